Background: an optimization exercise with open tools, aiming at small area, a short achievable clock period and few clock cycles per item. Do not read the settings as production practice. Only simulation tests tie the RTL to the original design; equivalence was not proved. Order is by start time. A run may have started before the one above it ended, and the first run may already hold edits. Some runs may be left out. An edit can pass the tests and still lose a function that they never use.

===== run.sh =====
#!/bin/bash
# synth_recipe.tcl (not shown) runs the flow's synth.tcl, then flattens the netlist and writes it again
# the make line also repeats each setting of config.mk as NAME=value (left out here)
make -C /OpenROAD-flow-scripts/flow DESIGN_CONFIG=/design/flow/config.mk WORK_HOME=/design/flow/orfs CLKGATE_MAP_FILE= SYNTH_SCRIPT=/design/flow/synth_recipe.tcl finish

===== config.mk =====
export PLATFORM = sky130hd
export DESIGN_NAME = MulDiv
export DESIGN_NICKNAME = MulDiv
export VERILOG_FILES = /design/flow/design.v
export SDC_FILE = /design/flow/constraint.sdc
export NUM_CORES = 4
export LEC_CHECK = 0
export CAP_MARGIN = 20
export CORE_MARGIN = 2
export CORE_UTILIZATION = 40
export SLEW_MARGIN = 20

===== constraint.sdc =====
create_clock -name core_clock -period 30.0 [get_ports {clk}]
set_input_delay 6.0000 -clock core_clock [delete_from_list [all_inputs] [get_ports {clk}]]
set_output_delay 6.0000 -clock core_clock [all_outputs]
set_load 0.01 [all_outputs]

===== design.v =====
module Multiplicador (A, B, resultHigh, resultLow, MultIn, MultOut, clk, Reset);
input [31:0] A, B;
input clk, Reset;
output reg [31:0] resultHigh, resultLow;
reg [64:0] Add, Sub, Produto;
reg [31:0] comp2;
output reg MultOut;
integer contador;
input MultIn;
always @(posedge clk) begin
if (Reset == 1) begin
resultHigh = 32'b0;
resultLow = 32'b0;
MultOut = 1'b0;
contador = -1;
end
if (MultIn == 1'b1) begin
Add = {A, 33'b0};
comp2 = (~A + 1'b1);
Sub = {comp2, 33'b0};
Produto = {32'b0, B, 1'b0};
contador = 32;
MultOut = 1'b0;
end
case (Produto[1:0])
2'b01: begin
 Produto = Produto + Add;
end
2'b10: begin
    Produto = Produto + Sub;
end
default: ;
endcase
Produto = Produto >> 1;
if (Produto[63] == 1'b1) begin
Produto[64] = 1'b1;
end
if (contador > 0) begin
contador = (contador - 1);
end
if (contador == 0) begin
resultHigh = Produto[64:33];
resultLow = Produto[32:1];
MultOut = 1'b1;
contador = -1;
end
if(contador == -1)begin
    Add = 65'd0;
    comp2 = 32'd0;
    Sub = 65'd0;
    Produto = 65'd0; 
end
end
endmodule
module Divisao (
input[31:0] Divisor, input[31:0] Dividendo,
output reg[31:0] Hi, output reg[31:0] Lo,
input divIn, output reg divOut, output reg divZero,
input clock, input reset );
reg signed[31:0] A, Q, M, Support;
reg working, select, signal, signalEnd;
reg[5:0] contador;
always@(negedge clock)
begin
if(reset == 0)
begin
    case(working)
    1'b0:
    begin
        Q = Dividendo;
        A = 32'b11111111111111111111111111111111;
        if(Q[31] == 0)
        begin
            A = 0;
        end
        M = Divisor;
        divOut <= 1'b0;
        if(divIn == 1)
        begin
            if(M == 0)
            begin
                divZero <= 1;
            end
            else
            begin
                divZero <= 0;
                working <= 1'b1;
                {A, Q} = {A, Q} << 1;
                Support = A^M;
                signalEnd = Support[31];
                signal = A[31];
                if(Support>=0)
                begin
                    A = A - M;
                    select = 0;
                end
                else
                begin
                    A = A + M;
                    select = 1;
                end
                if((((A < 0) && (signal == 1)) || ((A>=0) && (signal == 0))) || ((A == 0) && (Q == 0)))
                begin
                    Q = Q + 1;
                end
                else
                begin
                    if(select == 0)
                    begin
                        A = A + M;
                    end
                    else
                    begin
                        A = A - M;
                    end
                end
                contador = 31;
            end
        end
    end
    1'b1:
    begin
        {A, Q} = {A, Q} << 1;
        Support = A^M;
        signal = A[31];
        if(Support>=0)
        begin
            A = A - M;
            select = 0;
        end
        else
        begin
            A = A + M;
            select = 1;
        end
        if((((A < 0) && (signal == 1)) || ((A>=0) && (signal == 0))) || ((A == 0) && (Q == 0)))
        begin
            Q = Q + 1;
        end
        else
        begin
            if(select == 0)
            begin
                A = A + M;
            end
            else
            begin
                A = A - M;
            end
        end
        contador = contador - 1;
        if(contador == 0)
        begin
            working <= 1'b0;
            if(signalEnd ==1)
            begin
                Q = -Q;
            end
            if(A < 0)
            begin
                if(M < 0)
                begin
                    A = A - M;
                end
                else
                begin
                    A = A + M;
                end
                if(Q < 0)
                begin
                    Q = Q - 1;
                end
                else
                begin
                    Q = Q + 1;
                end
            end
            Lo <= Q;
            Hi <= A;
            divOut <= 1'b1;
        end
        else
        begin
            divOut <= 1'b0;
        end
    end
    endcase
end
else
begin
    A <= 0;
    Q <= 0;
    M <= 0;
    Support <= 0;
    working <= 0;
    select <= 0;
    signal <= 0;
    signalEnd <= 0;
    contador <= 0;
    Hi <= 0;
    Lo <= 0;
    divOut <= 0;
    divZero <= 0;
end    
end
endmodule
module MulDiv (
    input         clk,
    input         reset,
    input  [31:0] a,
    input  [31:0] b,
    input         start_mul,
    input         start_div,
    output [31:0] hi,
    output [31:0] lo,
    output        done,
    output        div_zero
);
wire [31:0] mul_hi, mul_lo, div_hi, div_lo;
wire mul_out, div_out, div_z;
reg  sel_div;
reg  div_done;
Multiplicador mult (a, b, mul_hi, mul_lo, start_mul, mul_out, clk, reset);
Divisao div (b, a, div_hi, div_lo, start_div, div_out, div_z, clk, reset);
always @(posedge clk) begin
    if (reset) begin
        sel_div  <= 1'b0;
        div_done <= 1'b0;
    end else begin
        if (start_mul)
            sel_div <= 1'b0;
        else if (start_div)
            sel_div <= 1'b1;
        if (start_div)
            div_done <= 1'b0;
        else if (div_out)
            div_done <= 1'b1;
    end
end
assign hi       = sel_div ? div_hi : mul_hi;
assign lo       = sel_div ? div_lo : mul_lo;
assign done     = sel_div ? (div_out | div_done | div_z) : mul_out;
assign div_zero = sel_div & div_z;
endmodule

==> results of run 1 <==
worst paths after layout:
kind | slack, ps | from | to | cells after the start
setup / recovery | 620 | a[0] | div.A[12] | 26
hold / removal | 450 | mult.MultOut | mult.MultOut | 2
setup reg to reg | 14300 | div.divOut | div_done | 2
hold reg to reg | 450 | mult.MultOut | mult.MultOut | 2
through the flow:
| step | hold WS (ps) | utilization [%] | area [sq um] |
|---|---|---|---|
| floorplan | 417 | - | 37200 |
| global placement | 433 | 43.1 | 39600 |
| detailed placement | 435 | 43.1 | 39600 |
| CTS | 447 | 45.8 | 42100 |
| global route | 454 | 45.8 | 42100 |
| finish | 448 | 45.8 | 42100 |
cells by family after synthesis:
family          Yosys count
mux                     294
simple gates           1789
compound gates         1171
buf+inv                 432
fa+ha+maj               217
flops                   461
xor+xnor                460
critical path, stage by stage:
cell	delay, ps
clkdlybuf4s50_1	420
inv_1	90
ha_1	220
or4b_4	480
or4_4	440
or3_4	340
or3b_4	390
or4_4	490
or4_4	450
or3_4	370
or3b_4	470
nor3_1	230
nand3b_1	110
or4_1	410
or4_1	410
or4_1	420
or4_1	420
or4_1	420
or4_1	420
or4b_1	550
o21a_1	220
o21ai_4	150
buf_12	200
mux2_2	350
a221oi_1	260
o22ai_1	120
sequential cells by signal, summed over array words and instances (netlist names), 6 cells and up:
name,flops
mult.Sub,65
div.Lo,32
mult.contador,32
div.A,31
div.Q,32
mult.Add,65
div.contador,6
mult.Produto,64
div.Hi,32
mult.resultLow,32
div.M,32
mult.resultHigh,31
synth_stat cells, types with 29 or more instances:
master	number
clkbuf_1	217
nor2_1	630
mux2i_1	185
a21o_1	96
nand2b_1	57
nor2b_1	68
a21oi_1	365
o22ai_1	35
o21bai_1	38
nor4_1	40
nand2_1	468
or3_1	41
inv_1	157
o21a_1	29
nand4_1	31
and3_1	29
a31oi_1	54
ha_1	196
o21ai_0	279
mux2_2	108
nand3_1	84
nor3_1	121
buf_1	37
xor2_1	162
and2_1	101
edfxtp_1	63
dfxtp_1	398
xnor2_1	289
a221oi_1	36
area by class of cell:
type                            count  share of cell area, %
Clock inverter                    200                   2.33
Inverter                          162                   1.44
Sequential cell                   461                   23.4
Tap cell                         1243                   3.69
Clock buffer                       64                   3.58
Multi-Input combinational cell   3931                   61.1
Timing Repair Buffer              202                   4.45
layer usage:
metal | up-vias | share of wire (%) | wire length, microns | track usage [%]
met4 | 2 | 4.3 | 5600 | 11.3
met3 | 238 | 6.4 | 8420 | 3.72
met5 | - | 0.0099 | 13 | 0
met2 | 1141 | 43 | 56100 | 41.3
li1 | 17400 | - | - | -
met1 | 16700 | 46 | 60800 | 37.7
==> impl_results.md, run 1 <==
* Mux share of post-synthesis cell area at 8.31%
* Hold WC Path Type: reg -> reg
* Max_cap viols at 0
* Clock latency (worst-skew pair) at 670 ps
* Yosys top cell by area: dfxtp_1
* Multi-input gate area at 0.0257 sq mm
* Setup TNS at 0 ps
* Seq cells post-synth at around 460
* CTS Buffer Depth at 3
* Relative max-transition margin at 16.9%
* Core Footprint at slightly above 0.09 sq mm
* Setup Buffers After CTS at 0
* Syn Nets at 5091
* GRT Resource Usage Total at 26.9%
* Final worst slack at between 600 and 700 ps
* Ports at 134
* Die Span Y at 309 microns
* RSZ-0062 raised after global routing: no
* Area share of fa/ha/maj cells after synthesis at 7.24%
* Most common cell after layout, fill and taps aside: nor2_1
* Final wirelength at between 100000 and 150000 microns
* Complex-gate fraction of the synthesized area at 19.7%
* Final Net Count at 5245
* Post-Syn Area at 0.0372 sq mm
* Clk pin slew, worst setup/hold paths at 70 ps
* Vias per inst at 5.66
* Post-synth EDFFs at 63
* Endpoints failing setup at 0
* DRC Markers at 0
* Final cell count without fillers at roughly 6300
* First-pass GRT wire length at 199000 microns
* Filler cell count in the final layout at 9340
* Sequential area share after synthesis at 26.5%
* Share of the synthesized area in the top cell type at 21.4%
* Simple-gate share of the synthesized area at 22.6%
* Critical Path RT at between 15000 and 20000 ps
* # port buffers at 133
* Final GP Congestion at 0.969
* Synth area leaders: dfxtp_1, xnor2_1, ha_1, nor2_1, edfxtp_1
* Status: timing/DRC/antenna clean
* Antenna viol nets, final at 0
* Initial drt markers at 3387
* Die area at 0.0954 sq mm
* Drt pass-1 iters at 6
* Crit. End Element: flip-flop
* Sequential Area at 0.00987 sq mm
* Total grt overflow at 0
* Largest family of logic cells by synthesized area: simple AND/OR/NAND/NOR gates
* Initial Util at between 40% and 50%
* CP arrival at 14860 ps
* # diodes at 0
* XOR/XNOR share of the synthesized area at 11.2%
* Crit start category: input pin
* Worst Tran Pin Value at approximately 1200 ps
* Die W at 309 microns
* FP Rows at about 110
* Most frequent cells in the layout: nor2_1, nand2_1, dfxtp_1
* CTS tree: built
* Area delta synth->final at 13.4%
* Via count at 35500
* Resized cells post-CTS at 0
* Clock skew at 31.0 ps
* Worst-path fanout max at 34
* Syn Area/Cell at slightly below 8 sq um
* Fin. max-slew vios at 0
* Pre-CTS setup slack at -8.22 ps
* Htree depth at 2
* Post-Synthesis Cells at ~4800
* Largest net degree at the start of global routing at 86
* DPL Wire Length at between 100000 and 150000 microns
* Main flop type after synthesis: dfxtp_1
* Clock Sinks at between 400 and 500
* Placed cells at 5998
* Initial antenna violation count at 2
* Hold Vio Cnt, Final at 0
* DR WL/cell at about 21 microns
* Synth warnings at 3
* CTS buffer count at 51
* FFs w/ async S/R, synth at 0%
* Post-synth cell types at 96
* Hold Buf Count CTS at 0
* Vias in the first global route at 33400
* Clock Root Buffer: clkbuf_16
* Layout cells sized above 1 at under 10%
* Path type of the worst setup path: in -> reg
Testbench counts, summed over its fixed seeds: cycles 61,440, items 1,920.
Power of run 1 is not shown: the default activity estimate is doubtful for this run.
==> inputs of run 2 (changes only) <==
==> design.v (replaced) <==
module Multiplicador (
    input  [33:0] P,       
    input  [32:0] X,       
    input  [8:0]  Y,       
    output [41:0] S        
);
function [33:0] pp;        
    input [32:0] x;
    input [2:0]  y;
    reg one, two, neg;
    begin
        one = y[1] ^ y[0];
        two = (y[2] & ~y[1] & ~y[0]) | (~y[2] & y[1] & y[0]);
        neg = y[2];
        pp  = (({34{one}} & {x[32], x}) | ({34{two}} & {x, 1'b0})) ^ {34{neg & (one | two)}};
    end
endfunction
wire [33:0] p0 = pp(X, Y[2:0]);
wire [33:0] p1 = pp(X, Y[4:2]);
wire [33:0] p2 = pp(X, Y[6:4]);
wire [33:0] p3 = pp(X, Y[8:6]);
wire n0 = Y[2] & ~(Y[1] & Y[0]);
wire n1 = Y[4] & ~(Y[3] & Y[2]);
wire n2 = Y[6] & ~(Y[5] & Y[4]);
wire n3 = Y[8] & ~(Y[7] & Y[6]);
wire [41:0] o0 = {{8{P[33]}}, P};
wire [41:0] o1 = {{8{p0[33]}}, p0};
wire [41:0] o2 = {{6{p1[33]}}, p1, 2'b0};
wire [41:0] o3 = {{4{p2[33]}}, p2, 4'b0};
wire [41:0] o4 = {{2{p3[33]}}, p3, 6'b0};
wire [41:0] o5 = {35'b0, n3, 1'b0, n2, 1'b0, n1, 1'b0, n0};
wire [41:0] s1a = o0 ^ o1 ^ o2;
wire [41:0] c1a = {((o0 & o1) | (o0 & o2) | (o1 & o2)), 1'b0};
wire [41:0] s1b = o3 ^ o4 ^ o5;
wire [41:0] c1b = {((o3 & o4) | (o3 & o5) | (o4 & o5)), 1'b0};
wire [41:0] s2  = s1a ^ c1a ^ s1b;
wire [41:0] c2  = {((s1a & c1a) | (s1a & s1b) | (c1a & s1b)), 1'b0};
wire [41:0] s3  = s2 ^ c2 ^ c1b;
wire [41:0] c3  = {((s2 & c2) | (s2 & c1b) | (c2 & c1b)), 1'b0};
assign S = s3 + c3;
endmodule
module Divisao (
    input  [31:0] R,       
    input  [33:0] D,       
    output [31:0] R2,      
    output        q1,      
    output        q2,      
    output [31:0] t1       
);
wire [34:0] d1 = {3'b0, R} - {1'b0, D};
assign q1 = ~d1[34];
assign t1 = d1[31:0];
wire [31:0] R1 = q1 ? d1[31:0] : R;
wire [34:0] d2 = {3'b0, R1} - {2'b0, D[33:1]};
assign q2 = ~d2[34];
assign R2 = q2 ? d2[31:0] : R1;
endmodule
module MulDiv (
    input         clk,
    input         reset,
    input  [31:0] a,
    input  [31:0] b,
    input         start_mul,
    input         start_div,
    output [31:0] hi,
    output [31:0] lo,
    output        done,
    output        div_zero
);
localparam IDLE = 3'd0, MUL = 3'd1, DPRE = 3'd2, DIV = 3'd3, DPOST = 3'd4;
reg [2:0]  st;
reg [4:0]  cnt;
reg [33:0] H;        
reg [31:0] L;        
reg [33:0] X;        
reg        e;        
reg        first;    
reg        sa, sb;   
reg        done_r, dz_r;
assign hi       = H[31:0];
assign lo       = L;
assign done     = done_r;
assign div_zero = dz_r;
wire [32:0] xm = {X[31] & (|X[30:0]), X[31:0]};    
wire [41:0] msum;
Multiplicador mstep (
    .P (first ? 34'd0 : H),
    .X (xm),
    .Y ({L[7:0], e & ~first}),
    .S (msum)
);
wire [31:0] r2, t1;
wire        q1, q2;
Divisao dstep (.R(H[31:0]), .D(X), .R2(r2), .q1(q1), .q2(q2), .t1(t1));
function [5:0] bitlen;
    input [31:0] v;
    integer i;
    begin
        bitlen = 6'd0;
        for (i = 0; i < 32; i = i + 1)
            if (v[i]) bitlen = i + 1;
    end
endfunction
wire        a_neg = X[31];
wire        b_neg = L[31];
wire [31:0] xa    = X[31:0] ^ {32{a_neg}};           
wire [31:0] xb    = L ^ {32{b_neg}};                  
wire [31:0] dabs  = b_neg ? (32'd0 - L) : L;          
wire [5:0]  la    = bitlen(xa);
wire [5:0]  lb    = bitlen(xb);
wire [6:0]  sdiff = {1'b0, la} - {1'b0, lb};          
wire        qzero = sdiff[6];                         
wire [4:0]  kk    = sdiff[5:1];                       
wire [33:0] dal   = qzero ? {2'b0, dabs} : ({1'b0, dabs, 1'b0} << {kk, 1'b0});
wire        bzero = ~|L;
wire        inv   = sa ^ sb;
wire        quirk = sa & ~sb & ~|L & ~&t1;            
wire [31:0] qfix  = quirk ? 32'd1 : ((L ^ {32{inv}}) + {31'd0, sb});
always @(posedge clk) begin
    if (reset) begin
        st     <= IDLE;
        done_r <= 1'b0;
        dz_r   <= 1'b0;
    end else begin
        case (st)
        IDLE: begin
            X <= {2'b0, a};
            if (start_mul | start_div) begin
                L      <= b;
                done_r <= 1'b0;
                dz_r   <= 1'b0;
            end
            first <= 1'b1;
            cnt   <= 5'd3;
            if (start_mul)      st <= MUL;
            else if (start_div) st <= DPRE;
        end
        MUL: begin
            H     <= msum[41:8];
            L     <= {msum[7:0], L[31:8]};
            e     <= L[7];
            first <= 1'b0;
            cnt   <= cnt - 5'd1;
            if (cnt == 5'd0) begin
                st     <= IDLE;
                done_r <= 1'b1;
            end
        end
        DPRE: begin
            sa  <= a_neg;
            sb  <= b_neg;
            H   <= {2'b0, xa};
            L   <= 32'd0;
            X   <= dal;
            cnt <= kk;
            if (bzero) begin
                st     <= IDLE;
                done_r <= 1'b1;
                dz_r   <= 1'b1;
            end else if (qzero) begin
                if (a_neg) st <= DPOST;
                else begin
                    st     <= IDLE;
                    done_r <= 1'b1;
                end
            end else
                st <= DIV;
        end
        DIV: begin
            H   <= {2'b0, r2};
            L   <= {L[29:0], q1, q2};
            cnt <= cnt - 5'd1;
            if (cnt == 5'd0) begin
                X <= {1'b0, X[33:1]};
                if (sa | sb) st <= DPOST;
                else begin
                    st     <= IDLE;
                    done_r <= 1'b1;
                end
            end else
                X <= {2'b0, X[33:2]};
        end
        DPOST: begin
            if (sa) H <= {2'b0, ~t1};
            L      <= qfix;
            st     <= IDLE;
            done_r <= 1'b1;
        end
        default: st <= IDLE;
        endcase
    end
end
endmodule
==> impl_results.md, run 2 <==
* Max_cap viols at 0 (unchanged)
* Clock latency (worst-skew pair) at 510 ps (-160 ps)
* Initial drt markers at 3664 (+8.2%)
* Resized cells post-CTS at 0 (unchanged)
* Drt pass-1 iters at 7 (+1)
* Htree depth at 4 (+2)
* Share of the synthesized area in the top cell type at 12.7% (-8.7 points)
* Family with the most delay on the worst path: buffers and inverters
* Complex-gate fraction of the synthesized area at 33.1% (+13 points)
* Largest family of logic cells by synthesized area: compound AO/OA/AOI/OAI gates
* Slowest CP cell: clkdlybuf4s50_1
* Via count at 27700 (-22%)
* Seq cells post-synth at 114 (-75%)
* Die Span Y at 257 microns (-17%)
* Crit start category: flip-flop
* # port buffers at 133 (unchanged)
* Initial Util at 40.6% (+0.14 points)
* CP cell instances: buf_4 > clkdlybuf4s50_1
* Filler cell count in the final layout at 6537 (-30%)
* Tightest hold margin at 581 ps (+133 ps)
* FMAX at 121 MHz
* Setup TNS at 0 ps (unchanged)
* RSZ-0062 raised after global routing: no
* Status: timing/DRC/antenna clean
* Tcrit/Tclk final at approximately 27%
* Reg2reg end: H[26]
* FFs w/ async S/R, synth at 0% (unchanged)
* DPL Wire Length at 75300 microns (-25%)
* Antenna viol nets, final at 0 (unchanged)
* Die W at 257 microns (-17%)
* Final Net Count at 3817 (-27%)
* Total grt overflow at 0 (unchanged)
* FP Rows at 92 (-17%)
* Most frequent cells in the layout: a21oi_1, nand2_1, nor2_1
* CP arrival at 2230 ps (-12630 ps)
* Worst-path fanout max at 80 (+140%)
* Fin. max-slew vios at 0 (unchanged)
* DRC Markers at 0 (unchanged)
* Worst-case reg-to-reg path depth at 24 (+22)
* Final GP Congestion at 0.986 (+1.8%)
* Finished Cell Area at 0.0279 sq mm (-34%)
* Yosys top cell by area: edfxtp_1
* CP Buf/Inv Count at 2 (-1)
* Post-Synthesis Cells at 3579 (-26%)
* Sequential area share after synthesis at 13.1% (-13 points)
* # diodes at 0 (unchanged)
* Simple-gate share of the synthesized area at 18.0% (-4.6 points)
* Post-synth cell types at 91 (-5.2%)
* Hold WC Path Type: reg -> reg
* Placed Area at 0.0274 sq mm (-31%)
* Hold Vio Cnt, Final at 0 (unchanged)
* Reg-to-reg startpoint: X[15]
* Hold Buf Count CTS at 0 (unchanged)
* Largest net degree at the start of global routing at 86 (unchanged)
* Vias in the first global route at 25100 (-25%)
* Synth area leaders: edfxtp_1, fa_1, a21oi_1, ha_1, nand2_1
* Most common cell after layout, fill and taps aside: a21oi_1
* Initial antenna violation count at 1 (-1)
* Ports at 134 (unchanged)
* Crit. End Element: output port
* Clock Root Buffer: clkbuf_16
* Clock skew at 24.6 ps (-6.32 ps)
* Post-Syn Area at 0.0257 sq mm (-31%)
* DR WL/cell at 24.0 microns (+15%)
* Path type of the worst setup path: reg -> out
* Endpoints failing setup at 0 (unchanged)
* Core Footprint at 0.0633 sq mm (-31%)
* GRT Resource Usage Total at 30.5% (+3.6 points)
* Setup Buffers After CTS at 0 (unchanged)
* Mux share of post-synthesis cell area at 3.36% (-5.0 points)
* Most common cell in the synthesized netlist: a21oi_1
* Clk pin slew, worst setup/hold paths at 70 ps (about the same)
* CTS tree: built
* CP peak stage delay at 700 ps (+150 ps)
* Synth top cells by count: a21oi_1, nand2_1, nor2_1
* Vias per inst at 6.39 (+13%)
* Hold path cells at 2 (unchanged)
* Syn Area/Cell at 7.18 sq um (-6.9%)
* Post-synth EDFFs at 109 (+73%)
* XOR/XNOR share of the synthesized area at 6.55% (-4.6 points)
* Crit path time final at just over 8000 ps
* Final wirelength at 104000 microns (-21%)
* Critical hold path startpoint: done_r
* Syn Nets at 3925 (-23%)
* Clock Sinks at 114 (-75%)
* Layout cells sized above 1 at 6.26% (-0.42 points)
* Main flop type after synthesis: edfxtp_1
* CTS buffer count at 17 (-67%)
* Relative max-transition margin at 21.2% (+4.3 points)
* Register-to-register setup slack at 21780 ps (+7480 ps)
* CTS Buffer Depth at 2 (-1)
* Worst Tran Pin Value at 1180 ps (-51.0 ps)
* Area share of fa/ha/maj cells after synthesis at 16.8% (+9.5 points)
* Area delta synth->final at 8.71%
* Synth warnings at 2 (-1)
* First-pass GRT wire length at 158000 microns (-21%)
* Die area at 0.0663 sq mm (-31%)
* Hold Path Sink: done_r
* Critical Path RT at 24000 ps (+8520 ps)
==> run 2: worst max-delay path by stage <==
stage / depth (start not counted) / slack [ps] / end / start
floorplan: 2 / 20920 / L[0] / reset
global placement: 23 / 22010 / H[33] / L[6]
detailed placement: 4 / 22050 / st[2] / reset
CTS: 2 / 21760 / lo[1] / L[1]
global route: 24 / 21390 / H[16] / X[15]
finish: 2 / 21770 / lo[1] / L[1]
==> run 2: tightest hold or removal path: cells and delay by family, from the launching register on <==
| kind | cells | cell delay (ps) |
|---|---|---|
| AOI/OAI and AO/OA | 1 | 140 |
| and+or+nand+nor | 1 | 40 |
| DFF | 1 | 360 |
==> run 2: kinds of logic (layout without fill, tap and decap cells) <==
| group | Yosys count | after routing |
|---|---|---|
| and+or+nand+nor | 1009 | 1009 |
| DFF | 114 | 114 |
| adders and majority gates | 278 | 278 |
| buffers and inverters | 586 | 491 |
| xor gates and xnor gates | 192 | 192 |
| AOI/OAI and AO/OA | 1320 | 1320 |
| muxes | 80 | 80 |
==> run 2: final cells by class <==
type	count	area, sq um	share of cell area, %
Clock buffer	17	425	1.52
Clock inverter	15	135	0.484
Inverter	245	920	3.29
Multi-Input combinational cell	2879	20100	71.9
Sequential cell	114	3380	12.1
Tap cell	846	1060	3.79
Timing Repair Buffer	214	1940	6.95
==> run 2: metal layers <==
layer  up-vias  track usage (%)  wire (microns)
li1      12800                -               -
met1     13300             43.2           45400
met2      1490             46.2           45100
met3       161             4.90            9590
met4         0             12.0            3910
met5         -                0               0
==> run 2: through the flow <==
| step | worst slack (ps) | std cells | utilization, % |
|---|---|---|---|
| 2_1_floorplan | 20920 | 3579 | - |
| 3_3_place_gp | 22010 | 4298 | 43.2 |
| 3_5_place_dp | 22050 | 4298 | 43.2 |
| 4_1_cts | 21760 | 4330 | 44.1 |
| 5_1_grt | 21390 | 4330 | 44.1 |
| 6_report | 21770 | 4330 | 44.1 |
Testbench counts for the RTL of run 2, summed over its fixed seeds: cycles 10,268, items 1,920.
Power of run 2 is left out: the tool's default activity adds up to more than one toggle a clock period on the data nets, which glitch-free logic cannot reach.
==> inputs of run 3 (changes only) <==
--- a/design.v
+++ b/design.v
@@ -41,17 +41,18 @@
 endmodule
 module Divisao (
     input  [31:0] R,       
-    input  [33:0] D,       
+    input  [34:0] N,       
+    input         cin,
     output [31:0] R2,      
     output        q1,      
     output        q2,      
     output [31:0] t1       
 );
-wire [34:0] d1 = {3'b0, R} - {1'b0, D};
+wire [34:0] d1 = {3'b0, R} + N + {34'd0, cin};
 assign q1 = ~d1[34];
 assign t1 = d1[31:0];
 wire [31:0] R1 = q1 ? d1[31:0] : R;
-wire [34:0] d2 = {3'b0, R1} - {2'b0, D[33:1]};
+wire [34:0] d2 = {3'b0, R1} + {N[34], N[34:1]} + {34'd0, cin};
 assign q2 = ~d2[34];
 assign R2 = q2 ? d2[31:0] : R1;
 endmodule
@@ -72,9 +73,10 @@
 reg [4:0]  cnt;
 reg [33:0] H;        
 reg [31:0] L;        
-reg [33:0] X;        
+reg [34:0] X;        
 reg        e;        
 reg        first;    
+reg [1:0]  skip;     
 reg        sa, sb;   
 reg        done_r, dz_r;
 assign hi       = H[31:0];
@@ -82,16 +84,32 @@
 assign done     = done_r;
 assign div_zero = dz_r;
 wire [32:0] xm = {X[31] & (|X[30:0]), X[31:0]};    
-wire [41:0] msum;
+wire [41:0] ms;
 Multiplicador mstep (
     .P (first ? 34'd0 : H),
     .X (xm),
     .Y ({L[7:0], e & ~first}),
-    .S (msum)
-);
+    .S (ms)
+);
+wire fit8  = (&L[31:7])  | ~|L[31:7];
+wire fit16 = (&L[31:15]) | ~|L[31:15];
+wire fit24 = (&L[31:23]) | ~|L[31:23];
+wire [1:0] skip0 = fit8 ? 2'd3 : fit16 ? 2'd2 : fit24 ? 2'd1 : 2'd0;
+wire       mlast = first ? fit8 : (cnt == 5'd0);
+wire [1:0] sk    = ~mlast ? 2'd0 : first ? skip0 : skip;
+reg [33:0] mh;
+reg [31:0] ml;
+always @(*) begin
+    case (sk)
+    2'd0: begin mh = ms[41:8];                   ml = {ms[7:0],  L[31:8]};  end
+    2'd1: begin mh = {{8{ms[41]}},  ms[41:16]};  ml = {ms[15:0], L[31:16]}; end
+    2'd2: begin mh = {{16{ms[41]}}, ms[41:24]};  ml = {ms[23:0], L[31:24]}; end
+    default: begin mh = {{24{ms[41]}}, ms[41:32]}; ml = ms[31:0];          end
+    endcase
+end
 wire [31:0] r2, t1;
 wire        q1, q2;
-Divisao dstep (.R(H[31:0]), .D(X), .R2(r2), .q1(q1), .q2(q2), .t1(t1));
+Divisao dstep (.R(H[31:0]), .N(X), .cin(~sb), .R2(r2), .q1(q1), .q2(q2), .t1(t1));
 function [5:0] bitlen;
     input [31:0] v;
     integer i;
@@ -105,13 +123,14 @@
 wire        b_neg = L[31];
 wire [31:0] xa    = X[31:0] ^ {32{a_neg}};           
 wire [31:0] xb    = L ^ {32{b_neg}};                  
-wire [31:0] dabs  = b_neg ? (32'd0 - L) : L;          
 wire [5:0]  la    = bitlen(xa);
-wire [5:0]  lb    = bitlen(xb);
+wire [5:0]  lb    = bitlen(xb);                       
 wire [6:0]  sdiff = {1'b0, la} - {1'b0, lb};          
 wire        qzero = sdiff[6];                         
 wire [4:0]  kk    = sdiff[5:1];                       
-wire [33:0] dal   = qzero ? {2'b0, dabs} : ({1'b0, dabs, 1'b0} << {kk, 1'b0});
+wire [34:0] bx    = {{3{b_neg}}, L};
+wire [34:0] bsh   = qzero ? bx : ({bx[33:0], 1'b0} << {kk, 1'b0});
+wire [34:0] nd    = bsh ^ {35{~b_neg}};               
 wire        bzero = ~|L;
 wire        inv   = sa ^ sb;
 wire        quirk = sa & ~sb & ~|L & ~&t1;            
@@ -124,24 +143,27 @@
     end else begin
         case (st)
         IDLE: begin
-            X <= {2'b0, a};
+            X <= {3'b0, a};
             if (start_mul | start_div) begin
                 L      <= b;
                 done_r <= 1'b0;
                 dz_r   <= 1'b0;
             end
             first <= 1'b1;
-            cnt   <= 5'd3;
             if (start_mul)      st <= MUL;
             else if (start_div) st <= DPRE;
         end
         MUL: begin
-            H     <= msum[41:8];
-            L     <= {msum[7:0], L[31:8]};
+            H     <= mh;
+            L     <= ml;
             e     <= L[7];
             first <= 1'b0;
-            cnt   <= cnt - 5'd1;
-            if (cnt == 5'd0) begin
+            if (first) begin
+                skip <= skip0;
+                cnt  <= {3'b0, 2'd2 - skip0};
+            end else
+                cnt  <= cnt - 5'd1;
+            if (mlast) begin
                 st     <= IDLE;
                 done_r <= 1'b1;
             end
@@ -151,7 +173,7 @@
             sb  <= b_neg;
             H   <= {2'b0, xa};
             L   <= 32'd0;
-            X   <= dal;
+            X   <= nd;
             cnt <= kk;
             if (bzero) begin
                 st     <= IDLE;
@@ -171,14 +193,14 @@
             L   <= {L[29:0], q1, q2};
             cnt <= cnt - 5'd1;
             if (cnt == 5'd0) begin
-                X <= {1'b0, X[33:1]};
+                X <= {X[34], X[34:1]};
                 if (sa | sb) st <= DPOST;
                 else begin
                     st     <= IDLE;
                     done_r <= 1'b1;
                 end
             end else
-                X <= {2'b0, X[33:2]};
+                X <= {{2{X[34]}}, X[34:2]};
         end
         DPOST: begin
             if (sa) H <= {2'b0, ~t1};
==> impl_results.md, run 3 <==
* FP Rows at 95 (+3.3%)
* Crit path time final at 8880 ps (+649 ps)
* Hold Buf Count CTS at 0 (unchanged)
* Via count at 30800 (+11%)
* Core Util, Final at 43.9% (-0.23 points)
* Multi-input gate area at 0.0214 sq mm (+6.7%)
* Path type of the worst setup path: reg -> reg
* Final GP Congestion at 1.03 (+4.6%)
* CTS buffer count at 17 (unchanged)
* Post-synth EDFFs at 112 (+2.8%)
* Yosys top cell by area: edfxtp_1
* Final wirelength at 125000 microns (+20%)
* Worst-path fanout max at 42 (-48%)
* Tightest hold margin at 545 ps (-36.0 ps)
* Post-Syn Area at 0.0272 sq mm (+5.9%)
* Vias in the first global route at 27900 (+11%)
* Worst Tran Pin Value at 1140 ps (-40.3 ps)
* Die Span Y at 265 microns (+2.9%)
* GRT Resource Usage Total at 34.7% (+4.2 points)
* Hold Vio Cnt, Final at 0 (unchanged)
* DR WL/cell at 27.3 microns (+14%)
* Core Footprint at 0.0673 sq mm (+6.3%)
* Clock latency (worst-skew pair) at 500 ps (about the same)
* RSZ-0062 raised after global routing: no
* Most flops, register: X
* FFs w/ async S/R, synth at 0% (unchanged)
* Sequential Area at 0.00346 sq mm (+2.6%)
* Area delta synth->final at 8.53%
* Tcrit/Tclk final at 29.6% (+2.2 points)
* Ports at 134 (unchanged)
* Post-Synthesis Cells at 3815 (+6.6%)
* Htree depth at 4 (unchanged)
* CP arrival at 9220 ps (+6990 ps)
* Setup Buffers After CTS at 0 (unchanged)
* Critical Path RT at 30340 ps (+6340 ps)
* Syn Area/Cell at 7.13 sq um (-0.67%)
* Most frequent cells in the layout: nand2_1, a21oi_1, nor2_1
* First-pass GRT wire length at 184000 microns (+17%)
* Total grt overflow at 0 (unchanged)
* # port buffers at 133 (unchanged)
* Finished Cell Area at 0.0295 sq mm (+5.7%)
* Initial drt markers at 4641 (+27%)
* Fin. max-slew vios at 0 (unchanged)
* CP peak stage delay at 800 ps (+100 ps)
* CTS Buffer Depth at 2 (unchanged)
* Initial Util at 40.4% (-0.15 points)
* DPL Wire Length at 91100 microns (+21%)
* Endpoints failing setup at 0 (unchanged)
* Crit. End Element: flip-flop
* Hold WC Path Type: reg -> reg
* Clk pin slew, worst setup/hold paths at 70 ps (about the same)
* Clock skew at 22.4 ps (-2.27 ps)
* Initial antenna violation count at 3 (+2)
* Slowest CP cell: edfxtp_1
* Sequential area share after synthesis at 12.7% (-0.40 points)
* Most common cell after layout, fill and taps aside: nand2_1
* Synth top cells by count: nand2_1, a21oi_1, nor2_1
* Relative max-transition margin at 23.3% (+2.1 points)
* Clock Root Buffer: clkbuf_16
* Max_cap viols at 0 (unchanged)
* Drt pass-1 iters at 11 (+4)
* Layout cells sized above 1 at 6.67% (+0.42 points)
* Synth area leaders: edfxtp_1, fa_1, ha_1, a21oi_1, nand2_1
* CTS tree: built
* Crit start category: flip-flop
* Share of the synthesized area in the top cell type at 12.4% (-0.38 points)
* Seq cells post-synth at 117 (+2.6%)
* Resized cells post-CTS at 0 (unchanged)
* Syn Nets at 4155 (+5.9%)
* Clock Sinks at 117 (+2.6%)
* Antenna viol nets, final at 0 (unchanged)
* Filler cell count in the final layout at 6995 (+7.0%)
* DRC Markers at 0 (unchanged)
* Main flop type after synthesis: edfxtp_1
* Final Net Count at 4028 (+5.5%)
* Most common cell in the synthesized netlist: nand2_1
* Setup TNS at 0 ps (unchanged)
* Largest net degree at the start of global routing at 62 (-28%)
* Die W at 265 microns (+2.9%)
* Status: timing/DRC/antenna clean
* Post-synth cell types at 100 (+9.9%)
* Placed Area at 0.0289 sq mm (+5.5%)
* Most frequent CP cell: fa_1
* Die area at 0.0701 sq mm (+5.8%)
* Max FFs per register at 35
* Vias per inst at 6.74 (+5.4%)
* FMAX at 113 MHz (-7.3%)
* Synth warnings at 2 (unchanged)
==> run 3: changes by cell type in the layout (fill, tap and decap cells not counted), moves of 26 or more <==
| cell | before | now |
|---|---|---|
| o31ai_1 | 72 | 15 |
| mux2i_1 | 48 | 88 |
| o22ai_1 | 34 | 60 |
| a31oi_1 | 69 | 119 |
| o21ai_0 | 192 | 220 |
| o21ai_1 | 64 | 10 |
| nand3_1 | 56 | 96 |
| nand2_1 | 323 | 441 |
| a21oi_1 | 434 | 375 |
==> run 3: area by class of cell <==
| cell class | count | area share [%] |
|---|---|---|
| diodes | 1 | 0.00848 |
| clock buffers | 17 | 1.44 |
| inverters | 224 | 2.85 |
| flip-flops and latches | 117 | 11.7 |
| well taps | 873 | 3.70 |
| multi-input cells | 3094 | 72.6 |
| repair buffers | 234 | 7.08 |
| clock inverters | 15 | 0.606 |
==> run 3: metrics by stage <==
stage               setup slack (ps)  std cells
global placement               21460       4541
CTS                            21290       4573
floorplan                      21680       3815
detailed placement             21330       4541
global route                   20600       4574
finish                         21120       4575
==> run 3: logic make-up (layout without fill, tap and decap cells) <==
group,count (synthesis),after routing,share of synthesized area [%]
compound gates,1343,1343,32.4
xor+xnor,171,171,5.51
fa+ha+maj,272,272,15.6
buf+inv,604,490,9.04
flops,117,117,12.7
mux,121,121,4.60
other cells,0,1,0
simple gates,1187,1187,20.0
==> run 3: routing by layer <==
| metal | track usage (%) | vias up | routed length [microns] |
|---|---|---|---|
| li1 | - | 13700 | - |
| met1 | 45.4 | 14500 | 48700 |
| met2 | 51.2 | 2236 | 51300 |
| met3 | 11.1 | 431 | 17400 |
| met4 | 17.3 | 4 | 7520 |
| met5 | 0.762 | - | 82 |
==> run 3: final timing paths <==
path,start,to,slack (ps),cells past startpoint
worst max register to register,X[0],H[10],21120,25
worst max-delay path,X[0],H[10],21120,25
worst min-delay path,done_r,done_r,540,2
worst min register to register,done_r,done_r,540,2
==> run 3: critical path, delay by kind of cell, from the launching register on <==
| kind | cells | cell delay (ps) |
|---|---|---|
| DFF | 1 | 800 |
| buffers and inverters | 2 | 790 |
| and+or+nand+nor | 3 | 1280 |
| AOI/OAI and AO/OA | 15 | 3750 |
| adders and majority gates | 4 | 1850 |
| muxes | 1 | 210 |
Testbench counts for the RTL of run 3, summed over its fixed seeds: cycles 8,909, items 1,920.
Power of run 3 is left out for the same reason.
==> inputs of run 4 (changes only) <==
--- a/design.v
+++ b/design.v
@@ -23,12 +23,12 @@
 wire n1 = Y[4] & ~(Y[3] & Y[2]);
 wire n2 = Y[6] & ~(Y[5] & Y[4]);
 wire n3 = Y[8] & ~(Y[7] & Y[6]);
-wire [41:0] o0 = {{8{P[33]}}, P};
-wire [41:0] o1 = {{8{p0[33]}}, p0};
-wire [41:0] o2 = {{6{p1[33]}}, p1, 2'b0};
-wire [41:0] o3 = {{4{p2[33]}}, p2, 4'b0};
-wire [41:0] o4 = {{2{p3[33]}}, p3, 6'b0};
-wire [41:0] o5 = {35'b0, n3, 1'b0, n2, 1'b0, n1, 1'b0, n0};
+wire [41:0] o0 = {8'b0, ~P[33],  P[32:0]};
+wire [41:0] o1 = {8'b0, ~p0[33], p0[32:0]};
+wire [41:0] o2 = {6'b0, ~p1[33], p1[32:0], 2'b0};
+wire [41:0] o3 = {4'b0, ~p2[33], p2[32:0], 4'b0};
+wire [41:0] o4 = {2'b0, ~p3[33], p3[32:0], 6'b0};
+wire [41:0] o5 = {8'b11010101, 27'b0, n3, 1'b0, n2, 1'b0, n1, 1'b0, n0};
 wire [41:0] s1a = o0 ^ o1 ^ o2;
 wire [41:0] c1a = {((o0 & o1) | (o0 & o2) | (o1 & o2)), 1'b0};
 wire [41:0] s1b = o3 ^ o4 ^ o5;
==> flow/run.sh (new file) <==
#!/bin/bash
# Standard layout, with repair_timing aiming for extra setup slack so that
# the critical paths get sized for a shorter period than the 30 ns clock.
set -euo pipefail
bash standard.sh SETUP_SLACK_MARGIN=23 finish > standard.log 2>&1
==> standard.sh (new file) <==
#!/bin/bash
# synth_recipe.tcl (not shown) runs the flow's synth.tcl, then flattens the netlist and writes it again
# the make line also repeats each setting of config.mk as NAME=value (left out here)
make -C /OpenROAD-flow-scripts/flow DESIGN_CONFIG=/design/flow/config.mk WORK_HOME=/design/flow/orfs CLKGATE_MAP_FILE= SYNTH_SCRIPT=/design/flow/synth_recipe.tcl "${@:-finish}"
--- a/config.mk
+++ b/config.mk
@@ -7,5 +7,5 @@
 export LEC_CHECK = 0
 export CAP_MARGIN = 20
 export CORE_MARGIN = 2
-export CORE_UTILIZATION = 40
+export CORE_UTILIZATION = 50
 export SLEW_MARGIN = 20
removed: run.sh
==> impl_results.md, run 4 <==
* Endpoints failing setup at 0 (unchanged)
* Final wirelength at 143000 microns (+14%)
* Relative max-transition margin at 14.5% (-8.8 points)
* Antenna viol nets, final at 0 (unchanged)
* Worst-path fanout max at 2 (-95%)
* RSZ-0062 raised after global routing: yes
* FMAX at 138 MHz (+23%)
* CP arrival at 1250 ps (-7970 ps)
* CTS tree: built
* DR WL met3 at 21900 microns (+26%)
* Clk pin slew, worst setup/hold paths at 70 ps (about the same)
* Status: timing/DRC/antenna clean
* Synth top cells by count: nand2_1, a21oi_1, o21ai_0
* Initial Util at 50.4% (+10 points)
* FFs w/ async S/R, synth at 0% (unchanged)
* Final worst slack at 22750 ps (+1630 ps)
* Total grt overflow at 0 (unchanged)
* Ports at 134 (unchanged)
* GRT Resource Usage Total at 49.1% (+14 points)
* Setup TNS at 0 ps (unchanged)
* Crit. End Element: output port
* Hold WC Path Type: reg -> reg
* Share of the synthesized area in the top cell type at 12.7% (+0.35 points)
* Syn Area/Cell at 7.10 sq um (-0.35%)
* Max FFs per register at 35 (unchanged)
* Max_cap viols at 0 (unchanged)
* Synth area leaders: edfxtp_1, fa_1, ha_1, a21oi_1, o21ai_0
* Die Span Y at 234 microns (-12%)
* Top routing layer in use: met5
* Clock latency (worst-skew pair) at 500 ps (about the same)
* Sequential area share after synthesis at 13.1% (+0.36 points)
* Vias in the first global route at 30000 (+7.5%)
* Post-Syn Area at 0.0264 sq mm (-2.8%)
* Main flop type after synthesis: edfxtp_1
* Slowest CP cell: edfxtp_1
* Post-Synthesis Cells at 3722 (-2.4%)
* DR WL met2 at 58000 microns (+13%)
* Critical Path RT at 24000 ps (-6340 ps)
* Final GP Congestion at 1.11 (+7.4%)
* Die W at 234 microns (-12%)
* Area delta synth->final at 19.9%
* Largest net degree at the start of global routing at 70 (+13%)
* DPL Wire Length at 92800 microns (+1.8%)
* Post-synth EDFFs at 112 (unchanged)
* Hold Vio Cnt, Final at 0 (unchanged)
* Most flops, register: X
* Clock Sinks at 117 (unchanged)
* Met1 wire length at 49700 microns (+2.2%)
* Die area at 0.0547 sq mm (-22%)
* Synth warnings at 2 (unchanged)
* Final Net Count at 4156 (+3.2%)
* Fin. max-slew vios at 0 (unchanged)
* Tcrit/Tclk final at 24.2% (-5.4 points)
* FP Rows at 84 (-12%)
* Syn Nets at 4053 (-2.5%)
* Vias per inst at 7.32 (+8.6%)
* Clock skew at 26.1 ps (+3.79 ps)
* Clock Root Buffer: clkbuf_16
* CP Buf/Inv Count at 1 (-1)
* Initial drt markers at 5809 (+25%)
* CTS Buffer Depth at 2 (unchanged)
* Initial antenna violation count at 2 (-1)
* DRC Markers at 0 (unchanged)
* Most common cell in the synthesized netlist: nand2_1
* First-pass GRT wire length at 197000 microns (+7.0%)
* Crit path time final at 7250 ps (-1630 ps)
* Worst Tran Pin Value at 1270 ps (+131 ps)
* Post-synth cell types at 91 (-9.0%)
* # port buffers at 133 (unchanged)
* Yosys top cell by area: edfxtp_1
* DR WL/cell at 31.5 microns (+15%)
* Hold Buf Count CTS at 0 (unchanged)
* CTS buffer count at 17 (unchanged)
* Most common cell after layout, fill and taps aside: nand2_1
* Seq cells post-synth at 117 (unchanged)
* Core Footprint at 0.0524 sq mm (-22%)
* Htree depth at 4 (unchanged)
* Path type of the worst setup path: reg -> out
* CP cell instances: buf_2
* Family with the most delay on the worst path: flip-flops
* Via count at 33100 (+7.5%)
* CP peak stage delay at 550 ps (-250 ps)
* Pre-CTS setup slack at 21030 ps (-300 ps)
* Crit start category: flip-flop
* Most frequent cells in the layout: nand2_1, a21oi_1, o21ai_0
* Layout cells sized above 1 at 17.0% (+10 points)
* Drt pass-1 iters at 10 (-1)
[run 4: cell count changes after synthesis, sizes merged, moves of 14 or more]
cell    delta
nand2     -39
a21o      -18
o22ai     -28
xnor2     +25
a31oi     -37
nand2b    -18
a22oi     +29
nor2      -18
a221oi    -14
inv       -14
o21ai     +97
buf       -17
[run 4: metrics by stage]
step                hold slack (ps)  cell area (sq um)  utilization, %  std cells
floorplan                       491              26500               -       3722
global placement                536              28000            53.3       4271
detailed placement              550              28000            53.3       4271
CTS                             544              30200            57.5       4442
global route                    586              31700            60.4       4526
finish                          553              31700            60.4       4528
[run 4: area by class of cell]
type	instances	area [sq um]
Inverter	212	822
Sequential cell	117	3470
Fill cell	4805	20800
Clock inverter	15	159
Timing Repair Buffer	447	4190
Multi-Input combinational cell	3030	21800
Antenna cell	2	5.00
Tap cell	688	861
Clock buffer	17	425
[run 4: path summary, 6_finish.rpt]
path                            cells past startpoint  endpoint  startpoint  slack (ps)
worst max-delay path                                1    hi[14]       H[14]       22750
worst max register to register                     29     H[17]        H[0]       22840
worst min register to register                      2      dz_r        dz_r         550
worst min-delay path                                2      dz_r        dz_r         550
[run 4: layer usage]
layer  up-vias  global-route usage, %
met3       817                   16.1
met2      3060                   72.2
met5         -                      0
met4         2                   35.8
met1     15500                   60.0
li1      13700                      -
[run 4: kinds of logic (layout without fill, tap and decap cells)]
logic type | Yosys count | in the layout | share of synthesized area [%]
other cells | 0 | 2 | 0
buf+inv | 582 | 691 | 8.79
simple gates | 1110 | 1113 | 19.3
mux | 117 | 120 | 4.73
flops | 117 | 117 | 13.1
compound gates | 1333 | 1334 | 32.0
fa+ha+maj | 264 | 264 | 15.4
xor+xnor | 199 | 199 | 6.65
[run 4: what timing repair did]
item                                    CTS  global route
setup buffers                           127            69
gates resized for setup                 420           140
pin swaps                                15            44
endpoints found under the setup margin  242           123
gates cloned                             12            15
Testbench counts for the RTL of run 4, summed over its fixed seeds: cycles 8,909, items 1,920.
Power of run 4 is left out for the same reason.
==> inputs of run 5 (changes only) <==
==> flow/run.sh (replaced) <==
#!/bin/bash
# Standard layout, with repair_timing aiming for extra setup slack so that
# the critical paths get sized for a shorter period than the 30 ns clock.
set -euo pipefail
bash standard.sh SETUP_SLACK_MARGIN=22.5 finish > standard.log 2>&1
--- a/config.mk
+++ b/config.mk
@@ -7,5 +7,5 @@
 export LEC_CHECK = 0
 export CAP_MARGIN = 20
 export CORE_MARGIN = 2
-export CORE_UTILIZATION = 50
+export CORE_UTILIZATION = 45
 export SLEW_MARGIN = 20
==> impl_results.md, run 5 <==
* Crit path time final at 7490 ps (+242 ps)
* Clock Root Buffer: clkbuf_16
* GR Util met3 at 10.7% (-5.3 points)
* Endpoints failing setup at 0 (unchanged)
* Htree depth at 4 (unchanged)
* Tcrit/Tclk final at 25.0% (+0.81 points)
* # diodes at 0 (-2)
* Vias in the first global route at 28700 (-4.1%)
* Vias per inst at 6.95 (-5.1%)
* Family with the most delay on the worst path: buffers and inverters
* Seq cells post-synth at 117 (unchanged)
* Worst Tran Pin Value at 1190 ps (-87.3 ps)
* Hold WC Path Type: reg -> reg
* Placed cells at 4358 (+2.0%)
* FMAX at 133 MHz (-3.2%)
* Hold Vio Cnt, Final at 0 (unchanged)
* Initial antenna violation count at 5 (+3)
* Synth top cells by count: nand2_1, a21oi_1, o21ai_0
* CP cell instances: clkdlybuf4s50_1
* Slowest CP cell: clkdlybuf4s50_1
* Critical hold path startpoint: dz_r
* CP Buf/Inv Count at 1 (unchanged)
* Final Net Count at 4031 (-3.0%)
* CTS Buffer Depth at 2 (unchanged)
* Max FFs per register at 35 (unchanged)
* Main flop type after synthesis: edfxtp_1
* Post-Syn Area at 0.0264 sq mm (unchanged)
* FP Rows at 88 (+4.8%)
* Die area at 0.0607 sq mm (+11%)
* Placed Area at 0.0281 sq mm (+0.66%)
* DPL Wire Length at 96500 microns (+4.1%)
* Post-Synthesis Cells at 3722 (unchanged)
* Fin. max-slew vios at 0 (unchanged)
* Critical Path RT at 24000 ps (about the same)
* Path type of the worst setup path: reg -> out
* Sequential area share after synthesis at 13.1% (unchanged)
* Via count at 31100 (-6.1%)
* Met2 Usage GRT at 65.4% (-6.7 points)
* Most flops, register: X
* Most common cell after layout, fill and taps aside: nand2_1
* Syn Area/Cell at 7.10 sq um (unchanged)
* Clock skew at 16.2 ps (-9.95 ps)
* # port buffers at 133 (unchanged)
* Synth area leaders: edfxtp_1, fa_1, ha_1, a21oi_1, o21ai_0
* Global route hottest layer: met2
* DRC Markers at 0 (unchanged)
* Drt pass-1 iters at 8 (-2)
* Relative max-transition margin at 20.4% (+5.9 points)
* Most common cell in the synthesized netlist: nand2_1
* Reg-to-reg startpoint: L[1]
* Final cell count without fillers at 4478 (-1.1%)
* Post-synth EDFFs at 112 (unchanged)
* Clock latency (worst-skew pair) at 480 ps (-20 ps)
* Post-synth cell types at 91 (unchanged)
* Status: timing/DRC/antenna clean
* First-pass GRT wire length at 194000 microns (-1.5%)
* Synth warnings at 2 (unchanged)
* Finished Cell Area at 0.0300 sq mm (-5.2%)
* CTS buffer count at 17 (unchanged)
* Antenna viol nets, final at 0 (unchanged)
* Largest net degree at the start of global routing at 60 (-14%)
* CP peak stage delay at 580 ps (+30 ps)
* Die W at 246 microns (+5.3%)
* CP arrival at 1490 ps (+240 ps)
* Final wirelength at 135000 microns (-5.3%)
* Die Span Y at 246 microns (+5.3%)
* Crit start category: flip-flop
* Clk pin slew, worst setup/hold paths at 70 ps (about the same)
* Worst-path fanout max at 2 (unchanged)
* Initial drt markers at 4544 (-22%)
* GRT Resource Usage Total at 43.3% (-5.8 points)
* FFs w/ async S/R, synth at 0% (unchanged)
* Ports at 134 (unchanged)
* Area delta synth->final at 13.6%
* Final GP Congestion at 1.02 (-7.7%)
* Layout cells sized above 1 at 10.6% (-6.4 points)
* Yosys top cell by area: edfxtp_1
* Share of the synthesized area in the top cell type at 12.7% (unchanged)
* Syn Nets at 4053 (unchanged)
* Core Footprint at 0.0579 sq mm (+10%)
* Total grt overflow at 0 (unchanged)
* Most frequent cells in the layout: nand2_1, a21oi_1, o21ai_0
* Hold Buf Count CTS at 0 (unchanged)
* RSZ-0062 raised after global routing: yes
* Max_cap viols at 0 (unchanged)
* Crit. End Element: output port
* DR WL/cell at 30.1 microns (-4.3%)
* Clock Sinks at 117 (unchanged)
* Met1 usage at 55.5% (-4.5 points)
* Critical path origin: H[1]
* Initial Util at 45.7% (-4.8 points)
* Setup TNS at 0 ps (unchanged)
* CTS tree: built
==> run 5: final timing paths <==
check                           endpoint  slack, ps  depth (start not counted)
worst max-delay path               hi[1]      22510                          1
worst max register to register      H[2]      22630                         27
worst min register to register      dz_r        480                          2
worst min-delay path                dz_r        480                          2
==> run 5: area by class of cell <==
type	count	area, sq um
multi-input cells	3026	21200
inverters	212	803
clock inverters	11	97.6
repair buffers	326	3030
well taps	765	957
flip-flops and latches	117	3460
clock buffers	21	526
fillers	5764	27900
==> run 5: logic make-up after synthesis <==
logic type / Yosys count / share of synthesized area (%)
compound gates: 1333 / 32.0
xor+xnor: 199 / 6.65
fa+ha+maj: 264 / 15.4
buf+inv: 582 / 8.79
flops: 117 / 13.1
mux: 117 / 4.73
simple gates: 1110 / 19.3
==> run 5: per-layer routing <==
metal	share of wire [%]	up-vias	wire length, microns
li1	-	13500	-
met1	38	14800	51500
met2	42	2266	57000
met3	12	512	16500
met4	7.3	10	9870
met5	0.060	-	81
==> run 5: metrics by stage <==
step	worst slack, ps	utilization, %	hold WS (ps)
after floorplan	22630	-	495
after global placement	21050	48.6	465
after detailed placement	20940	48.6	472
after CTS	22390	51.1	481
after global routing	22380	51.9	557
final	22510	51.9	480
==> run 5: timing repair <==
| action | 4_1_cts | 5_1_grt |
|---|---|---|
| resized for setup | 87 | 56 |
| buffers inserted | 63 | 19 |
| setup endpoints to repair | 203 | 93 |
| cloned | 5 | 1 |
| pin swaps | 3 | 10 |
Power of run 5 is left out for the same reason.
==> inputs of run 6 (changes only) <==
--- a/design.v
+++ b/design.v
@@ -1,8 +1,8 @@
 module Multiplicador (
-    input  [33:0] P,       
+    input  [31:0] P,       
     input  [32:0] X,       
     input  [8:0]  Y,       
-    output [41:0] S        
+    output [39:0] S        
 );
 function [33:0] pp;        
     input [32:0] x;
@@ -23,20 +23,20 @@
 wire n1 = Y[4] & ~(Y[3] & Y[2]);
 wire n2 = Y[6] & ~(Y[5] & Y[4]);
 wire n3 = Y[8] & ~(Y[7] & Y[6]);
-wire [41:0] o0 = {8'b0, ~P[33],  P[32:0]};
-wire [41:0] o1 = {8'b0, ~p0[33], p0[32:0]};
-wire [41:0] o2 = {6'b0, ~p1[33], p1[32:0], 2'b0};
-wire [41:0] o3 = {4'b0, ~p2[33], p2[32:0], 4'b0};
-wire [41:0] o4 = {2'b0, ~p3[33], p3[32:0], 6'b0};
-wire [41:0] o5 = {8'b11010101, 27'b0, n3, 1'b0, n2, 1'b0, n1, 1'b0, n0};
-wire [41:0] s1a = o0 ^ o1 ^ o2;
-wire [41:0] c1a = {((o0 & o1) | (o0 & o2) | (o1 & o2)), 1'b0};
-wire [41:0] s1b = o3 ^ o4 ^ o5;
-wire [41:0] c1b = {((o3 & o4) | (o3 & o5) | (o4 & o5)), 1'b0};
-wire [41:0] s2  = s1a ^ c1a ^ s1b;
-wire [41:0] c2  = {((s1a & c1a) | (s1a & s1b) | (c1a & s1b)), 1'b0};
-wire [41:0] s3  = s2 ^ c2 ^ c1b;
-wire [41:0] c3  = {((s2 & c2) | (s2 & c1b) | (c2 & c1b)), 1'b0};
+wire [39:0] o0 = {8'b0, ~P[31],  P[30:0]};
+wire [39:0] o1 = {6'b0, ~p0[33], p0[32:0]};
+wire [39:0] o2 = {4'b0, ~p1[33], p1[32:0], 2'b0};
+wire [39:0] o3 = {2'b0, ~p2[33], p2[32:0], 4'b0};
+wire [39:0] o4 = {~p3[33], p3[32:0], 6'b0};
+wire [39:0] o5 = {9'b010101011, 24'b0, n3, 1'b0, n2, 1'b0, n1, 1'b0, n0};
+wire [39:0] s1a = o0 ^ o1 ^ o2;
+wire [39:0] c1a = {((o0 & o1) | (o0 & o2) | (o1 & o2)), 1'b0};
+wire [39:0] s1b = o3 ^ o4 ^ o5;
+wire [39:0] c1b = {((o3 & o4) | (o3 & o5) | (o4 & o5)), 1'b0};
+wire [39:0] s2  = s1a ^ c1a ^ s1b;
+wire [39:0] c2  = {((s1a & c1a) | (s1a & s1b) | (c1a & s1b)), 1'b0};
+wire [39:0] s3  = s2 ^ c2 ^ c1b;
+wire [39:0] c3  = {((s2 & c2) | (s2 & c1b) | (c2 & c1b)), 1'b0};
 assign S = s3 + c3;
 endmodule
 module Divisao (
@@ -71,7 +71,7 @@
 localparam IDLE = 3'd0, MUL = 3'd1, DPRE = 3'd2, DIV = 3'd3, DPOST = 3'd4;
 reg [2:0]  st;
 reg [4:0]  cnt;
-reg [33:0] H;        
+reg [31:0] H;        
 reg [31:0] L;        
 reg [34:0] X;        
 reg        e;        
@@ -79,14 +79,14 @@
 reg [1:0]  skip;     
 reg        sa, sb;   
 reg        done_r, dz_r;
-assign hi       = H[31:0];
+assign hi       = H;
 assign lo       = L;
 assign done     = done_r;
 assign div_zero = dz_r;
 wire [32:0] xm = {X[31] & (|X[30:0]), X[31:0]};    
-wire [41:0] ms;
+wire [39:0] ms;
 Multiplicador mstep (
-    .P (first ? 34'd0 : H),
+    .P (first ? 32'd0 : H),
     .X (xm),
     .Y ({L[7:0], e & ~first}),
     .S (ms)
@@ -97,19 +97,19 @@
 wire [1:0] skip0 = fit8 ? 2'd3 : fit16 ? 2'd2 : fit24 ? 2'd1 : 2'd0;
 wire       mlast = first ? fit8 : (cnt == 5'd0);
 wire [1:0] sk    = ~mlast ? 2'd0 : first ? skip0 : skip;
-reg [33:0] mh;
+reg [31:0] mh;
 reg [31:0] ml;
 always @(*) begin
     case (sk)
-    2'd0: begin mh = ms[41:8];                   ml = {ms[7:0],  L[31:8]};  end
-    2'd1: begin mh = {{8{ms[41]}},  ms[41:16]};  ml = {ms[15:0], L[31:16]}; end
-    2'd2: begin mh = {{16{ms[41]}}, ms[41:24]};  ml = {ms[23:0], L[31:24]}; end
-    default: begin mh = {{24{ms[41]}}, ms[41:32]}; ml = ms[31:0];          end
+    2'd0: begin mh = ms[39:8];                   ml = {ms[7:0],  L[31:8]};  end
+    2'd1: begin mh = {{8{ms[39]}},  ms[39:16]};  ml = {ms[15:0], L[31:16]}; end
+    2'd2: begin mh = {{16{ms[39]}}, ms[39:24]};  ml = {ms[23:0], L[31:24]}; end
+    default: begin mh = {{24{ms[39]}}, ms[39:32]}; ml = ms[31:0];          end
     endcase
 end
 wire [31:0] r2, t1;
 wire        q1, q2;
-Divisao dstep (.R(H[31:0]), .N(X), .cin(~sb), .R2(r2), .q1(q1), .q2(q2), .t1(t1));
+Divisao dstep (.R(H), .N(X), .cin(~sb), .R2(r2), .q1(q1), .q2(q2), .t1(t1));
 function [5:0] bitlen;
     input [31:0] v;
     integer i;
@@ -171,7 +171,7 @@
         DPRE: begin
             sa  <= a_neg;
             sb  <= b_neg;
-            H   <= {2'b0, xa};
+            H   <= xa;
             L   <= 32'd0;
             X   <= nd;
             cnt <= kk;
@@ -189,7 +189,7 @@
                 st <= DIV;
         end
         DIV: begin
-            H   <= {2'b0, r2};
+            H   <= r2;
             L   <= {L[29:0], q1, q2};
             cnt <= cnt - 5'd1;
             if (cnt == 5'd0) begin
@@ -203,7 +203,7 @@
                 X <= {{2{X[34]}}, X[34:2]};
         end
         DPOST: begin
-            if (sa) H <= {2'b0, ~t1};
+            if (sa) H <= ~t1;
             L      <= qfix;
             st     <= IDLE;
             done_r <= 1'b1;
==> impl_results.md, run 6 <==
* Initial antenna violation count at 9 (+4)
* Final worst slack at 22530 ps (+19.8 ps)
* Ports at 134 (unchanged)
* Filler cell count in the final layout at 5670 (-1.6%)
* Pre-CTS setup slack at 21440 ps (+507 ps)
* Final GP Congestion at 1.05 (+3.3%)
* Post-synth EDFFs at 110 (-1.8%)
* Worst-path fanout max at 2 (unchanged)
* Worst Tran Pin Value at 1200 ps (+16.6 ps)
* Area share of fa/ha/maj cells after synthesis at 15.6% (+0.24 points)
* Vias in the first global route at 28100 (-2.0%)
* Vias per inst at 7.04 (+1.3%)
* Main flop type after synthesis: edfxtp_1
* Most frequent cells in the layout: nand2_1, a21oi_1, nor2_1, o21ai_0, inv_1
* Post-synth cell types at 105 (+15%)
* Initial drt markers at 4742 (+4.4%)
* Initial Util at 45.5% (-0.15 points)
* Multi-input gate area at 0.0204 sq mm (-3.4%)
* Core Footprint at 0.0564 sq mm (-2.6%)
* Placed cells at 4214 (-3.3%)
* Sequential Area at 0.00340 sq mm (-1.7%)
* Final cell count without fillers at 4339 (-3.1%)
* Path type of the worst setup path: reg -> out
* Endpoints failing setup at 0 (unchanged)
* XOR/XNOR share of the synthesized area at 6.49% (-0.16 points)
* Complex-gate fraction of the synthesized area at 32.1% (about the same)
* Post-Synthesis Cells at 3548 (-4.7%)
* # port buffers at 133 (unchanged)
* Clock Sinks at 115 (-1.7%)
* DR WL/cell at 31.2 microns (+3.5%)
* Area delta synth->final at 14.0%
* Hold WC Path Type: reg -> reg
* FMAX at 134 MHz (+0.26%)
* Setup TNS at 0 ps (unchanged)
* Clk pin slew, worst setup/hold paths at 70 ps (about the same)
* Relative max-transition margin at 19.2% (-1.2 points)
* Final wirelength at 135000 microns (+0.26%)
* Share of the synthesized area in the top cell type at 12.9% (+0.15 points)
* Tcrit/Tclk final at 24.9% (-0.066 points)
* Simple-gate share of the synthesized area at 18.2% (-1.0 points)
* RSZ-0062 raised after global routing: no
* Syn Nets at 3876 (-4.4%)
* Synth warnings at 2 (unchanged)
* Antenna viol nets, final at 0 (unchanged)
* Max FFs per register at 35 (unchanged)
* Final Net Count at 3896 (-3.3%)
* Syn Area/Cell at 7.23 sq um (+1.8%)
* Drt pass-1 iters at 9 (+1)
* CP cell instances: clkdlybuf4s50_1
* CP Buf/Inv Count at 1 (unchanged)
* DPL Wire Length at 94700 microns (-1.9%)
* DRC Markers at 0 (unchanged)
* Mux share of post-synthesis cell area at 5.99% (+1.3 points)
* Max_cap viols at 0 (unchanged)
* Critical Path RT at 24000 ps (about the same)
* CTS tree: built
* Clock Root Buffer: clkbuf_16
* Yosys top cell by area: edfxtp_1
* Synth area leaders: edfxtp_1, fa_1, ha_1, a21oi_1, nand2_1
* Total grt overflow at 0 (unchanged)
* Seq cells post-synth at 115 (-1.7%)
* Status: timing/DRC/antenna clean
* Most common cell in the synthesized netlist: nand2_1
* Clock skew at 23.9 ps (+7.66 ps)
* Slowest CP cell: clkdlybuf4s50_1
* Die area at 0.0589 sq mm (-2.9%)
* CP arrival at 1470 ps (-20 ps)
* CTS Buffer Depth at 2 (unchanged)
* Family with the most delay on the worst path: buffers and inverters
* Clock latency (worst-skew pair) at 500 ps (+20 ps)
* Crit start category: flip-flop
* Largest family of logic cells by synthesized area: compound AO/OA/AOI/OAI gates
* GRT Resource Usage Total at 44.3% (+1.1 points)
* Die Span Y at 243 microns (-1.5%)
* Layout cells sized above 1 at 10.5% (-0.11 points)
* FFs w/ async S/R, synth at 0% (unchanged)
* Crit. End Element: output port
* CTS buffer count at 17 (unchanged)
* Hold Vio Cnt, Final at 0 (unchanged)
* FP Rows at 87 (-1.1%)
* Most flops, register: X
* Die W at 243 microns (-1.5%)
* Hold Buf Count CTS at 0 (unchanged)
* Most common cell after layout, fill and taps aside: nand2_1
* Crit path time final at 7470 ps (-19.8 ps)
* Fin. max-slew vios at 0 (unchanged)
* Largest net degree at the start of global routing at 62 (+3.3%)
* Synth top cells by count: nand2_1, a21oi_1, clkbuf_1, o21ai_0, nor2_1
* CP peak stage delay at 560 ps (-20 ps)
* First-pass GRT wire length at 194000 microns (-0.26%)
* Htree depth at 4 (unchanged)
* Via count at 30500 (-1.8%)
* Post-Syn Area at 0.0257 sq mm (-3.0%)
* Sequential area share after synthesis at 13.3% (+0.17 points)
==> run 6: path summary, 6_finish.rpt <==
check	slack (ps)	endpoint	start	cells past startpoint
hold / removal	510	done_r	done_r	2
setup reg to reg	22630	L[31]	L[0]	25
hold reg to reg	510	done_r	done_r	2
setup / recovery	22530	hi[1]	H[1]	1
==> run 6: cell families (layout without fill, tap and decap cells) <==
logic type | count (synthesis) | in the layout
AOI/OAI and AO/OA | 1272 | 1272
xor gates and xnor gates | 188 | 188
adders and majority gates | 261 | 261
buffers and inverters | 543 | 575
DFF | 115 | 115
muxes | 146 | 146
other | 0 | 2
and+or+nand+nor | 1023 | 1024
==> run 6: what timing repair did <==
| action | CTS | global route |
|---|---|---|
| gates resized for setup | 80 | 41 |
| pin swaps | 3 | 10 |
| endpoints found under the setup margin | 149 | 66 |
| cloned | 5 | 1 |
| setup buffers | 66 | 19 |
==> run 6: area by class of cell <==
class | count | area share (%)
clock buffer | 17 | 1.45
tap | 756 | 3.23
multi-input combinational | 2891 | 69.9
sequential | 115 | 11.6
clock inverter | 15 | 0.697
inverter | 219 | 2.81
timing repair buffer | 324 | 10.3
antenna | 2 | 0.0171
==> run 6: per-stage QoR <==
stage / utilization [%] / hold slack, ps / instance area, sq um
floorplan: - / 506 / 25700
global placement: 48.7 / 480 / 27500
detailed placement: 48.7 / 491 / 27500
CTS: 51.2 / 511 / 28900
global route: 51.9 / 550 / 29300
finish: 51.9 / 506 / 29300
==> run 6: per-layer routing <==
metal	part of all wire (%)	global-route usage, %	wire (microns)
met2	40	63.4	54400
met5	0.059	0	80
met1	39	59.8	52800
met3	14	13.6	19600
met4	6.3	22.6	8480
Testbench counts for the RTL of run 6, summed over its fixed seeds: cycles 8,909, items 1,920.
Power of run 6 is left out for the same reason.
==> inputs of run 7 (changes only) <==
==> flow/run.sh (replaced) <==
#!/bin/bash
# Standard layout, with repair_timing aiming for extra setup slack so that
# the critical paths get sized for a shorter period than the 30 ns clock.
set -euo pipefail
bash standard.sh SETUP_SLACK_MARGIN=22.75 finish > standard.log 2>&1
--- a/config.mk
+++ b/config.mk
@@ -7,5 +7,5 @@
 export LEC_CHECK = 0
 export CAP_MARGIN = 20
 export CORE_MARGIN = 2
-export CORE_UTILIZATION = 45
+export CORE_UTILIZATION = 50
 export SLEW_MARGIN = 20
==> impl_results.md, run 7 <==
* Htree depth at 4 (unchanged)
* Hold Vio Cnt, Final at 0 (unchanged)
* Vias in the first global route at 27800 (-1.3%)
* Syn Nets at 3876 (unchanged)
* Post-synth EDFFs at 110 (unchanged)
* Clk pin slew, worst setup/hold paths at 60 ps (about the same)
* Hold Buf Count CTS at 0 (unchanged)
* Final GP Congestion at 0.994 (-5.8%)
* Fin. max-slew vios at 0 (unchanged)
* FFs w/ async S/R, synth at 0% (unchanged)
* Drt pass-1 iters at 10 (+1)
* Family with the most delay on the worst path: flip-flops
* Post-synth cell types at 105 (unchanged)
* Die Span Y at 231 microns (-5.0%)
* Crit. End Element: output port
* GRT Resource Usage Total at 45.5% (+1.2 points)
* DRC Markers at 0 (unchanged)
* Final Net Count at 3943 (+1.2%)
* Seq cells post-synth at 115 (unchanged)
* Crit path time final at 7260 ps (-207 ps)
* Share of the synthesized area in the top cell type at 12.9% (unchanged)
* Critical Path RT at 24000 ps (about the same)
* Synth warnings at 2 (unchanged)
* CP peak stage delay at 490 ps (-70 ps)
* Area delta synth->final at 16.6%
* CTS Buffer Depth at 2 (unchanged)
* Initial drt markers at 4545 (-4.2%)
* Clock Root Buffer: clkbuf_16
* Die area at 0.0531 sq mm (-9.8%)
* # port buffers at 133 (unchanged)
* Status: timing/DRC/antenna clean
* Synth area leaders: edfxtp_1, fa_1, ha_1, a21oi_1, nand2_1
* Main flop type after synthesis: edfxtp_1
* CP cell instances: clkdlybuf4s15_1
* Max_cap viols at 0 (unchanged)
* Syn Area/Cell at 7.23 sq um (unchanged)
* FMAX at 138 MHz (+2.9%)
* Initial Util at 50.3% (+4.8 points)
* Max FFs per register at 35 (unchanged)
* DR WL/cell at 29.4 microns (-5.9%)
* Worst-path fanout max at 2 (unchanged)
* Critical Path Stages at 1 (unchanged)
* Clock skew at 9.65 ps (-14.2 ps)
* Ports at 134 (unchanged)
* Hold WC Path Type: reg -> reg
* Worst Tran Pin Value at 1220 ps (+16.1 ps)
* Synth top cells by count: nand2_1, a21oi_1, clkbuf_1, o21ai_0, nor2_1
* Final wirelength at 127000 microns (-6.4%)
* FP Rows at 83 (-4.6%)
* Core Footprint at 0.0510 sq mm (-9.6%)
* Clock latency (worst-skew pair) at 490 ps (about the same)
* Sequential area share after synthesis at 13.3% (unchanged)
* Path type of the worst setup path: reg -> out
* Initial antenna violation count at 5 (-4)
* Most common cell in the synthesized netlist: nand2_1
* CP arrival at 1260 ps (-210 ps)
* First-pass GRT wire length at 181000 microns (-6.3%)
* Post-Syn Area at 0.0257 sq mm (unchanged)
* Relative max-transition margin at 18.1% (-1.1 points)
* Crit start category: flip-flop
* Via count at 30600 (+0.12%)
* Tcrit/Tclk final at 24.2% (-0.69 points)
* Most common cell after layout, fill and taps aside: nand2_1
* Largest net degree at the start of global routing at 71 (+15%)
* DPL Wire Length at 86800 microns (-8.3%)
* Vias per inst at 7.09 (+0.70%)
* CTS tree: built
* CTS buffer count at 17 (unchanged)
* Yosys top cell by area: edfxtp_1
* Worst-case reg-to-reg path depth at 24 (-4.0%)
* Slowest CP cell: edfxtp_1
* Most flops, register: X
* Antenna viol nets, final at 0 (unchanged)
* Setup TNS at 0 ps (unchanged)
* RSZ-0062 raised after global routing: yes
* Layout cells sized above 1 at 13.6% (+3.1 points)
* Endpoints failing setup at 0 (unchanged)
* Clock Sinks at 115 (unchanged)
* Most frequent cells in the layout: nand2_1, a21oi_1, o21ai_0
* Post-Synthesis Cells at 3548 (unchanged)
* Total grt overflow at 0 (unchanged)
* Die W at 231 microns (-5.0%)
* CP Buf/Inv Count at 1 (unchanged)
* Hold path cells at 2 (unchanged)
[run 7: final cells by class]
type                    instances  area [sq um]
inverters                     219           826
clock inverters                14           179
multi-input cells            2894         20800
well taps                     680           851
fillers                      4762         21100
flip-flops and latches        115          3400
clock buffers                  18           429
repair buffers                368          3440
diodes                          6          15.0
[run 7: stage by stage]
stage | area [sq um] | setup slack (ps) | cells | utilization (%) | hold slack (ps)
floorplan | 25700 | 22750 | 3548 | - | 506
detailed placement | 27400 | 21450 | 4132 | 53.7 | 526
global placement | 27300 | 21590 | 4130 | 53.6 | 533
global route | 29900 | 22700 | 4308 | 58.6 | 575
finish | 29900 | 22740 | 4314 | 58.7 | 558
CTS | 29100 | 22700 | 4260 | 57.0 | 549
[run 7: kinds of logic (layout without fill, tap and decap cells)]
logic type / Yosys count / in the layout / share of synthesized area [%]
adders and majority gates: 261 / 261 / 15.6
other: 0 / 6 / 0
and+or+nand+nor: 1023 / 1024 / 18.2
DFF: 115 / 115 / 13.3
muxes: 146 / 147 / 5.99
xor gates and xnor gates: 188 / 188 / 6.49
AOI/OAI and AO/OA: 1272 / 1274 / 32.1
buffers and inverters: 543 / 619 / 8.31
[run 7: path summary, 6_finish.rpt]
path,start,end,slack (ps)
setup / recovery,L[28],lo[28],22740
hold / removal,done_r,done_r,560
setup reg to reg,L[5],L[19],22770
hold reg to reg,done_r,done_r,560
[run 7: per-layer routing]
| layer | track usage, % | wire length, microns | part of all wire, % | vias up |
|---|---|---|---|---|
| met2 | 69.5 | 53700 | 42 | 2409 |
| li1 | - | - | - | 13100 |
| met4 | 30.5 | 10500 | 8.3 | 6 |
| met3 | 12.3 | 16100 | 13 | 553 |
| met1 | 56.1 | 46200 | 37 | 14500 |
| met5 | 0.643 | 119 | 0.094 | - |
[run 7: worst min-delay path: stages, from the launching register on]
cell and delay (ps):
dfxtp_1 360, a21oi_1 80, nor2_1 80
[run 7: what timing repair did]
item,CTS,global route
hold endpoints to repair,0,0
setup buffers,91,41
gates resized for setup,259,95
cloned,5,7
setup endpoints to repair,214,67
pin swaps,6,19
Power of run 7 is left out for the same reason.
==> inputs of run 8 (changes only) <==
--- a/design.v
+++ b/design.v
@@ -127,7 +127,7 @@
 wire [5:0]  lb    = bitlen(xb);                       
 wire [6:0]  sdiff = {1'b0, la} - {1'b0, lb};          
 wire        qzero = sdiff[6];                         
-wire [4:0]  kk    = sdiff[5:1];                       
+wire [3:0]  kk    = sdiff[5] ? 4'd15 : sdiff[4:1];
 wire [34:0] bx    = {{3{b_neg}}, L};
 wire [34:0] bsh   = qzero ? bx : ({bx[33:0], 1'b0} << {kk, 1'b0});
 wire [34:0] nd    = bsh ^ {35{~b_neg}};               
@@ -174,7 +174,7 @@
             H   <= xa;
             L   <= 32'd0;
             X   <= nd;
-            cnt <= kk;
+            cnt <= {1'b0, kk};
             if (bzero) begin
                 st     <= IDLE;
                 done_r <= 1'b1;
==> flow/run.sh (replaced) <==
#!/bin/bash
# Standard layout, with repair_timing aiming for extra setup slack so that
# the critical paths get sized for a shorter period than the 30 ns clock.
set -euo pipefail
bash standard.sh SETUP_SLACK_MARGIN=22.5 finish > standard.log 2>&1
--- a/config.mk
+++ b/config.mk
@@ -7,5 +7,5 @@
 export LEC_CHECK = 0
 export CAP_MARGIN = 20
 export CORE_MARGIN = 2
-export CORE_UTILIZATION = 50
+export CORE_UTILIZATION = 45
 export SLEW_MARGIN = 20
==> impl_results.md, run 8 <==
* Hold WC Path Type: reg -> reg
* Hold Path Sink: dz_r
* CTS tree: built
* Initial Util at 45.7% (-4.6 points)
* Crit start category: flip-flop
* Clock Root Buffer: clkbuf_16
* Synth warnings at 2 (unchanged)
* Synth area leaders: edfxtp_1, fa_1, ha_1, a21oi_1, nand2_1
* Final Net Count at 4056 (+2.9%)
* CTS Buffer Depth at 2 (unchanged)
* Vias per inst at 7.05 (-0.50%)
* DPL Wire Length at 96200 microns (+11%)
* Drt pass-1 iters at 9 (-1)
* Clock skew at 14.9 ps (+5.22 ps)
* Critical Path RT at 24000 ps (about the same)
* Layout cells sized above 1 at 10.7% (-2.9 points)
* Status: timing/DRC/antenna clean
* Vias in the first global route at 29500 (+6.3%)
* Die W at 247 microns (+7.0%)
* Most common cell in the synthesized netlist: nand2_1
* Tightest hold margin at 558 ps (-0.464 ps)
* Tcrit/Tclk final at 25.0% (+0.76 points)
* Max FFs per register at 35 (unchanged)
* CP cell instances: clkdlybuf4s50_1
* Share of the synthesized area in the top cell type at 12.5% (-0.41 points)
* Endpoints failing setup at 0 (unchanged)
* Total grt overflow at 0 (unchanged)
* Antenna viol nets, final at 0 (unchanged)
* Most frequent cells in the layout: nand2_1, a21oi_1, o21ai_0
* FFs w/ async S/R, synth at 0% (unchanged)
* Core Footprint at 0.0579 sq mm (+14%)
* Max_cap viols at 0 (unchanged)
* First-pass GRT wire length at 197000 microns (+8.5%)
* CP arrival at 1490 ps (+230 ps)
* Clock latency (worst-skew pair) at 480 ps (about the same)
* Largest net degree at the start of global routing at 69 (-2.8%)
* Setup TNS at 0 ps (unchanged)
* Crit path time final at 7490 ps (+229 ps)
* Worst Tran Pin Value at 1220 ps (+5.54 ps)
* Via count at 31800 (+4.0%)
* Placed Area at 0.0284 sq mm (+3.9%)
* Final wirelength at 135000 microns (+6.9%)
* Post-synth cell types at 91 (-13%)
* Htree depth at 4 (unchanged)
* Most common cell after layout, fill and taps aside: nand2_1
* CTS buffer count at 17 (unchanged)
* Area delta synth->final at 13.8%
* Critical hold path startpoint: dz_r
* Seq cells post-synth at 115 (unchanged)
* Initial drt markers at 4616 (+1.6%)
* FP Rows at 88 (+6.0%)
* Ports at 134 (unchanged)
* Crit. End Element: output port
* FMAX at 133 MHz (-3.1%)
* RSZ-0062 raised after global routing: yes
* # port buffers at 133 (unchanged)
* Fin. max-slew vios at 0 (unchanged)
* Yosys top cell by area: edfxtp_1
* Family with the most delay on the worst path: buffers and inverters
* Most flops, register: X
* CP peak stage delay at 570 ps (+80 ps)
* CP Buf/Inv Count at 1 (unchanged)
* Hold Buf Count CTS at 0 (unchanged)
* Finished Cell Area at 0.0302 sq mm (+0.81%)
* Clk pin slew, worst setup/hold paths at 60 ps (about the same)
* GRT Resource Usage Total at 43.6% (-1.9 points)
* Reg-to-reg startpoint: L[0]
* Sequential area share after synthesis at 12.8% (-0.42 points)
* Hold Vio Cnt, Final at 0 (unchanged)
* Worst-case reg-to-reg path depth at 24 (unchanged)
* Die area at 0.0608 sq mm (+14%)
* Post-Syn Area at 0.0265 sq mm (+3.3%)
* Slowest CP cell: clkdlybuf4s50_1
* Syn Area/Cell at 7.10 sq um (-1.8%)
* Reg2reg end: L[25]
* Hold path cells at 2 (unchanged)
* Post-Synthesis Cells at 3732 (+5.2%)
* Path type of the worst setup path: reg -> out
* Main flop type after synthesis: edfxtp_1
* Die Span Y at 247 microns (+7.0%)
* Syn Nets at 4060 (+4.7%)
* DRC Markers at 0 (unchanged)
* DR WL/cell at 30.0 microns (+2.3%)
* Register-to-register setup slack at 22630 ps (-140 ps)
* Clock Sinks at 115 (unchanged)
* Worst-path fanout max at 2 (unchanged)
* Relative max-transition margin at 17.8% (-0.33 points)
* Post-synth EDFFs at 110 (unchanged)
* Final GP Congestion at 1.05 (+5.8%)
* Synth top cells by count: nand2_1, a21oi_1, clkbuf_1
* Initial antenna violation count at 2 (-3)
## run 8: cell types whose count changed after synthesis, moves of 16 or more
cell	previous run	this run
clkbuf_1	250	305
mux2i_1	112	66
a211oi_1	35	77
nand2b_1	24	65
a21oi_1	353	389
o21ai_0	250	273
nor2_1	249	270
nand2_1	423	443
buf_2	27	9
a31o_2	18	34
o31ai_2	0	16
## run 8: layout make-up
type	instances	area, sq um
well taps	765	957
clock buffers	20	437
repair buffers	319	3050
multi-input cells	3058	21300
diodes	4	10.0
clock inverters	12	133
flip-flops and latches	115	3400
fillers	5812	27800
inverters	217	822
## run 8: worst min-delay path, cell delays in order (launching register included)
cell and delay (ps):
dfxtp_1 340, nor2_1 110, nor3_1 50
## run 8: logic make-up after synthesis
family	after synthesis	share of synthesized area (%)
compound gates	1427	35.6
xor+xnor	175	5.79
fa+ha+maj	260	15.1
buf+inv	560	8.08
flops	115	12.8
mux	95	3.73
simple gates	1100	18.8
## run 8: routing by layer
metal / GRT usage [%] / routed length (microns)
met1: 54.2 / 49800
met2: 67.2 / 57900
met3: 10.2 / 16300
met4: 29.0 / 11500
met5: 0 / 0
## run 8: worst max-delay path by stage
stage	slack, ps	depth (start not counted)	from	end
floorplan	22450	3	reset	L[0]
global placement	21520	26	X[0]	H[16]
detailed placement	21220	26	X[0]	H[28]
CTS	22420	4	reset	L[13]
global route	22490	23	L[3]	L[28]
finish	22510	1	H[15]	hi[15]
## run 8: what timing repair did
item	4_1_cts	5_1_grt
buffers inserted	55	13
setup endpoints to repair	159	164
pin swaps	2	3
gates cloned	6	0
resized for setup	109	47
## run 8: metrics by stage
step / instances / utilization [%] / setup WS [ps]
floorplan: 3732 / - / 22450
global placement: 4400 / 49.1 / 21520
detailed placement: 4400 / 49.1 / 21220
CTS: 4493 / 51.5 / 22420
global route: 4506 / 52.1 / 22490
finish: 4510 / 52.1 / 22510
Testbench counts for the RTL of run 8, summed over its fixed seeds: cycles 8,909, items 1,920.
Power of run 8 is left out for the same reason.
==> inputs of run 9 (changes only) <==
--- a/config.mk
+++ b/config.mk
@@ -7,5 +7,5 @@
 export LEC_CHECK = 0
 export CAP_MARGIN = 20
 export CORE_MARGIN = 2
-export CORE_UTILIZATION = 45
+export CORE_UTILIZATION = 40
 export SLEW_MARGIN = 20
==> impl_results.md, run 9 <==
* Die W at 261 microns (+6.0%)
* Clk pin slew, worst setup/hold paths at 60 ps (about the same)
* Main flop type after synthesis: edfxtp_1
* Critical Path RT at 30200 ps (+6200 ps)
* Die Span Y at 261 microns (+6.0%)
* Largest net degree at the start of global routing at 85 (+23%)
* Initial drt markers at 4529 (-1.9%)
* Seq cells post-synth at 115 (unchanged)
* CP arrival at 7700 ps (+6210 ps)
* Htree depth at 4 (unchanged)
* Max_cap viols at 0 (unchanged)
* Placed Area at 0.0285 sq mm (+0.26%)
* CTS Buffer Depth at 2 (unchanged)
* Post-synth EDFFs at 110 (unchanged)
* Hold WC Path Type: reg -> reg
* Path type of the worst setup path: in -> reg
* Die area at 0.0683 sq mm (+12%)
* DPL Wire Length at 88600 microns (-7.9%)
* Crit path time final at 7500 ps (+3.20 ps)
* Slowest CP cell: clkdlybuf4s50_1
* FFs w/ async S/R, synth at 0% (unchanged)
* Finished Cell Area at 0.0301 sq mm (about the same)
* Drt pass-1 iters at 9 (unchanged)
* Placed cells at 4490 (+2.0%)
* Most common cell in the synthesized netlist: nand2_1
* Synth warnings at 2 (unchanged)
* Clock Sinks at 115 (unchanged)
* Hold Buf Count CTS at 0 (unchanged)
* Post-synth cell types at 91 (unchanged)
* Clock skew at 21.0 ps (+6.16 ps)
* CP peak stage delay at 770 ps (+200 ps)
* Worst Tran Pin Value at 1150 ps (-74.9 ps)
* Most flops, register: X
* Synth top cells by count: nand2_1, a21oi_1, clkbuf_1
* Total grt overflow at 0 (unchanged)
* Tcrit/Tclk final at 25.0% (about the same)
* # port buffers at 133 (unchanged)
* Setup TNS at 0 ps (unchanged)
* Via count at 31000 (-2.5%)
* Relative max-transition margin at 22.8% (+5.0 points)
* Vias in the first global route at 28000 (-5.2%)
* Final wirelength at 127000 microns (-6.2%)
* Final Net Count at 4044 (-0.30%)
* Clock latency (worst-skew pair) at 510 ps (+30 ps)
* CTS tree: built
* Max FFs per register at 35 (unchanged)
* Share of the synthesized area in the top cell type at 12.5% (unchanged)
* Yosys top cell by area: edfxtp_1
* Vias per inst at 6.75 (-4.3%)
* FMAX at 133 MHz (about the same)
* Clock Root Buffer: clkbuf_16
* Crit. End Element: flip-flop
* CP cell instances: clkdlybuf4s50_1 > a21oi_4 > buf_16
* FP Rows at 94 (+6.8%)
* Final worst slack at 22500 ps (-3.20 ps)
* Ports at 134 (unchanged)
* Initial antenna violation count at 12 (+10)
* Status: timing/DRC/antenna clean
* Post-Syn Area at 0.0265 sq mm (unchanged)
* Crit start category: input pin
* Area delta synth->final at 13.8% (about the same)
* RSZ-0062 raised after global routing: yes
* First-pass GRT wire length at 185000 microns (-6.2%)
* Endpoints failing setup at 0 (unchanged)
* Syn Area/Cell at 7.10 sq um (unchanged)
* Final GP Congestion at 1.01 (-3.9%)
* Hold Vio Cnt, Final at 0 (unchanged)
* Most common cell after layout, fill and taps aside: nand2_1
* DRC Markers at 0 (unchanged)
* Pre-CTS setup slack at 21360 ps (+140 ps)
* DR WL/cell at 27.6 microns (-7.9%)
* CTS buffer count at 17 (unchanged)
* Core Footprint at 0.0656 sq mm (+13%)
* Syn Nets at 4060 (unchanged)
* Antenna viol nets, final at 0 (unchanged)
* GRT Resource Usage Total at 36.1% (-7.5 points)
* Most frequent cells in the layout: nand2_1, a21oi_1, o21ai_0
* Post-Synthesis Cells at 3732 (unchanged)
* Sequential area share after synthesis at 12.8% (unchanged)
* Worst-path fanout max at 20 (+18)
* Layout cells sized above 1 at 10.6% (-0.12 points)
* Fin. max-slew vios at 0 (unchanged)
* Final cell count without fillers at 4595 (+1.9%)
* Synth area leaders: edfxtp_1, fa_1, ha_1, a21oi_1, nand2_1
* Initial Util at 40.4% (-5.4 points)
run 9: final timing paths:
kind	end	depth (start not counted)	startpoint	slack (ps)
max	H[30]	3	reset	22500
min	done_r	2	done_r	500
max reg2reg	H[7]	23	L[1]	22700
min reg2reg	done_r	2	done_r	500
run 9: final cells by class:
type                    count  area (sq um)
well taps                 864          1080
multi-input cells        3057         21400
clock buffers              17           425
flip-flops and latches    115          3400
inverters                 217           816
fillers                  6660         35500
clock inverters            14           116
diodes                      3          7.51
repair buffers            308          2940
run 9: logic make-up (layout without fill, tap and decap cells):
family          Yosys count  count (layout)  synth area share (%)
flops                   115             115                  12.8
other cells               0               3                     0
xor+xnor                175             175                  5.79
fa+ha+maj               260             260                  15.1
mux                      95              95                  3.73
simple gates           1100            1100                  18.8
compound gates         1427            1427                  35.6
buf+inv                 560             556                  8.08
run 9: per-layer routing:
layer | part of all wire, % | GRT usage, %
met1 | 38 | 46.7
met2 | 42 | 54.6
met3 | 12 | 8.96
met4 | 7.2 | 21.3
met5 | 0.13 | 0
run 9: through the flow:
| step | utilization, % | hold slack (ps) |
|---|---|---|
| CTS | 45.4 | 509 |
| global route | 45.9 | 554 |
| detailed placement | 43.4 | 488 |
| finish | 45.9 | 503 |
| global placement | 43.4 | 487 |
| floorplan | - | 446 |
run 9: timing repair:
action / 4_1_cts / 5_1_grt
gates cloned: 4 / 1
buffers inserted: 59 / 5
endpoints found under the setup margin: 150 / 97
gates resized for setup: 100 / 54
pin swaps: 1 / 3
run 9: worst max-delay path: cells and delay by family:
family                 cells  cell delay, ps
buffers and inverters      2            1010
AOI/OAI and AO/OA          1             650
Power of run 9 is left out for the same reason.

[afterwards: timing with drivers on the ports]
No port has a modelled driver above. Below, the same layouts with a new extraction and two added sets of constraints. Step 1: set_driving_cell puts a clkbuf_16 on clk and a buf_2 on each other input, an assumption about the parent block. Step 2 also shifts input and output timing later by t, the mid clock arrival at the registers, as if the neighbouring blocks saw the same clock. a / b / c = ideal / step 1 / step 2; a / b = the first two.
| run | shift t [ns] | setup slack, ns | worst setup path after step 2 |
|---|---|---|---|
| run 2 | 0.557 | 21.767 / 21.706 / 21.784 | register to register |
| run 3 | 0.555 | 21.118 / 21.118 / 21.118 | register to register |
| run 4 | 0.556 | 22.750 / 22.684 / 22.448 | input to register |
| run 5 | 0.540 | 22.508 / 22.444 / 22.185 | input to register |
| run 6 | 0.549 | 22.528 / 22.468 / 22.032 | input to register |
| run 7 | 0.544 | 22.735 / 22.679 / 22.326 | input to register |
| run 8 | 0.538 | 22.506 / 22.440 / 22.086 | input to register |
| run 9 | 0.557 | 22.503 / 22.473 / 21.981 | input to register |
After both steps every run listed still meets setup and hold. For run 9, which loses most, drivers alone change the setup slack by -0.030 ns; drivers and shift together by -0.522 ns.
